Source: an optimization exercise on an open RTL-to-GDS flow (aim: small area and a short achievable clock period). Production flows keep margins and buffers that such runs may drop. RTL that was checked went through simulation tests only; none was proved equivalent to the original. Runs are listed by start time; runs that overlapped did not see each other's results, and the first one shown may already differ from the original design. Not every run is shown, and edits may drop behaviour that the tests do not exercise. Function not checked in runs 1 to 4: the RTL went through the layout flow alone. No driver is modelled on the clock port, so clocking that relies on it looks cheaper here than on a real chip. Power is estimated from default activity; no workload was simulated.

===== run.sh =====
#!/bin/bash
# synth_recipe.tcl (not shown) runs the flow's synth.tcl, then flattens the netlist and writes it again
# the make line also repeats each setting of config.mk as NAME=value (left out here)
make -C /OpenROAD-flow-scripts/flow DESIGN_CONFIG=/design/flow/config.mk WORK_HOME=/design/flow/orfs CLKGATE_MAP_FILE= SYNTH_SCRIPT=/design/flow/synth_recipe.tcl finish

===== config.mk =====
export PLATFORM = sky130hd
export DESIGN_NAME = CC_top
export DESIGN_NICKNAME = CC_top
export VERILOG_FILES = /design/flow/design.v
export SDC_FILE = /design/flow/constraint.sdc
export NUM_CORES = 4
export LEC_CHECK = 0
export CAP_MARGIN = 20
export CORE_MARGIN = 2
export CORE_UTILIZATION = 40
export SLEW_MARGIN = 20

===== constraint.sdc =====
create_clock -name core_clock -period 18.0 [get_ports {clk}]
set_input_delay 3.6000 -clock core_clock [delete_from_list [all_inputs] [get_ports {clk}]]
set_output_delay 3.6000 -clock core_clock [all_outputs]
set_load 0.01 [all_outputs]

===== design.v =====
module CC_top(
	input  wire              clk,
	input  wire signed [3:0] in_n0,
	input  wire signed [3:0] in_n1,
	input  wire signed [3:0] in_n2,
	input  wire signed [3:0] in_n3,
	input  wire        [2:0] opt,
	output reg  signed [8:0] out_n
);
reg signed [3:0] r_n0, r_n1, r_n2, r_n3;
reg        [2:0] r_opt;
wire signed [8:0] cc_out;
CC cc_0(
	.in_n0(r_n0),
	.in_n1(r_n1),
	.in_n2(r_n2),
	.in_n3(r_n3),
	.opt(r_opt),
	.out_n(cc_out)
);
always @(posedge clk) begin
	r_n0  <= in_n0;
	r_n1  <= in_n1;
	r_n2  <= in_n2;
	r_n3  <= in_n3;
	r_opt <= opt;
	out_n <= cc_out;
end
endmodule

module CC(
	in_n0,
	in_n1, 
	in_n2, 
	in_n3, 
	opt,
	out_n
);
input wire signed [3:0] in_n0, in_n1, in_n2, in_n3;
input wire [2:0] opt;
output reg signed [8:0] out_n;
reg signed [5:0] n0, n1, n2, n3;				 
reg signed [8:0] ar_n0, ar_n1, ar_n2, ar_n3;	 
wire signed [3:0] sort_n0, sort_n1, sort_n2, sort_n3;  
wire signed [5:0] rm_n0, rm_n1, rm_n2, rm_n3;	 
Sort sort_0(
	in_n0, in_n1, in_n2, in_n3, 
	sort_n0, sort_n1, sort_n2,sort_n3	
);
Reduce_mean rm_0(
	n0, n1, n2, n3,
	rm_n0, rm_n1, rm_n2, rm_n3
);
always @(*) begin
	case (opt[0])
		1'b0: begin
			n0 <= in_n0;
			n1 <= in_n1;
			n2 <= in_n2;
			n3 <= in_n3;
		end
		1'b1: begin
			n0 <= sort_n0;
			n1 <= sort_n1;
			n2 <= sort_n2;
			n3 <= sort_n3;			
		end
	endcase
	case (opt[1])
		1'b0: begin
			ar_n0 <= n0;
			ar_n1 <= n1;
			ar_n2 <= n2;
			ar_n3 <= n3;	
		end
		1'b1: begin
			ar_n0 <= rm_n0;
			ar_n1 <= rm_n1;
			ar_n2 <= rm_n2;
			ar_n3 <= rm_n3;				
		end
	endcase	
	case (opt[2])
		1'b0: begin
			out_n <= (ar_n3 + ar_n2) * ar_n1;
		end
		1'b1: begin
			out_n <= (2 * ar_n1 * ar_n0) + ar_n3;
		end
	endcase	
end
endmodule
module Reduce_mean (
	n0, n1, n2, n3,
	rm_n0, rm_n1, rm_n2, rm_n3
);
input wire signed [5:0] n0, n1, n2, n3;	 
output reg signed [5:0] rm_n0, rm_n1, rm_n2, rm_n3;
reg signed [6:0] mean;	 
always @(*) begin
	mean = (n0 + n1 + n2 + n3);
	if (mean >= 0) begin
		mean = mean >>> 2;
	end else begin
		mean = -mean;
		mean = mean >>> 2;
		mean = -mean;
	end
	rm_n0 <= n0 - mean;
	rm_n1 <= n1 - mean;
	rm_n2 <= n2 - mean;
	rm_n3 <= n3 - mean;
end
endmodule
module Sort (
	in_n0, in_n1, in_n2, in_n3, 
	sort_n0, sort_n1, sort_n2, sort_n3	
);
input signed [3:0] in_n0, in_n1, in_n2, in_n3;
output signed [3:0] sort_n0, sort_n1, sort_n2, sort_n3;
wire [1:0] max_idx, min_idx;
wire [3:0] temp_max[0:1], temp_min[0:1], mux_num_out_0[0:2], mux_num_out_1[0:1];
wire [1:0] temp_max_idx[0:1], temp_min_idx[0:1], mux_idx_out_0[0:2], mux_idx_out_1[0:1];
max max_0(in_n0, in_n1, 2'b00, 2'b01, temp_max[0], temp_max_idx[0]);
max max_1(temp_max[0], in_n2, temp_max_idx[0], 2'b10, temp_max[1], temp_max_idx[1]);
max max_2(temp_max[1], in_n3, temp_max_idx[1], 2'b11, sort_n0, max_idx);
min min_0(in_n0, in_n1, 2'b00, 2'b01, temp_min[0], temp_min_idx[0]);
min min_1(temp_min[0], in_n2, temp_min_idx[0], 2'b10, temp_min[1], temp_min_idx[1]);
min min_2(temp_min[1], in_n3, temp_min_idx[1], 2'b11, sort_n3, min_idx);
mux_4_3 mux_4_3_0(
				{in_n0, in_n1, in_n2, in_n3}, 
				{2'b00, 2'b01, 2'b10, 2'b11},
				max_idx, 
				{mux_num_out_0[0], mux_num_out_0[1], mux_num_out_0[2]},
				{mux_idx_out_0[0], mux_idx_out_0[1], mux_idx_out_0[2]}
				); 
mux_3_2 mux_3_2_0(
				{mux_num_out_0[0], mux_num_out_0[1], mux_num_out_0[2]},
				{mux_idx_out_0[0], mux_idx_out_0[1], mux_idx_out_0[2]},
				min_idx, 
				{mux_num_out_1[0], mux_num_out_1[1]},
				{mux_idx_out_1[0], mux_idx_out_1[1]}
				);
compare compare_0(mux_num_out_1[0], mux_num_out_1[1], sort_n1, sort_n2);
endmodule
module mux_4_3 (
		num,
		idx,
		sel_idx,
		num_out,
		idx_out
	);
input wire [15:0] num;
input wire [7:0] idx;
input wire [1:0] sel_idx;
wire [3:0] temp_num [0:3];
wire [1:0] temp_idx [0:3];
output reg [11:0] num_out;  
output reg [5:0] idx_out;  
assign {temp_num[0], temp_num[1], temp_num[2], temp_num[3]} = num;
assign {temp_idx[0], temp_idx[1], temp_idx[2], temp_idx[3]} = idx;
always @(*) begin
	if (sel_idx == temp_idx[0]) begin
		num_out <= {temp_num[1], temp_num[2], temp_num[3]};
		idx_out <= {temp_idx[1], temp_idx[2], temp_idx[3]};
	end else if (sel_idx == temp_idx[1]) begin
		num_out <= {temp_num[0], temp_num[2], temp_num[3]};
		idx_out <= {temp_idx[0], temp_idx[2], temp_idx[3]};
	end else if (sel_idx == temp_idx[2]) begin
		num_out <= {temp_num[0], temp_num[1], temp_num[3]};
		idx_out <= {temp_idx[0], temp_idx[1], temp_idx[3]};
	end else begin
		num_out <= {temp_num[0], temp_num[1], temp_num[2]};
		idx_out <= {temp_idx[0], temp_idx[1], temp_idx[2]};
	end	
end
endmodule
module mux_3_2 (
		num,
		idx,
		sel_idx,
		num_out,
		idx_out
	);
input wire [11:0] num;
input wire [5:0] idx;
input wire [1:0] sel_idx;
wire [3:0] temp_num [0:2];
wire [1:0] temp_idx [0:2];
output reg [7:0] num_out;  
output reg [3:0] idx_out;  
assign {temp_num[0], temp_num[1], temp_num[2]} = num;
assign {temp_idx[0], temp_idx[1], temp_idx[2]} = idx;
always @(*) begin
	if (sel_idx == temp_idx[0]) begin
		num_out <= {temp_num[1], temp_num[2]};
		idx_out <= {temp_idx[1], temp_idx[2]};
	end else if (sel_idx == temp_idx[1]) begin
		num_out <= {temp_num[0], temp_num[2]};
		idx_out <= {temp_idx[0], temp_idx[2]};
	end else begin
		num_out <= {temp_num[0], temp_num[1]};
		idx_out <= {temp_idx[0], temp_idx[1]};
	end	
end
endmodule
module max (
	num_1,
	num_2,
	idx_1,
	idx_2,
	max_num,
	max_idx
	);
input signed [3:0] num_1, num_2;
input wire [1:0] idx_1, idx_2;
output reg signed [3:0] max_num;
output reg [1:0] max_idx;
always @(*) begin
	if (num_1 > num_2) begin
		max_num <= num_1;
		max_idx <= idx_1;
	end else begin
		max_num <= num_2;
		max_idx <= idx_2;	
	end
end
endmodule
module min (
	num_1,
	num_2,
	idx_1,
	idx_2,
	min_num,
	min_idx
	);
input signed [3:0] num_1, num_2;
input wire [1:0] idx_1, idx_2;
output reg signed [3:0] min_num;
output reg [1:0] min_idx;
always @(*) begin
	if (num_1 > num_2) begin
		min_num <= num_2;
		min_idx <= idx_2;
	end else begin
		min_num <= num_1;
		min_idx <= idx_1;	
	end
end
endmodule
module compare (
		num_1,
		num_2,
		max_num,
		min_num
	);
input wire signed [3:0] num_1, num_2;
output reg signed [3:0] max_num, min_num;
always @(*) begin
	if (num_1 > num_2) begin
		max_num <= num_1;
		min_num <= num_2;
	end else begin
		max_num <= num_2;
		min_num <= num_1;
	end
end
endmodule

==> results of run 1 <==
cell usage after synthesis (4+ instances only):
cell	n	area (um^2)
nand2_1	61	229
inv_1	106	398
o211ai_1	8	60.1
o21a_1	7	52.6
nand3_1	19	95.1
mux2i_1	14	140
or3_1	8	50.1
nand2b_1	7	43.8
fa_1	42	841
and3b_1	4	35.0
o211a_1	5	50.1
clkbuf_1	12	45.0
nor3_1	17	85.1
and3_1	4	25.0
a21o_1	13	97.6
o22ai_1	4	25.0
ha_1	100	1250
a21oi_1	42	210
a31oi_1	6	37.5
o21ai_0	30	150
xor2_1	11	96.3
xnor2_1	46	403
nor2b_1	10	62.6
nor2_1	81	304
or2_2	6	37.5
dfxtp_1	28	561
a211oi_1	12	90.1
mux2_2	10	113
o21bai_1	7	52.6
placed cells by master (no fill, tap or decap), types with 4 or more instances in the layout:
cell / count
ha_1: 100
nand2b_1: 7
o21bai_1: 7
a211oi_1: 12
nor3_1: 17
mux2i_1: 14
o211a_1: 5
mux2_2: 10
and3_1: 4
or3_1: 8
a31oi_1: 6
and3b_1: 4
xor2_1: 11
o21ai_0: 30
inv_1: 106
clkdlybuf4s50_1: 28
nand2_1: 61
o21a_1: 7
a21o_1: 13
nor2b_1: 10
fa_1: 42
nand3_1: 19
xnor2_1: 46
buf_4: 6
nor2_1: 80
or2_2: 6
dfxtp_1: 28
a21oi_1: 41
o211ai_1: 8
timing repair:
item | in CTS | in global routing
gates resized for setup | 0 | 6
setup endpoints to repair | 0 | 1
hold buffers | 0 | 0
setup buffers | 0 | 0
hold endpoints to repair | 0 | 0
worst min path at each step:
stage                        start       end  slack [ps]  depth (start not counted)
final                     r_opt[2]  out_n[7]         710                          1
after global routing      r_opt[2]  out_n[2]         760                          1
after CTS                 r_opt[2]  out_n[7]         720                          1
after detailed placement  r_opt[2]  out_n[7]         700                          1
after global placement    r_opt[2]  out_n[7]         690                          1
after floorplan           r_opt[2]  out_n[1]         510                          1
final cells by class:
type,instances,area [um^2],area share [%]
inverters,110,413,5.94
well taps,216,270,3.89
flip-flops and latches,28,561,8.07
multi-input cells,637,5300,76.3
clock buffers,3,75.1,1.08
repair buffers,34,325,4.68
kinds of logic (layout without fill, tap and decap cells):
group,count (synthesis),in the layout
AOI/OAI and AO/OA,176,176
xor gates and xnor gates,62,62
adders and majority gates,143,143
buffers and inverters,130,147
DFF,28,28
muxes,24,24
and+or+nand+nor,232,232
registers in the layout, summed over array words and instances (netlist names):
name and flops:
r_n0 4, out_n 9, r_opt 3, r_n2 4, r_n1 4, r_n3 4
routing by layer:
layer	global-route usage, %	up-vias	wire [um]
li1	-	2780	-
met1	27.9	2515	7790
met2	31.4	130	7050
met3	1.56	31	666
met4	5.69	0	381
met5	0	-	0
per-stage QoR:
stage	util, %	instance area (um^2)	setup WS, ps	instances	hold slack, ps
after detailed placement	43.6	6850	817	1025	695
after global routing	44.2	6950	-16.1	1028	758
after floorplan	-	6340	2600	795	506
final	44.2	6950	1200	1028	712
after global placement	43.6	6850	1000	1025	690
after CTS	44.0	6920	746	1028	722
critical path, delay by kind of cell, from the launching register on:
family / cells / cell delay [ps]
adders and majority gates: 17 / 6160
AOI/OAI and AO/OA: 17 / 4120
and+or+nand+nor: 16 / 3280
xor gates and xnor gates: 6 / 1410
muxes: 3 / 880
DFF: 1 / 400
buffers and inverters: 6 / 390
==> flow_metrics.tcl, run 1 <==
set metrics [dict create \
    cts.reportedPaths.clkPinSlew_ps 70 \
    areaGrowthSynthToFinish_pct 9.55 \
    setup_tns_ps 0 \
    max_cap_violations 0 \
    report.final.slew_viol_count 0 \
    num_antenna_cells 0 \
    synthSimpleGateAreaFrac_pct 17.0 \
    drt-initial-drc-count 416 \
    die_y_um 130 \
    tightestPinTransition_ps 826 \
    clkSinkCount 28 \
    ys_warn_count 9 \
    nets 976 \
    reg2regPathDepth 65 \
    start_util_pct 40.3 \
    die_area_um2 16900 \
    finalHoldViolCount 0 \
    fmax_ghz 0.0595 \
    end_kind "flop" \
    cp_max_fo 11 \
    io_pins 29 \
    drcViolationCount 0 \
    htreeDepth 1 \
    cts_tree "yes" \
    globalRouteTotalUtil_pct 19.5 \
    numCtsBuffers 3 \
    globalplace.congestion 0.958 \
    synth_area_per_cell_um2 7.97 \
    status "timing/DRC/antenna clean" \
    setup_viol 0 \
    slowest_delay_ps 540 \
    crit_arrival_ps 16960 \
    r2r-end "out_n[8]" \
    yosys_most_used_dff "dfxtp_1" \
    synth_xor_xnor_area_share_pct 9.45 \
    critPathCapture "out_n[8]" \
    fillers 1598 \
    die_x_um 130 \
    synth_edf_count 0 \
    cpMostUsedCell "ha_1" \
    clockRootBuffer "clkbuf_16" \
    io_buffers 28 \
    netlist_area_um2 6340 \
    drt.antenna.violating_nets 0 \
    via_count 5456 \
    placementRows 46 \
    grt_antenna_before_repair 0 \
    hpwl_um 13200 \
    detail_route.vias_per_cell 5.31 \
    ys_seq_area_share_pct 8.84 \
    fin_crit_ps 16800 \
    worst_clock_skew_ps 7.68 \
    synth_top_family_by_area "adder cells" \
    yosys-mux-area-fraction_pct 3.99 \
    r2r_start "r_n1[1]" \
    grt_pass1_wl_um 26300 \
    drive_gt1_share_pct 6.03 \
    synth_seq_cells 28 \
    synth-async-reset-ratio_pct 0 \
    grt_max_degree 35 \
    first_global_vias 5288 \
    syn_inst 795 \
    synth_fp_nets 957 \
    slowest_stage "or4_4" \
    startpoint_type "flop" \
    core-area_um2 15700 \
    wl_per_cell_um 15.5 \
    dr.pass1.iters 6 \
    synth_cell_types 78 \
    fin_crit_sh_pct 93.3 \
    startpoint "r_n1[1]" \
    yosys.area_share.adder_pct 33.2 \
    drt_wl_total_um 15900 \
    crit_required_ps 18150 \
    synth_compound_area_share_pct 19.6 \
    hold_class "reg2reg" \
    clk_path_buf_depth 2 \
    clkLatencyLatePin_ps 270 \
    relSlewSlack_pct 45.0 \
    worst-setup-path-type "reg2reg" \
    r2r_setup_slack_ps 1200 \
    grt_overflow 0 \
]
Power of run 1 is not shown: default switching activity piles up to over one toggle a cycle in this logic, so the estimate is an artifact.
==> run 2: changes to the inputs <==
==> design.v (replaced) <==
module CC_top(
	input  wire              clk,
	input  wire signed [3:0] in_n0,
	input  wire signed [3:0] in_n1,
	input  wire signed [3:0] in_n2,
	input  wire signed [3:0] in_n3,
	input  wire        [2:0] opt,
	output reg  signed [8:0] out_n
);
reg signed [3:0] r_n0, r_n1, r_n2, r_n3;
reg        [2:0] r_opt;
wire signed [8:0] cc_out;
CC cc_0(
	.in_n0(r_n0),
	.in_n1(r_n1),
	.in_n2(r_n2),
	.in_n3(r_n3),
	.opt(r_opt),
	.out_n(cc_out)
);
always @(posedge clk) begin
	r_n0  <= in_n0;
	r_n1  <= in_n1;
	r_n2  <= in_n2;
	r_n3  <= in_n3;
	r_opt <= opt;
	out_n <= cc_out;
end
endmodule

module CC(
	in_n0,
	in_n1,
	in_n2,
	in_n3,
	opt,
	out_n
);
input wire signed [3:0] in_n0, in_n1, in_n2, in_n3;
input wire [2:0] opt;
output wire signed [8:0] out_n;
wire signed [5:0] sum = in_n0 + in_n1 + in_n2 + in_n3;
wire signed [5:0] sum_adj = sum + {4'b0, sum[5], sum[5]};
wire signed [3:0] mean = opt[1] ? sum_adj[5:2] : 4'sd0;
wire signed [3:0] hi0 = (in_n0 > in_n1) ? in_n0 : in_n1;
wire signed [3:0] lo0 = (in_n0 > in_n1) ? in_n1 : in_n0;
wire signed [3:0] hi1 = (in_n2 > in_n3) ? in_n2 : in_n3;
wire signed [3:0] lo1 = (in_n2 > in_n3) ? in_n3 : in_n2;
wire signed [3:0] s_max  = (hi0 > hi1) ? hi0 : hi1;
wire signed [3:0] mid_a  = (hi0 > hi1) ? hi1 : hi0;
wire signed [3:0] s_min  = (lo0 > lo1) ? lo1 : lo0;
wire signed [3:0] mid_b  = (lo0 > lo1) ? lo0 : lo1;
wire signed [3:0] s_2nd  = (mid_a > mid_b) ? mid_a : mid_b;
wire signed [3:0] s_3rd  = (mid_a > mid_b) ? mid_b : mid_a;
wire signed [3:0] a = opt[0] ? s_max : in_n0;
wire signed [3:0] b = opt[0] ? s_2nd : in_n1;
wire signed [3:0] c = opt[0] ? s_min : in_n3;
wire signed [4:0] p = opt[0] ? (s_3rd + s_min) : (in_n2 + in_n3);
wire signed [8:0] x = b - mean;
wire signed [8:0] y = opt[2] ? ((a - mean) <<< 1) : (p - (mean <<< 1));
wire signed [8:0] z = opt[2] ? (c - mean) : 9'sd0;
assign out_n = x * y + z;
endmodule
==> run 2 against run 1 <==
Compared with the run above:
- critical path depth down 22
- via count down 44%
- non-clock buffer count down 6
- flip-flop and latch count unchanged
- wire length down 47%
- final cell count down 41%
- die area down 37%
- setup slack better by 5600 ps
- count of clock-buffer cells in the layout unchanged
- clock skew down 4.2 ps
==> flow_metrics.tcl, run 2 <==
set metrics [dict create \
    numCtsBuffers 3 \
    cp_max_fo 12 \
    synth_top_area_cell "ha_1" \
    clk_path_buf_depth 2 \
    tightestPinTransition_ps 916 \
    worst-setup-path-type "reg2reg" \
    synth_top_area_share_pct 19.9 \
    clkLatencyLatePin_ps 280 \
    max_cap_violations 0 \
    grt_pass1_wl_um 14700 \
    hold_class "reg2reg" \
    synth_cell_types 50 \
    detail_route.vias_per_cell 5.05 \
    io_buffers 28 \
    post_cts_resized 0 \
    fin_crit_sh_pct 62.1 \
    globalRouteTotalUtil_pct 17.7 \
    synth-async-reset-ratio_pct 0 \
    die_y_um 103 \
    ys_top_cells_by_area "ha_1 (20%), fa_1 (17%), dfxtp_1 (14%), inv_1 (7.3%), mux2i_1 (4.8%)" \
    synthTopCellsByCount "inv_1 (77), ha_1 (63), nor2_1 (43)" \
    setup_viol 0 \
    io_pins 29 \
    first_global_vias 3150 \
    clkSinkCount 28 \
    end_kind "flop" \
    largest_register_ffs 9 \
    yosysMostFrequentCell "inv_1" \
    drcViolationCount 0 \
    startpoint_type "flop" \
    worst_clock_skew_ps 3.51 \
    cts_setup_buffers 0 \
    drt_wl_total_um 8490 \
    yosys_most_used_dff "dfxtp_1" \
    num_antenna_cells 0 \
    wl_per_cell_um 14.1 \
    synth_seq_cells 28 \
    ys_seq_area_share_pct 14.2 \
    syn_inst 446 \
    drive_gt1_share_pct 5.74 \
    cts_hold_buf 0 \
    crit_arrival_ps 11410 \
    htreeDepth 1 \
    nets 588 \
    cts.reportedPaths.clkPinSlew_ps 100 \
    top_register "out_n" \
    grt_max_degree 23 \
    finalHoldViolCount 0 \
    slowest_stage "a21oi_1" \
    final_common_cell "inv_1" \
    cts_tree "yes" \
    die_area_um2 10700 \
    ys_warn_count 1 \
    areaGrowthSynthToFinish_pct 11.5 \
    grt_antenna_before_repair 0 \
    start_util_pct 40.9 \
    dr.pass1.iters 5 \
    fmax_ghz 0.0894 \
    netlist_area_um2 3960 \
    status "timing/DRC/antenna clean" \
    synth_fp_nets 562 \
    fin_crit_ps 11190 \
    setup_tns_ps 0 \
    crit_required_ps 18220 \
    drt.antenna.violating_nets 0 \
    placementRows 36 \
    relSlewSlack_pct 38.8 \
    report.final.slew_viol_count 0 \
    rsz0062_at_grt "no" \
    final_cell_mix "inv_1 (77), ha_1 (63), nor2_1 (43), fa_1 (33)" \
    via_count 3044 \
    clockRootBuffer "clkbuf_8" \
    grt_overflow 0 \
    globalplace.congestion 0.873 \
    cpMostUsedCell "inv_1" \
    synth_area_per_cell_um2 8.88 \
    synth_edf_count 0 \
    hpwl_um 7400 \
    core-area_um2 9680 \
    die_x_um 103 \
    slowest_delay_ps 700 \
    drt-initial-drc-count 124 \
]
## run 2: cell types whose count changed in the layout (fill, tap and decap cells not counted), moves of 11 or more
cell and delta:
o21ai_0 -23, nor2_1 -37, ha_1 -37, inv_1 -29, nand2_1 -47, a21oi_1 -14
nand3_1 -18, a211oi_1 -11, nor3_1 -16, xnor2_1 -27
## run 2: worst paths after layout
kind                                from       end  slack, ps  depth (start not counted)
worst min register to register  r_opt[2]  out_n[0]        900                          2
worst max register to register   r_n1[3]  out_n[8]       6810                         43
worst min-delay path            r_opt[2]  out_n[0]        900                          2
worst max-delay path             r_n1[3]  out_n[8]       6810                         43
## run 2: cells by family (layout without fill, tap and decap cells)
logic type	count (synthesis)	count (layout)	share of synthesized area, %
AO/OA/AOI/OAI	78	78	12.7
XOR/XNOR	31	31	6.86
adder cells (fa/ha/maj)	97	97	36.9
buffers and inverters	84	108	8.15
flip-flops	28	28	14.2
multiplexers	28	28	8.60
AND/OR/NAND/NOR	100	100	12.6
## run 2: per-layer routing
metal / vias up / share of wire, % / wire length [um] / GRT usage [%]
li1: 1526 / - / - / -
met1: 1417 / 43 / 3680 / 21.7
met4: 0 / 3.2 / 269 / 6.07
met2: 80 / 50 / 4240 / 31.6
met3: 21 / 3.6 / 304 / 2.76
met5: - / 0 / 0 / 0
## run 2: layout make-up
cell class	count	area [um^2]
repair buffers	28	280
flip-flops and latches	28	561
multi-input cells	334	3080
inverters	77	289
fillers	930	5270
clock buffers	3	41.3
well taps	133	166
## run 2: metrics by stage
step / worst slack, ps / instances / utilization, % / instance area [um^2] / hold slack, ps
floorplan: 7790 / 446 / - / 3960 / 832
global placement: 7060 / 600 / 45.1 / 4370 / 891
detailed placement: 6830 / 600 / 45.1 / 4370 / 892
CTS: 6840 / 603 / 45.6 / 4410 / 919
global route: 5930 / 603 / 45.6 / 4410 / 952
finish: 6810 / 603 / 45.6 / 4410 / 904
## run 2: critical path, delay by kind of cell, from the launching register on
family	cells	cell delay [ps]
xor+xnor	4	770
buf+inv	7	650
simple gates	5	940
compound gates	13	2930
mux	2	850
fa+ha+maj	12	4570
flops	1	420
Power of run 2 is left out for the same reason.
==> run 3: changes to the inputs <==
==> design.v (replaced) <==
module CC_top(
	input  wire              clk,
	input  wire signed [3:0] in_n0,
	input  wire signed [3:0] in_n1,
	input  wire signed [3:0] in_n2,
	input  wire signed [3:0] in_n3,
	input  wire        [2:0] opt,
	output reg  signed [8:0] out_n
);
reg signed [3:0] r_n0, r_n1, r_n2, r_n3;
reg        [2:0] r_opt;
wire signed [8:0] cc_out;
CC cc_0(
	.in_n0(r_n0),
	.in_n1(r_n1),
	.in_n2(r_n2),
	.in_n3(r_n3),
	.opt(r_opt),
	.out_n(cc_out)
);
always @(posedge clk) begin
	r_n0  <= in_n0;
	r_n1  <= in_n1;
	r_n2  <= in_n2;
	r_n3  <= in_n3;
	r_opt <= opt;
	out_n <= cc_out;
end
endmodule

module CC(
	in_n0,
	in_n1,
	in_n2,
	in_n3,
	opt,
	out_n
);
input wire signed [3:0] in_n0, in_n1, in_n2, in_n3;
input wire [2:0] opt;
output wire signed [8:0] out_n;
wire t1 = ~opt[0];
wire t2 = ~in_n0[3];
wire t3 = ~in_n1[3];
wire t4 = ~in_n1[0];
wire t5 = in_n0[0] | t4;
wire t6 = (in_n0[1] & ~in_n1[1]) | (~(in_n0[1] ^ in_n1[1]) & t5);
wire t7 = (in_n0[2] & ~in_n1[2]) | (~(in_n0[2] ^ in_n1[2]) & t6);
wire t8 = (t2 & ~t3) | (~(t2 ^ t3) & t7);
wire t9 = t8 | t1;
wire t10 = ~t9;
wire t11 = ~in_n0[3];
wire t12 = ~in_n2[3];
wire t13 = ~in_n2[0];
wire t14 = in_n0[0] | t13;
wire t15 = (in_n0[1] & ~in_n2[1]) | (~(in_n0[1] ^ in_n2[1]) & t14);
wire t16 = (in_n0[2] & ~in_n2[2]) | (~(in_n0[2] ^ in_n2[2]) & t15);
wire t17 = (t11 & ~t12) | (~(t11 ^ t12) & t16);
wire t18 = t17 | t1;
wire t19 = ~t18;
wire t20 = ~in_n0[3];
wire t21 = ~in_n3[3];
wire t22 = ~in_n3[0];
wire t23 = in_n0[0] | t22;
wire t24 = (in_n0[1] & ~in_n3[1]) | (~(in_n0[1] ^ in_n3[1]) & t23);
wire t25 = (in_n0[2] & ~in_n3[2]) | (~(in_n0[2] ^ in_n3[2]) & t24);
wire t26 = (t20 & ~t21) | (~(t20 ^ t21) & t25);
wire t27 = t26 | t1;
wire t28 = ~t27;
wire t29 = ~in_n1[3];
wire t30 = ~in_n2[3];
wire t31 = ~in_n2[0];
wire t32 = in_n1[0] | t31;
wire t33 = (in_n1[1] & ~in_n2[1]) | (~(in_n1[1] ^ in_n2[1]) & t32);
wire t34 = (in_n1[2] & ~in_n2[2]) | (~(in_n1[2] ^ in_n2[2]) & t33);
wire t35 = (t29 & ~t30) | (~(t29 ^ t30) & t34);
wire t36 = t35 | t1;
wire t37 = ~t36;
wire t38 = ~in_n1[3];
wire t39 = ~in_n3[3];
wire t40 = ~in_n3[0];
wire t41 = in_n1[0] | t40;
wire t42 = (in_n1[1] & ~in_n3[1]) | (~(in_n1[1] ^ in_n3[1]) & t41);
wire t43 = (in_n1[2] & ~in_n3[2]) | (~(in_n1[2] ^ in_n3[2]) & t42);
wire t44 = (t38 & ~t39) | (~(t38 ^ t39) & t43);
wire t45 = t44 | t1;
wire t46 = ~t45;
wire t47 = ~in_n2[3];
wire t48 = ~in_n3[3];
wire t49 = ~in_n3[0];
wire t50 = in_n2[0] | t49;
wire t51 = (in_n2[1] & ~in_n3[1]) | (~(in_n2[1] ^ in_n3[1]) & t50);
wire t52 = (in_n2[2] & ~in_n3[2]) | (~(in_n2[2] ^ in_n3[2]) & t51);
wire t53 = (t47 & ~t48) | (~(t47 ^ t48) & t52);
wire t54 = t53 | t1;
wire t55 = ~t54;
wire t56 = ~(t10 | t19 | t28);
wire t57 = t10 & t19 & t28;
wire t58 = (t10 ^ t19 ^ t28) & ~(t10 & t19 & t28);
wire t59 = ((t10 & t19) | (t10 & t28) | (t19 & t28)) & ~(t10 & t19 & t28);
wire t60 = ~(t9 | t37 | t46);
wire t61 = t9 & t37 & t46;
wire t62 = (t9 ^ t37 ^ t46) & ~(t9 & t37 & t46);
wire t63 = ((t9 & t37) | (t9 & t46) | (t37 & t46)) & ~(t9 & t37 & t46);
wire t64 = ~(t18 | t36 | t55);
wire t65 = t18 & t36 & t55;
wire t66 = (t18 ^ t36 ^ t55) & ~(t18 & t36 & t55);
wire t67 = ((t18 & t36) | (t18 & t55) | (t36 & t55)) & ~(t18 & t36 & t55);
wire t68 = ~(t27 | t45 | t54);
wire t69 = t27 & t45 & t54;
wire t70 = (t27 ^ t45 ^ t54) & ~(t27 & t45 & t54);
wire t71 = ((t27 & t45) | (t27 & t54) | (t45 & t54)) & ~(t27 & t45 & t54);
wire t72 = (t56 & in_n0[0]) | (t60 & in_n1[0]) | (t64 & in_n2[0]) | (t68 & in_n3[0]);
wire t73 = (t56 & in_n0[1]) | (t60 & in_n1[1]) | (t64 & in_n2[1]) | (t68 & in_n3[1]);
wire t74 = (t56 & in_n0[2]) | (t60 & in_n1[2]) | (t64 & in_n2[2]) | (t68 & in_n3[2]);
wire t75 = (t56 & in_n0[3]) | (t60 & in_n1[3]) | (t64 & in_n2[3]) | (t68 & in_n3[3]);
wire t76 = (t58 & in_n0[0]) | (t62 & in_n1[0]) | (t66 & in_n2[0]) | (t70 & in_n3[0]);
wire t77 = (t58 & in_n0[1]) | (t62 & in_n1[1]) | (t66 & in_n2[1]) | (t70 & in_n3[1]);
wire t78 = (t58 & in_n0[2]) | (t62 & in_n1[2]) | (t66 & in_n2[2]) | (t70 & in_n3[2]);
wire t79 = (t58 & in_n0[3]) | (t62 & in_n1[3]) | (t66 & in_n2[3]) | (t70 & in_n3[3]);
wire t80 = (t59 & in_n0[0]) | (t63 & in_n1[0]) | (t67 & in_n2[0]) | (t71 & in_n3[0]);
wire t81 = (t59 & in_n0[1]) | (t63 & in_n1[1]) | (t67 & in_n2[1]) | (t71 & in_n3[1]);
wire t82 = (t59 & in_n0[2]) | (t63 & in_n1[2]) | (t67 & in_n2[2]) | (t71 & in_n3[2]);
wire t83 = (t59 & in_n0[3]) | (t63 & in_n1[3]) | (t67 & in_n2[3]) | (t71 & in_n3[3]);
wire t84 = (t57 & in_n0[0]) | (t61 & in_n1[0]) | (t65 & in_n2[0]) | (t69 & in_n3[0]);
wire t85 = (t57 & in_n0[1]) | (t61 & in_n1[1]) | (t65 & in_n2[1]) | (t69 & in_n3[1]);
wire t86 = (t57 & in_n0[2]) | (t61 & in_n1[2]) | (t65 & in_n2[2]) | (t69 & in_n3[2]);
wire t87 = (t57 & in_n0[3]) | (t61 & in_n1[3]) | (t65 & in_n2[3]) | (t69 & in_n3[3]);
wire t88 = ~in_n0[3];
wire t89 = ~in_n1[3];
wire t90 = ~in_n2[3];
wire t91 = ~in_n3[3];
wire t92 = in_n0[0] ^ in_n1[0] ^ in_n2[0];
wire t93 = (in_n0[0] & in_n1[0]) | (in_n0[0] & in_n2[0]) | (in_n1[0] & in_n2[0]);
wire t94 = in_n0[1] ^ in_n1[1] ^ in_n2[1];
wire t95 = (in_n0[1] & in_n1[1]) | (in_n0[1] & in_n2[1]) | (in_n1[1] & in_n2[1]);
wire t96 = in_n0[2] ^ in_n1[2] ^ in_n2[2];
wire t97 = (in_n0[2] & in_n1[2]) | (in_n0[2] & in_n2[2]) | (in_n1[2] & in_n2[2]);
wire t98 = t88 ^ t89 ^ t90;
wire t99 = (t88 & t89) | (t88 & t90) | (t89 & t90);
wire t100 = t93 ^ t94 ^ in_n3[1];
wire t101 = (t93 & t94) | (t93 & in_n3[1]) | (t94 & in_n3[1]);
wire t102 = t95 ^ t96 ^ in_n3[2];
wire t103 = (t95 & t96) | (t95 & in_n3[2]) | (t96 & in_n3[2]);
wire t104 = t97 ^ t98 ^ t91;
wire t105 = (t97 & t98) | (t97 & t91) | (t98 & t91);
wire [5:0] s106 = {1'b1, t105, t103, t101, t100, t92} + {1'b0, t99, t104, t102, 1'b0, in_n3[0]};
wire t107 = s106[1] | s106[0];
wire t108 = s106[5] & t107;
wire [3:0] s109 = {s106[5], s106[4], s106[3], s106[2]} + {1'b0, 1'b0, 1'b0, t108};
wire t110 = opt[1] & s109[0];
wire t111 = opt[1] & s109[1];
wire t112 = opt[1] & s109[2];
wire t113 = opt[1] & s109[3];
wire t114 = ~t110;
wire t115 = ~t111;
wire t116 = ~t112;
wire t117 = ~t113;
wire [4:0] s118 = {t79, t79, t78, t77, t76} + {t117, t117, t116, t115, t114} + 1'b1;
wire t119 = ~opt[2];
wire t120 = t119 & t80;
wire t121 = opt[2] ? t72 : t81;
wire t122 = opt[2] ? t73 : t82;
wire t123 = opt[2] ? t74 : t83;
wire t124 = opt[2] ? t75 : t83;
wire t125 = t119 & t84;
wire t126 = t119 & t85;
wire t127 = t119 & t86;
wire t128 = t119 & t87;
wire t129 = ~t124;
wire t130 = ~t128;
wire t131 = ~t117;
wire t132 = t121 ^ t126 ^ t114;
wire t133 = (t121 & t126) | (t121 & t114) | (t126 & t114);
wire t134 = t122 ^ t127 ^ t115;
wire t135 = (t122 & t127) | (t122 & t115) | (t127 & t115);
wire t136 = t123 ^ t130 ^ t116;
wire t137 = (t123 & t130) | (t123 & t116) | (t130 & t116);
wire t138 = t129 ^ t131;
wire t139 = ~t138;
wire t140 = t129 | t131;
wire t141 = t135 ^ t136;
wire t142 = ~t141;
wire t143 = t135 | t136;
wire t144 = t143 ^ t137 ^ t139;
wire t145 = (t143 & t137) | (t143 & t139) | (t137 & t139);
wire [5:0] s146 = {t145, t144, t142, t133, t132, t120} + {t140, 1'b0, 1'b0, t134, 1'b1, t125};
wire t147 = s118[0] & s146[0];
wire t148 = s118[0] & s146[1];
wire t149 = s118[0] & s146[2];
wire t150 = s118[0] & s146[3];
wire t151 = s118[0] & s146[4];
wire t152 = ~(s118[0] & s146[5]);
wire t153 = s118[1] & s146[0];
wire t154 = s118[1] & s146[1];
wire t155 = s118[1] & s146[2];
wire t156 = s118[1] & s146[3];
wire t157 = s118[1] & s146[4];
wire t158 = ~(s118[1] & s146[5]);
wire t159 = s118[2] & s146[0];
wire t160 = s118[2] & s146[1];
wire t161 = s118[2] & s146[2];
wire t162 = s118[2] & s146[3];
wire t163 = s118[2] & s146[4];
wire t164 = ~(s118[2] & s146[5]);
wire t165 = s118[3] & s146[0];
wire t166 = s118[3] & s146[1];
wire t167 = s118[3] & s146[2];
wire t168 = s118[3] & s146[3];
wire t169 = s118[3] & s146[4];
wire t170 = ~(s118[3] & s146[5]);
wire t171 = ~(s118[4] & s146[0]);
wire t172 = ~(s118[4] & s146[1]);
wire t173 = ~(s118[4] & s146[2]);
wire t174 = ~(s118[4] & s146[3]);
wire t175 = ~(s118[4] & s146[4]);
wire t176 = opt[2] & t84;
wire t177 = opt[2] & t85;
wire t178 = opt[2] & t86;
wire t179 = opt[2] & t87;
wire t180 = ~t179;
wire t181 = opt[2] & t114;
wire t182 = opt[2] & t115;
wire t183 = opt[2] & t116;
wire t184 = opt[2] & t117;
wire t185 = ~t184;
wire t186 = t147 ^ t176 ^ t181;
wire t187 = (t147 & t176) | (t147 & t181) | (t176 & t181);
wire t188 = t148 ^ t153 ^ t177;
wire t189 = (t148 & t153) | (t148 & t177) | (t153 & t177);
wire t190 = t149 ^ t154 ^ t159;
wire t191 = (t149 & t154) | (t149 & t159) | (t154 & t159);
wire t192 = t150 ^ t155 ^ t160;
wire t193 = (t150 & t155) | (t150 & t160) | (t155 & t160);
wire t194 = t165 ^ t180 ^ t185;
wire t195 = (t165 & t180) | (t165 & t185) | (t180 & t185);
wire t196 = t151 ^ t156 ^ t161;
wire t197 = (t151 & t156) | (t151 & t161) | (t156 & t161);
wire t198 = t152 ^ t157 ^ t162;
wire t199 = (t152 & t157) | (t152 & t162) | (t157 & t162);
wire t200 = t167 ^ t172;
wire t201 = ~t200;
wire t202 = t167 | t172;
wire t203 = t158 ^ t163 ^ t168;
wire t204 = (t158 & t163) | (t158 & t168) | (t163 & t168);
wire t205 = t164 ^ t169 ^ t174;
wire t206 = (t164 & t169) | (t164 & t174) | (t169 & t174);
wire t207 = t187 ^ t188 ^ t182;
wire t208 = (t187 & t188) | (t187 & t182) | (t188 & t182);
wire t209 = t189 ^ t190 ^ t178;
wire t210 = (t189 & t190) | (t189 & t178) | (t190 & t178);
wire t211 = t191 ^ t192 ^ t194;
wire t212 = (t191 & t192) | (t191 & t194) | (t192 & t194);
wire t213 = t193 ^ t195 ^ t196;
wire t214 = (t193 & t195) | (t193 & t196) | (t195 & t196);
wire t215 = t197 ^ t198 ^ t201;
wire t216 = (t197 & t198) | (t197 & t201) | (t198 & t201);
wire t217 = t199 ^ t202 ^ t203;
wire t218 = (t199 & t202) | (t199 & t203) | (t202 & t203);
wire t219 = t206 ^ t170 ^ t175;
wire t220 = (t206 & t170) | (t206 & t175) | (t170 & t175);
wire t221 = t208 ^ t209 ^ t183;
wire t222 = (t208 & t209) | (t208 & t183) | (t209 & t183);
wire t223 = t212 ^ t213 ^ t166;
wire t224 = (t212 & t213) | (t212 & t166) | (t213 & t166);
wire t225 = t216 ^ t217 ^ t173;
wire t226 = (t216 & t217) | (t216 & t173) | (t217 & t173);
wire t227 = t218 ^ t204 ^ t205;
wire t228 = (t218 & t204) | (t218 & t205) | (t204 & t205);
wire t229 = t222 ^ t210 ^ t211;
wire t230 = (t222 & t210) | (t222 & t211) | (t210 & t211);
wire t231 = t224 ^ t214 ^ t215;
wire t232 = (t224 & t214) | (t224 & t215) | (t214 & t215);
wire t233 = t230 ^ t223 ^ t171;
wire t234 = (t230 & t223) | (t230 & t171) | (t223 & t171);
wire [8:0] s235 = {t228, t226, t232, t234, t233, t229, t221, t207, t186} + {t219, t227, t225, t231, 1'b0, 1'b0, 1'b0, 1'b0, opt[2]};
assign out_n = {s235[8], s235[7], s235[6], s235[5], s235[4], s235[3], s235[2], s235[1], s235[0]};
endmodule
==> run 3 against run 2 <==
Compared with the run above:
- non-clock buffer count increased by 1
- sequential share of layout area up 1.5 points
- setup slack better by 3000 ps
- die area down 12%
- via count shrank 9.3%
- clock skew is 14 ps higher
- critical path depth down 16
- critical path type unchanged
- largest cell class unchanged
==> flow_metrics.tcl, run 3 <==
set metrics [dict create \
    clk_path_buf_depth 2 \
    fillers 794 \
    drive_gt1_share_pct 4.37 \
    largest_register_ffs 9 \
    final_common_cell "inv_1" \
    die_area_um2 9410 \
    synth-async-reset-ratio_pct 0 \
    cp_max_fo 8 \
    io_pins 29 \
    ys_top_cells_by_area "fa_1 (20%), ha_1 (17%), dfxtp_1 (16%), inv_1 (6.1%), xnor2_1 (4.0%)" \
    crit_required_ps 18190 \
    placementRows 33 \
    status "timing/DRC/antenna clean" \
    fin_crit_ps 8180 \
    startpoint_type "flop" \
    num_antenna_cells 0 \
    worst_clock_skew_ps 17.1 \
    slowest_delay_ps 580 \
    cts.reportedPaths.clkPinSlew_ps 120 \
    top_register "out_n" \
    cts_setup_buffers 0 \
    netlist_area_um2 3460 \
    grt_antenna_before_repair 0 \
    clkSinkCount 28 \
    rsz0062_at_grt "no" \
    drt-initial-drc-count 224 \
    io_buffers 28 \
    synth_cell_types 49 \
    synth_edf_count 0 \
    max_cap_violations 0 \
    fin_crit_sh_pct 45.4 \
    crit_arrival_ps 8370 \
    post_cts_resized 0 \
    cts_hold_buf 0 \
    cpMostUsedCell "fa_1" \
    relSlewSlack_pct 54.1 \
    globalplace.congestion 0.891 \
    clkLatencyLatePin_ps 290 \
    hpwl_um 6590 \
    setup_viol 0 \
    nets 515 \
    yosysMostFrequentCell "inv_1" \
    synth_fp_nets 485 \
    synth_top_area_cell "fa_1" \
    grt_max_degree 22 \
    start_util_pct 41.7 \
    synth_top_area_share_pct 20.2 \
    wl_per_cell_um 15.9 \
    synthTopCellsByCount "inv_1 (56), ha_1 (47), fa_1 (35)" \
    dr.pass1.iters 8 \
    finalHoldViolCount 0 \
    yosys_most_used_dff "dfxtp_1" \
    globalRouteTotalUtil_pct 18.4 \
    hold_class "reg2reg" \
    fmax_ghz 0.122 \
    ys_seq_area_share_pct 16.2 \
    slowest_stage "fa_1" \
    synth_seq_cells 28 \
    clockRootBuffer "clkbuf_8" \
    ys_warn_count 1 \
    core-area_um2 8300 \
    drt.antenna.violating_nets 0 \
    die_y_um 97.0 \
    hold_depth 1 \
    syn_inst 383 \
    synth_area_per_cell_um2 9.04 \
    grt_pass1_wl_um 14100 \
    drcViolationCount 0 \
    report.final.slew_viol_count 0 \
    areaGrowthSynthToFinish_pct 13.7 \
    setup_tns_ps 0 \
    worst-setup-path-type "reg2reg" \
    detail_route.vias_per_cell 5.34 \
    drt_wl_total_um 8230 \
    numCtsBuffers 3 \
    cts_tree "yes" \
    tightestPinTransition_ps 688 \
    htreeDepth 1 \
    end_kind "flop" \
    reg2regPathDepth 27 \
    die_x_um 97.0 \
    first_global_vias 2833 \
    final_cell_mix "inv_1 (56), ha_1 (47), fa_1 (35), nand2_1 (29)" \
    via_count 2761 \
    grt_overflow 0 \
]
run 3: cell count changes in the layout (fill, tap and decap cells not counted), sizes merged, moves of 6 or more:
cell	before	now
nand3	1	17
ha	63	47
a21o	11	3
mux2i	19	4
inv	77	58
a21oi	29	11
nand2b	7	13
nand2	14	29
or2	9	2
nor2	43	21
run 3: per-stage QoR:
step	util (%)	area [um^2]	std cells	setup WS, ps	hold slack [ps]
2_1_floorplan	-	3460	383	10420	461
3_3_place_gp	46.5	3860	513	10000	917
3_5_place_dp	46.5	3860	513	9830	918
4_1_cts	47.4	3930	517	9790	947
5_1_grt	47.4	3930	517	9340	1010
6_report	47.4	3930	517	9820	964
run 3: worst paths after layout:
check                           startpoint        to  slack [ps]
worst max-delay path               r_n1[2]  out_n[8]        9820
worst min register to register    r_opt[2]  out_n[0]         960
worst max register to register     r_n1[2]  out_n[8]        9820
worst min-delay path              r_opt[2]  out_n[0]         960
run 3: per-layer routing:
layer / share of wire, % / wire, um / global-route usage, %
met5: 0 / 0 / 0
met4: 0.92 / 76 / 3.36
met3: 6.7 / 552 / 2.53
met2: 44 / 3640 / 29.3
met1: 48 / 3950 / 26.9
run 3: cells by family after synthesis:
kind of cell	share of synthesized area, %
AND/OR/NAND/NOR	17.7
AO/OA/AOI/OAI	13.8
multiplexers	1.16
flip-flops	16.2
buffers and inverters	6.94
XOR/XNOR	6.98
adder cells (fa/ha/maj)	37.2
run 3: worst max-delay path: cells and delay by family, from the launching register on:
kind	cells	cell delay, ps
AO/OA/AOI/OAI	6	1220
AND/OR/NAND/NOR	2	260
buffers and inverters	3	170
XOR/XNOR	3	820
adder cells (fa/ha/maj)	13	5080
flip-flops	1	540
run 3: cell type report:
cell class	count	area [um^2]	share of cell area, %
inverter	58	223	5.66
clock inverter	1	30.0	0.763
timing repair buffer	29	288	7.32
clock buffer	3	41.3	1.05
sequential	28	561	14.2
multi-input combinational	293	2660	67.6
tap	105	131	3.34
Power of run 3 is left out for the same reason.
==> run 4: changes to the inputs <==
--- a/design.v
+++ b/design.v
@@ -146,133 +146,186 @@
 wire t105 = (t97 & t98) | (t97 & t91) | (t98 & t91);
-wire [5:0] s106 = {1'b1, t105, t103, t101, t100, t92} + {1'b0, t99, t104, t102, 1'b0, in_n3[0]};
-wire t107 = s106[1] | s106[0];
-wire t108 = s106[5] & t107;
-wire [3:0] s109 = {s106[5], s106[4], s106[3], s106[2]} + {1'b0, 1'b0, 1'b0, t108};
-wire t110 = opt[1] & s109[0];
-wire t111 = opt[1] & s109[1];
-wire t112 = opt[1] & s109[2];
-wire t113 = opt[1] & s109[3];
-wire t114 = ~t110;
-wire t115 = ~t111;
-wire t116 = ~t112;
-wire t117 = ~t113;
-wire [4:0] s118 = {t79, t79, t78, t77, t76} + {t117, t117, t116, t115, t114} + 1'b1;
-wire t119 = ~opt[2];
-wire t120 = t119 & t80;
-wire t121 = opt[2] ? t72 : t81;
-wire t122 = opt[2] ? t73 : t82;
-wire t123 = opt[2] ? t74 : t83;
-wire t124 = opt[2] ? t75 : t83;
-wire t125 = t119 & t84;
-wire t126 = t119 & t85;
-wire t127 = t119 & t86;
-wire t128 = t119 & t87;
-wire t129 = ~t124;
-wire t130 = ~t128;
-wire t131 = ~t117;
-wire t132 = t121 ^ t126 ^ t114;
-wire t133 = (t121 & t126) | (t121 & t114) | (t126 & t114);
-wire t134 = t122 ^ t127 ^ t115;
-wire t135 = (t122 & t127) | (t122 & t115) | (t127 & t115);
-wire t136 = t123 ^ t130 ^ t116;
-wire t137 = (t123 & t130) | (t123 & t116) | (t130 & t116);
-wire t138 = t129 ^ t131;
-wire t139 = ~t138;
-wire t140 = t129 | t131;
-wire t141 = t135 ^ t136;
-wire t142 = ~t141;
-wire t143 = t135 | t136;
-wire t144 = t143 ^ t137 ^ t139;
-wire t145 = (t143 & t137) | (t143 & t139) | (t137 & t139);
-wire [5:0] s146 = {t145, t144, t142, t133, t132, t120} + {t140, 1'b0, 1'b0, t134, 1'b1, t125};
-wire t147 = s118[0] & s146[0];
-wire t148 = s118[0] & s146[1];
-wire t149 = s118[0] & s146[2];
-wire t150 = s118[0] & s146[3];
-wire t151 = s118[0] & s146[4];
-wire t152 = ~(s118[0] & s146[5]);
-wire t153 = s118[1] & s146[0];
-wire t154 = s118[1] & s146[1];
-wire t155 = s118[1] & s146[2];
-wire t156 = s118[1] & s146[3];
-wire t157 = s118[1] & s146[4];
-wire t158 = ~(s118[1] & s146[5]);
-wire t159 = s118[2] & s146[0];
-wire t160 = s118[2] & s146[1];
-wire t161 = s118[2] & s146[2];
-wire t162 = s118[2] & s146[3];
-wire t163 = s118[2] & s146[4];
-wire t164 = ~(s118[2] & s146[5]);
-wire t165 = s118[3] & s146[0];
-wire t166 = s118[3] & s146[1];
-wire t167 = s118[3] & s146[2];
-wire t168 = s118[3] & s146[3];
-wire t169 = s118[3] & s146[4];
-wire t170 = ~(s118[3] & s146[5]);
-wire t171 = ~(s118[4] & s146[0]);
-wire t172 = ~(s118[4] & s146[1]);
-wire t173 = ~(s118[4] & s146[2]);
-wire t174 = ~(s118[4] & s146[3]);
-wire t175 = ~(s118[4] & s146[4]);
-wire t176 = opt[2] & t84;
-wire t177 = opt[2] & t85;
-wire t178 = opt[2] & t86;
-wire t179 = opt[2] & t87;
-wire t180 = ~t179;
-wire t181 = opt[2] & t114;
-wire t182 = opt[2] & t115;
-wire t183 = opt[2] & t116;
-wire t184 = opt[2] & t117;
-wire t185 = ~t184;
-wire t186 = t147 ^ t176 ^ t181;
-wire t187 = (t147 & t176) | (t147 & t181) | (t176 & t181);
-wire t188 = t148 ^ t153 ^ t177;
-wire t189 = (t148 & t153) | (t148 & t177) | (t153 & t177);
-wire t190 = t149 ^ t154 ^ t159;
-wire t191 = (t149 & t154) | (t149 & t159) | (t154 & t159);
-wire t192 = t150 ^ t155 ^ t160;
-wire t193 = (t150 & t155) | (t150 & t160) | (t155 & t160);
-wire t194 = t165 ^ t180 ^ t185;
-wire t195 = (t165 & t180) | (t165 & t185) | (t180 & t185);
-wire t196 = t151 ^ t156 ^ t161;
-wire t197 = (t151 & t156) | (t151 & t161) | (t156 & t161);
-wire t198 = t152 ^ t157 ^ t162;
-wire t199 = (t152 & t157) | (t152 & t162) | (t157 & t162);
-wire t200 = t167 ^ t172;
-wire t201 = ~t200;
-wire t202 = t167 | t172;
-wire t203 = t158 ^ t163 ^ t168;
-wire t204 = (t158 & t163) | (t158 & t168) | (t163 & t168);
-wire t205 = t164 ^ t169 ^ t174;
-wire t206 = (t164 & t169) | (t164 & t174) | (t169 & t174);
-wire t207 = t187 ^ t188 ^ t182;
-wire t208 = (t187 & t188) | (t187 & t182) | (t188 & t182);
-wire t209 = t189 ^ t190 ^ t178;
-wire t210 = (t189 & t190) | (t189 & t178) | (t190 & t178);
-wire t211 = t191 ^ t192 ^ t194;
-wire t212 = (t191 & t192) | (t191 & t194) | (t192 & t194);
-wire t213 = t193 ^ t195 ^ t196;
-wire t214 = (t193 & t195) | (t193 & t196) | (t195 & t196);
-wire t215 = t197 ^ t198 ^ t201;
-wire t216 = (t197 & t198) | (t197 & t201) | (t198 & t201);
-wire t217 = t199 ^ t202 ^ t203;
-wire t218 = (t199 & t202) | (t199 & t203) | (t202 & t203);
-wire t219 = t206 ^ t170 ^ t175;
-wire t220 = (t206 & t170) | (t206 & t175) | (t170 & t175);
-wire t221 = t208 ^ t209 ^ t183;
-wire t222 = (t208 & t209) | (t208 & t183) | (t209 & t183);
-wire t223 = t212 ^ t213 ^ t166;
-wire t224 = (t212 & t213) | (t212 & t166) | (t213 & t166);
-wire t225 = t216 ^ t217 ^ t173;
-wire t226 = (t216 & t217) | (t216 & t173) | (t217 & t173);
-wire t227 = t218 ^ t204 ^ t205;
-wire t228 = (t218 & t204) | (t218 & t205) | (t204 & t205);
-wire t229 = t222 ^ t210 ^ t211;
-wire t230 = (t222 & t210) | (t222 & t211) | (t210 & t211);
-wire t231 = t224 ^ t214 ^ t215;
-wire t232 = (t224 & t214) | (t224 & t215) | (t214 & t215);
-wire t233 = t230 ^ t223 ^ t171;
-wire t234 = (t230 & t223) | (t230 & t171) | (t223 & t171);
-wire [8:0] s235 = {t228, t226, t232, t234, t233, t229, t221, t207, t186} + {t219, t227, t225, t231, 1'b0, 1'b0, 1'b0, 1'b0, opt[2]};
-assign out_n = {s235[8], s235[7], s235[6], s235[5], s235[4], s235[3], s235[2], s235[1], s235[0]};
+wire t106 = t92 ^ in_n3[0];
+wire t107 = t92 & in_n3[0];
+wire t108 = t100 ^ t107;
+wire t109 = t100 & t107;
+wire t110 = t101 ^ t102 ^ t109;
+wire t111 = (t101 & t102) | (t101 & t109) | (t102 & t109);
+wire t112 = t103 ^ t104 ^ t111;
+wire t113 = (t103 & t104) | (t103 & t111) | (t104 & t111);
+wire t114 = t105 ^ t99 ^ t113;
+wire t115 = (t105 & t99) | (t105 & t113) | (t99 & t113);
+wire t116 = ~t115;
+wire t117 = t108 | t106;
+wire t118 = t116 & t117;
+wire t119 = t110 ^ t118;
+wire t120 = t110 & t118;
+wire t121 = t112 ^ t120;
+wire t122 = t112 & t120;
+wire t123 = t114 ^ t122;
+wire t124 = t114 & t122;
+wire t125 = t116 ^ t124;
+wire t126 = opt[1] & t119;
+wire t127 = opt[1] & t121;
+wire t128 = opt[1] & t123;
+wire t129 = opt[1] & t125;
+wire t130 = ~t126;
+wire t131 = ~t127;
+wire t132 = ~t128;
+wire t133 = ~t129;
+wire t134 = t76 ^ t130 ^ 1'b1;
+wire t135 = (t76 & t130) | (t76 & 1'b1) | (t130 & 1'b1);
+wire t136 = t77 ^ t131 ^ t135;
+wire t137 = (t77 & t131) | (t77 & t135) | (t131 & t135);
+wire t138 = t78 ^ t132 ^ t137;
+wire t139 = (t78 & t132) | (t78 & t137) | (t132 & t137);
+wire t140 = t79 ^ t133 ^ t139;
+wire t141 = (t79 & t133) | (t79 & t139) | (t133 & t139);
+wire t142 = t79 ^ t133;
+wire t143 = t142 ^ t141;
+wire t144 = ~opt[2];
+wire t145 = t144 & t80;
+wire t146 = opt[2] ? t72 : t81;
+wire t147 = opt[2] ? t73 : t82;
+wire t148 = opt[2] ? t74 : t83;
+wire t149 = opt[2] ? t75 : t83;
+wire t150 = t144 & t84;
+wire t151 = t144 & t85;
+wire t152 = t144 & t86;
+wire t153 = t144 & t87;
+wire t154 = ~t149;
+wire t155 = ~t153;
+wire t156 = ~t133;
+wire t157 = t146 ^ t151 ^ t130;
+wire t158 = (t146 & t151) | (t146 & t130) | (t151 & t130);
+wire t159 = t147 ^ t152 ^ t131;
+wire t160 = (t147 & t152) | (t147 & t131) | (t152 & t131);
+wire t161 = t148 ^ t155 ^ t132;
+wire t162 = (t148 & t155) | (t148 & t132) | (t155 & t132);
+wire t163 = t154 ^ t156;
+wire t164 = ~t163;
+wire t165 = t154 | t156;
+wire t166 = t160 ^ t161;
+wire t167 = ~t166;
+wire t168 = t160 | t161;
+wire t169 = t168 ^ t162 ^ t164;
+wire t170 = (t168 & t162) | (t168 & t164) | (t162 & t164);
+wire t171 = t145 ^ t150;
+wire t172 = t145 & t150;
+wire t173 = t157 ^ 1'b1 ^ t172;
+wire t174 = (t157 & 1'b1) | (t157 & t172) | (1'b1 & t172);
+wire t175 = t158 ^ t159 ^ t174;
+wire t176 = (t158 & t159) | (t158 & t174) | (t159 & t174);
+wire t177 = t167 ^ t176;
+wire t178 = t167 & t176;
+wire t179 = t169 ^ t178;
+wire t180 = t169 & t178;
+wire t181 = t170 ^ t165;
+wire t182 = t181 ^ t180;
+wire t183 = t134 & t171;
+wire t184 = t134 & t173;
+wire t185 = t134 & t175;
+wire t186 = t134 & t177;
+wire t187 = t134 & t179;
+wire t188 = ~(t134 & t182);
+wire t189 = t136 & t171;
+wire t190 = t136 & t173;
+wire t191 = t136 & t175;
+wire t192 = t136 & t177;
+wire t193 = t136 & t179;
+wire t194 = ~(t136 & t182);
+wire t195 = t138 & t171;
+wire t196 = t138 & t173;
+wire t197 = t138 & t175;
+wire t198 = t138 & t177;
+wire t199 = t138 & t179;
+wire t200 = ~(t138 & t182);
+wire t201 = t140 & t171;
+wire t202 = t140 & t173;
+wire t203 = t140 & t175;
+wire t204 = t140 & t177;
+wire t205 = t140 & t179;
+wire t206 = ~(t140 & t182);
+wire t207 = ~(t143 & t171);
+wire t208 = ~(t143 & t173);
+wire t209 = ~(t143 & t175);
+wire t210 = ~(t143 & t177);
+wire t211 = ~(t143 & t179);
+wire t212 = opt[2] & t84;
+wire t213 = opt[2] & t85;
+wire t214 = opt[2] & t86;
+wire t215 = opt[2] & t87;
+wire t216 = ~t215;
+wire t217 = opt[2] & t130;
+wire t218 = opt[2] & t131;
+wire t219 = opt[2] & t132;
+wire t220 = opt[2] & t133;
+wire t221 = ~t220;
+wire t222 = t183 ^ t212 ^ t217;
+wire t223 = (t183 & t212) | (t183 & t217) | (t212 & t217);
+wire t224 = t184 ^ t189 ^ t213;
+wire t225 = (t184 & t189) | (t184 & t213) | (t189 & t213);
+wire t226 = t185 ^ t190 ^ t195;
+wire t227 = (t185 & t190) | (t185 & t195) | (t190 & t195);
+wire t228 = t186 ^ t191 ^ t196;
+wire t229 = (t186 & t191) | (t186 & t196) | (t191 & t196);
+wire t230 = t201 ^ t216 ^ t221;
+wire t231 = (t201 & t216) | (t201 & t221) | (t216 & t221);
+wire t232 = t187 ^ t192 ^ t197;
+wire t233 = (t187 & t192) | (t187 & t197) | (t192 & t197);
+wire t234 = t188 ^ t193 ^ t198;
+wire t235 = (t188 & t193) | (t188 & t198) | (t193 & t198);
+wire t236 = t203 ^ t208;
+wire t237 = ~t236;
+wire t238 = t203 | t208;
+wire t239 = t194 ^ t199 ^ t204;
+wire t240 = (t194 & t199) | (t194 & t204) | (t199 & t204);
+wire t241 = t200 ^ t205 ^ t210;
+wire t242 = (t200 & t205) | (t200 & t210) | (t205 & t210);
+wire t243 = t223 ^ t224 ^ t218;
+wire t244 = (t223 & t224) | (t223 & t218) | (t224 & t218);
+wire t245 = t225 ^ t226 ^ t214;
+wire t246 = (t225 & t226) | (t225 & t214) | (t226 & t214);
+wire t247 = t227 ^ t228 ^ t230;
+wire t248 = (t227 & t228) | (t227 & t230) | (t228 & t230);
+wire t249 = t229 ^ t231 ^ t232;
+wire t250 = (t229 & t231) | (t229 & t232) | (t231 & t232);
+wire t251 = t233 ^ t234 ^ t237;
+wire t252 = (t233 & t234) | (t233 & t237) | (t234 & t237);
+wire t253 = t235 ^ t238 ^ t239;
+wire t254 = (t235 & t238) | (t235 & t239) | (t238 & t239);
+wire t255 = t242 ^ t206 ^ t211;
+wire t256 = (t242 & t206) | (t242 & t211) | (t206 & t211);
+wire t257 = t244 ^ t245 ^ t219;
+wire t258 = (t244 & t245) | (t244 & t219) | (t245 & t219);
+wire t259 = t248 ^ t249 ^ t202;
+wire t260 = (t248 & t249) | (t248 & t202) | (t249 & t202);
+wire t261 = t252 ^ t253 ^ t209;
+wire t262 = (t252 & t253) | (t252 & t209) | (t253 & t209);
+wire t263 = t254 ^ t240 ^ t241;
+wire t264 = (t254 & t240) | (t254 & t241) | (t240 & t241);
+wire t265 = t258 ^ t246 ^ t247;
+wire t266 = (t258 & t246) | (t258 & t247) | (t246 & t247);
+wire t267 = t260 ^ t250 ^ t251;
+wire t268 = (t260 & t250) | (t260 & t251) | (t250 & t251);
+wire t269 = t266 ^ t259 ^ t207;
+wire t270 = (t266 & t259) | (t266 & t207) | (t259 & t207);
+wire t271 = t222 ^ opt[2];
+wire t272 = t222 & opt[2];
+wire t273 = t243 ^ t272;
+wire t274 = t243 & t272;
+wire t275 = t257 ^ t274;
+wire t276 = t257 & t274;
+wire t277 = t265 ^ t276;
+wire t278 = t265 & t276;
+wire t279 = t269 ^ t278;
+wire t280 = t269 & t278;
+wire t281 = t270 ^ t267 ^ t280;
+wire t282 = (t270 & t267) | (t270 & t280) | (t267 & t280);
+wire t283 = t268 ^ t261 ^ t282;
+wire t284 = (t268 & t261) | (t268 & t282) | (t261 & t282);
+wire t285 = t262 ^ t263 ^ t284;
+wire t286 = (t262 & t263) | (t262 & t284) | (t263 & t284);
+wire t287 = t264 ^ t255;
+wire t288 = t287 ^ t286;
+assign out_n = {t288, t285, t283, t281, t279, t277, t275, t273, t271};
 endmodule
==> flow/run.sh (new file) <==
#!/bin/bash
# Own layout flow: the standard flow (standard.sh), with these synthesis changes:
#  - no full/half-adder extraction (ADDER_MAP_FILE empty), so ABC maps all logic;
#  - ABC area script replaced by flow/abc_area.script (delay-targeted mapping).
# Everything else, from floorplan to the final layout, is the standard flow, run
# from an unmodified copy of ORFS's scripts folder.
set -euo pipefail
W=$(pwd)
rm -rf "$W/myscripts"
cp -r "$FLOW_HOME/scripts" "$W/myscripts"
cp "$W/flow/abc_area.script" "$W/myscripts/abc_area.script"
export SCRIPTS_DIR="$W/myscripts"
export ADDER_MAP_FILE=
export ABC_AREA=1
bash "$W/standard.sh" > "$W/standard.log" 2>&1
==> flow/abc_area.script (new file) <==
strash
dch
map -D 4500
topo
stime -c
buffer -c
upsize -c -D 4500
dnsize -c -D 4500
==> standard.sh (new file) <==
#!/bin/bash
# synth_recipe.tcl (not shown) runs the flow's synth.tcl, then flattens the netlist and writes it again
# the make line also repeats each setting of config.mk as NAME=value (left out here)
make -C /OpenROAD-flow-scripts/flow DESIGN_CONFIG=/design/flow/config.mk WORK_HOME=/design/flow/orfs CLKGATE_MAP_FILE= SYNTH_SCRIPT=/design/flow/synth_recipe.tcl "${@:-finish}"
--- a/config.mk
+++ b/config.mk
@@ -7,2 +7,3 @@
 export LEC_CHECK = 0
+export ABC_AREA = 1
 export CAP_MARGIN = 20
removed: run.sh
==> run 4 against run 3 <==
Compared with the run above:
- still clean on timing, DRC and antenna
- synthesized cell count grew 47%
- setup slack gained 2600 ps
- die area grew 0.66%
- wire length grew 11%
- final cell count grew 34%
- via count grew 33%
- sequential share of layout area is essentially flat
- non-clock buffer count shrank 1
- global-route usage grew 1.4 points
- worst hold slack gained 12 ps
- clock skew shrank 9.8 ps
- critical path type unchanged
==> flow_metrics.tcl, run 4 <==
set metrics [dict create \
    status "timing/DRC/antenna clean" \
    final_common_cell "nand2_1" \
    synth_seq_cells 28 \
    rsz0062_at_grt "no" \
    syn_inst 562 \
    nets 607 \
    cpMostUsedCell "nand2_1" \
    grt_pass1_wl_um 15600 \
    synth-async-reset-ratio_pct 0 \
    fillers 890 \
    drive_gt1_share_pct 16.2 \
    globalRouteTotalUtil_pct 19.8 \
    ys_seq_area_share_pct 16.1 \
    drcViolationCount 0 \
    crit_arrival_ps 5820 \
    fmax_ghz 0.178 \
    start_util_pct 40.6 \
    clkSinkCount 28 \
    max_cap_violations 0 \
    areaGrowthSynthToFinish_pct 12.9 \
    setup_viol 0 \
    fin_crit_ps 5610 \
    die_x_um 97.3 \
    worst_clock_skew_ps 7.31 \
    drt_wl_total_um 9130 \
    synth_top_area_cell "dfxtp_1" \
    final_cell_mix "nand2_1 (127), nor2_1 (87), inv_1 (49), clkdlybuf4s50_1 (28), dfxtp_1 (28)" \
    slowest_delay_ps 570 \
    num_antenna_cells 0 \
    synth_fp_nets 582 \
    synth_area_per_cell_um2 6.20 \
    top_layer "met4" \
    hpwl_um 7420 \
    cp_max_fo 9 \
    synth_edf_count 0 \
    grt_overflow 0 \
    pre_cts_ws_ps 12470 \
    yosysMostFrequentCell "nand2_1" \
    drt-initial-drc-count 227 \
    report.final.slew_viol_count 0 \
    synth_top_area_share_pct 16.1 \
    placementRows 34 \
    grt_max_degree 17 \
    relSlewSlack_pct 53.8 \
    finalHoldViolCount 0 \
    fin_util_pct 45.8 \
    htreeDepth 1 \
    io_buffers 28 \
    route.met3.wl_um 533 \
    netlist_area_um2 3480 \
    synthTopCellsByCount "nand2_1 (127), nor2_1 (87), inv_1 (49)" \
    setup_tns_ps 0 \
    cts.reportedPaths.clkPinSlew_ps 120 \
    wl_per_cell_um 13.2 \
    clkLatencyLatePin_ps 300 \
    synth_cell_types 54 \
    dr.pass1.iters 5 \
    cts_tree "yes" \
    tightestPinTransition_ps 688 \
    clk_path_buf_depth 2 \
    cts_setup_buffers 0 \
    hold_class "reg2reg" \
    die_y_um 97.3 \
    numCtsBuffers 3 \
    first_global_vias 3400 \
    globalplace.congestion 0.974 \
    fin_crit_sh_pct 31.2 \
    crit_required_ps 18210 \
    core-area_um2 8590 \
    wl_met1_um 4220 \
    end_kind "flop" \
    io_pins 29 \
    grt_antenna_before_repair 0 \
    met2_length_um 4230 \
    startpoint_type "flop" \
    hold-worst-slack_ps 975 \
    via_count 3676 \
    worst-setup-path-type "reg2reg" \
    die_area_um2 9470 \
    ys_top_cells_by_area "dfxtp_1 (16%), nand2_1 (14%), nor2_1 (9.4%), xor2_1 (6.0%), inv_1 (5.3%)" \
    clockRootBuffer "clkbuf_8" \
    cts_hold_buf 0 \
    drt.antenna.violating_nets 0 \
    largest_register_ffs 9 \
    worst_slack_ps 12390 \
    yosys_most_used_dff "dfxtp_1" \
    post_cts_resized 0 \
    slowest_stage "xnor2_1" \
    top_register "out_n" \
    ys_warn_count 1 \
    detail_route.vias_per_cell 5.30 \
]
==> run 4: cell count changes after synthesis, moves of 9 or more <==
cell | previous run | this run
fa_1 | 35 | 0
xor2_1 | 9 | 24
nand2_1 | 29 | 127
nor2_1 | 21 | 87
nand2_2 | 0 | 14
a21oi_1 | 11 | 20
nand2b_1 | 13 | 0
o22ai_1 | 0 | 21
inv_2 | 0 | 27
nor2_2 | 0 | 11
ha_1 | 47 | 0
or2_1 | 0 | 11
==> run 4: logic make-up after synthesis <==
| group | count (synthesis) | share of synthesized area [%] |
|---|---|---|
| buffers and inverters | 87 | 9.62 |
| DFF | 28 | 16.1 |
| AOI/OAI and AO/OA | 109 | 22.6 |
| and+or+nand+nor | 292 | 38.2 |
| xor gates and xnor gates | 45 | 13.2 |
| adders and majority gates | 1 | 0.287 |
==> run 4: per-stage QoR <==
step / instances / instance area (um^2)
after detailed placement: 690 / 3860
after floorplan: 562 / 3480
final: 694 / 3930
after global routing: 694 / 3930
after CTS: 694 / 3930
after global placement: 690 / 3860
==> run 4: layout make-up <==
type                       count  area [um^2]  area share [%]
clock buffer                   3         41.3            1.05
clock inverter                 1         30.0           0.764
inverter                      79          297            7.54
multi-input combinational    447         2590            65.8
sequential                    28          561            14.3
tap                          108          135            3.44
timing repair buffer          28          280            7.13
==> run 4: path summary, 6_finish.rpt <==
check | startpoint | endpoint | slack, ps | depth (start not counted)
setup reg to reg | r_n1[1] | out_n[8] | 12390 | 33
setup / recovery | r_n1[1] | out_n[8] | 12390 | 33
hold / removal | r_opt[1] | out_n[0] | 980 | 5
hold reg to reg | r_opt[1] | out_n[0] | 980 | 5
==> run 4: metal layers <==
| metal | vias up | GRT usage, % |
|---|---|---|
| met5 | - | 0 |
| met3 | 9 | 2.37 |
| met4 | 0 | 5.34 |
| met2 | 116 | 34.7 |
| met1 | 1673 | 25.8 |
| li1 | 1878 | - |
==> run 4: critical path, delay by kind of cell (launching register included) <==
kind	cells	cell delay, ps
compound gates	14	1990
simple gates	13	1560
buf+inv	4	540
xor+xnor	2	880
flops	1	560
Power of run 4 is not shown: the default activity estimate is doubtful for this run.
==> run 5: changes to the inputs <==
==> design.v (replaced) <==
module CC_top(
	input  wire              clk,
	input  wire signed [3:0] in_n0,
	input  wire signed [3:0] in_n1,
	input  wire signed [3:0] in_n2,
	input  wire signed [3:0] in_n3,
	input  wire        [2:0] opt,
	output reg  signed [8:0] out_n
);
reg signed [3:0] r_n0, r_n1, r_n2, r_n3;
reg        [2:0] r_opt;
wire signed [8:0] cc_out;
CC cc_0(
	.in_n0(r_n0),
	.in_n1(r_n1),
	.in_n2(r_n2),
	.in_n3(r_n3),
	.opt(r_opt),
	.out_n(cc_out)
);
always @(posedge clk) begin
	r_n0  <= in_n0;
	r_n1  <= in_n1;
	r_n2  <= in_n2;
	r_n3  <= in_n3;
	r_opt <= opt;
	out_n <= cc_out;
end
endmodule

module CC(
	in_n0,
	in_n1,
	in_n2,
	in_n3,
	opt,
	out_n
);
input wire signed [3:0] in_n0, in_n1, in_n2, in_n3;
input wire [2:0] opt;
output wire signed [8:0] out_n;
wire t1 = ~opt[0];
wire t2 = ~in_n0[3];
wire t3 = ~in_n1[3];
wire t4 = ~in_n1[0];
wire t5 = in_n0[0] | t4;
wire t6 = (in_n0[1] & ~in_n1[1]) | (~(in_n0[1] ^ in_n1[1]) & t5);
wire t7 = (in_n0[2] & ~in_n1[2]) | (~(in_n0[2] ^ in_n1[2]) & t6);
wire t8 = (t2 & ~t3) | (~(t2 ^ t3) & t7);
wire t9 = t8 | t1;
wire t10 = ~t9;
wire t11 = ~in_n0[3];
wire t12 = ~in_n2[3];
wire t13 = ~in_n2[0];
wire t14 = in_n0[0] | t13;
wire t15 = (in_n0[1] & ~in_n2[1]) | (~(in_n0[1] ^ in_n2[1]) & t14);
wire t16 = (in_n0[2] & ~in_n2[2]) | (~(in_n0[2] ^ in_n2[2]) & t15);
wire t17 = (t11 & ~t12) | (~(t11 ^ t12) & t16);
wire t18 = t17 | t1;
wire t19 = ~t18;
wire t20 = ~in_n0[3];
wire t21 = ~in_n3[3];
wire t22 = ~in_n3[0];
wire t23 = in_n0[0] | t22;
wire t24 = (in_n0[1] & ~in_n3[1]) | (~(in_n0[1] ^ in_n3[1]) & t23);
wire t25 = (in_n0[2] & ~in_n3[2]) | (~(in_n0[2] ^ in_n3[2]) & t24);
wire t26 = (t20 & ~t21) | (~(t20 ^ t21) & t25);
wire t27 = t26 | t1;
wire t28 = ~t27;
wire t29 = ~in_n1[3];
wire t30 = ~in_n2[3];
wire t31 = ~in_n2[0];
wire t32 = in_n1[0] | t31;
wire t33 = (in_n1[1] & ~in_n2[1]) | (~(in_n1[1] ^ in_n2[1]) & t32);
wire t34 = (in_n1[2] & ~in_n2[2]) | (~(in_n1[2] ^ in_n2[2]) & t33);
wire t35 = (t29 & ~t30) | (~(t29 ^ t30) & t34);
wire t36 = t35 | t1;
wire t37 = ~t36;
wire t38 = ~in_n1[3];
wire t39 = ~in_n3[3];
wire t40 = ~in_n3[0];
wire t41 = in_n1[0] | t40;
wire t42 = (in_n1[1] & ~in_n3[1]) | (~(in_n1[1] ^ in_n3[1]) & t41);
wire t43 = (in_n1[2] & ~in_n3[2]) | (~(in_n1[2] ^ in_n3[2]) & t42);
wire t44 = (t38 & ~t39) | (~(t38 ^ t39) & t43);
wire t45 = t44 | t1;
wire t46 = ~t45;
wire t47 = ~in_n2[3];
wire t48 = ~in_n3[3];
wire t49 = ~in_n3[0];
wire t50 = in_n2[0] | t49;
wire t51 = (in_n2[1] & ~in_n3[1]) | (~(in_n2[1] ^ in_n3[1]) & t50);
wire t52 = (in_n2[2] & ~in_n3[2]) | (~(in_n2[2] ^ in_n3[2]) & t51);
wire t53 = (t47 & ~t48) | (~(t47 ^ t48) & t52);
wire t54 = t53 | t1;
wire t55 = ~t54;
wire t56 = ~(t10 | t19 | t28);
wire t57 = t10 & t19 & t28;
wire t58 = (t10 ^ t19 ^ t28) & ~(t10 & t19 & t28);
wire t59 = ((t10 & t19) | (t10 & t28) | (t19 & t28)) & ~(t10 & t19 & t28);
wire t60 = ~(t9 | t37 | t46);
wire t61 = t9 & t37 & t46;
wire t62 = (t9 ^ t37 ^ t46) & ~(t9 & t37 & t46);
wire t63 = ((t9 & t37) | (t9 & t46) | (t37 & t46)) & ~(t9 & t37 & t46);
wire t64 = ~(t18 | t36 | t55);
wire t65 = t18 & t36 & t55;
wire t66 = (t18 ^ t36 ^ t55) & ~(t18 & t36 & t55);
wire t67 = ((t18 & t36) | (t18 & t55) | (t36 & t55)) & ~(t18 & t36 & t55);
wire t68 = ~(t27 | t45 | t54);
wire t69 = t27 & t45 & t54;
wire t70 = (t27 ^ t45 ^ t54) & ~(t27 & t45 & t54);
wire t71 = ((t27 & t45) | (t27 & t54) | (t45 & t54)) & ~(t27 & t45 & t54);
wire t72 = (t56 & in_n0[0]) | (t60 & in_n1[0]) | (t64 & in_n2[0]) | (t68 & in_n3[0]);
wire t73 = (t56 & in_n0[1]) | (t60 & in_n1[1]) | (t64 & in_n2[1]) | (t68 & in_n3[1]);
wire t74 = (t56 & in_n0[2]) | (t60 & in_n1[2]) | (t64 & in_n2[2]) | (t68 & in_n3[2]);
wire t75 = (t56 & in_n0[3]) | (t60 & in_n1[3]) | (t64 & in_n2[3]) | (t68 & in_n3[3]);
wire t76 = (t58 & in_n0[0]) | (t62 & in_n1[0]) | (t66 & in_n2[0]) | (t70 & in_n3[0]);
wire t77 = (t58 & in_n0[1]) | (t62 & in_n1[1]) | (t66 & in_n2[1]) | (t70 & in_n3[1]);
wire t78 = (t58 & in_n0[2]) | (t62 & in_n1[2]) | (t66 & in_n2[2]) | (t70 & in_n3[2]);
wire t79 = (t58 & in_n0[3]) | (t62 & in_n1[3]) | (t66 & in_n2[3]) | (t70 & in_n3[3]);
wire t80 = (t59 & in_n0[0]) | (t63 & in_n1[0]) | (t67 & in_n2[0]) | (t71 & in_n3[0]);
wire t81 = (t59 & in_n0[1]) | (t63 & in_n1[1]) | (t67 & in_n2[1]) | (t71 & in_n3[1]);
wire t82 = (t59 & in_n0[2]) | (t63 & in_n1[2]) | (t67 & in_n2[2]) | (t71 & in_n3[2]);
wire t83 = (t59 & in_n0[3]) | (t63 & in_n1[3]) | (t67 & in_n2[3]) | (t71 & in_n3[3]);
wire t84 = (t57 & in_n0[0]) | (t61 & in_n1[0]) | (t65 & in_n2[0]) | (t69 & in_n3[0]);
wire t85 = (t57 & in_n0[1]) | (t61 & in_n1[1]) | (t65 & in_n2[1]) | (t69 & in_n3[1]);
wire t86 = (t57 & in_n0[2]) | (t61 & in_n1[2]) | (t65 & in_n2[2]) | (t69 & in_n3[2]);
wire t87 = (t57 & in_n0[3]) | (t61 & in_n1[3]) | (t65 & in_n2[3]) | (t69 & in_n3[3]);
wire t88 = ~in_n0[3];
wire t89 = ~in_n1[3];
wire t90 = ~in_n2[3];
wire t91 = ~in_n3[3];
wire t92 = in_n0[0] ^ in_n1[0] ^ in_n2[0];
wire t93 = (in_n0[0] & in_n1[0]) | (in_n0[0] & in_n2[0]) | (in_n1[0] & in_n2[0]);
wire t94 = in_n0[1] ^ in_n1[1] ^ in_n2[1];
wire t95 = (in_n0[1] & in_n1[1]) | (in_n0[1] & in_n2[1]) | (in_n1[1] & in_n2[1]);
wire t96 = in_n0[2] ^ in_n1[2] ^ in_n2[2];
wire t97 = (in_n0[2] & in_n1[2]) | (in_n0[2] & in_n2[2]) | (in_n1[2] & in_n2[2]);
wire t98 = t88 ^ t89 ^ t90;
wire t99 = (t88 & t89) | (t88 & t90) | (t89 & t90);
wire t100 = t93 ^ t94 ^ in_n3[1];
wire t101 = (t93 & t94) | (t93 & in_n3[1]) | (t94 & in_n3[1]);
wire t102 = t95 ^ t96 ^ in_n3[2];
wire t103 = (t95 & t96) | (t95 & in_n3[2]) | (t96 & in_n3[2]);
wire t104 = t97 ^ t98 ^ t91;
wire t105 = (t97 & t98) | (t97 & t91) | (t98 & t91);
wire t106 = t92 ^ in_n3[0];
wire t107 = t92 & in_n3[0];
wire t108 = t100 ^ t107;
wire t109 = t100 & t107;
wire t110 = t101 ^ t102 ^ t109;
wire t111 = (t101 & t102) | (t101 & t109) | (t102 & t109);
wire t112 = t103 ^ t104 ^ t111;
wire t113 = (t103 & t104) | (t103 & t111) | (t104 & t111);
wire t114 = t105 ^ t99 ^ t113;
wire t115 = (t105 & t99) | (t105 & t113) | (t99 & t113);
wire t116 = ~t115;
wire t117 = t108 | t106;
wire t118 = t116 & t117;
wire t119 = opt[1] & t110;
wire t120 = opt[1] & t112;
wire t121 = opt[1] & t114;
wire t122 = opt[1] & t116;
wire t123 = opt[1] & t118;
wire t124 = ~t119;
wire t125 = ~t120;
wire t126 = ~t121;
wire t127 = ~t122;
wire t128 = ~t123;
wire t129 = t76 ^ t124 ^ t128;
wire t130 = (t76 & t124) | (t76 & t128) | (t124 & t128);
wire t131 = t77 ^ t125 ^ t130;
wire t132 = (t77 & t125) | (t77 & t130) | (t125 & t130);
wire t133 = t78 ^ t126 ^ t132;
wire t134 = (t78 & t126) | (t78 & t132) | (t126 & t132);
wire t135 = t79 ^ t127 ^ t134;
wire t136 = (t79 & t127) | (t79 & t134) | (t127 & t134);
wire t137 = t79 ^ t127;
wire t138 = t137 ^ t136;
wire t139 = ~opt[2];
wire t140 = t139 & t80;
wire t141 = opt[2] ? t72 : t81;
wire t142 = opt[2] ? t73 : t82;
wire t143 = opt[2] ? t74 : t83;
wire t144 = opt[2] ? t75 : t83;
wire t145 = t139 & t84;
wire t146 = t139 & t85;
wire t147 = t139 & t86;
wire t148 = t139 & t87;
wire t149 = ~t144;
wire t150 = ~t148;
wire t151 = ~t127;
wire t152 = t141 ^ t146 ^ t124;
wire t153 = (t141 & t146) | (t141 & t124) | (t146 & t124);
wire t154 = t142 ^ t147 ^ t125;
wire t155 = (t142 & t147) | (t142 & t125) | (t147 & t125);
wire t156 = t143 ^ t150 ^ t126;
wire t157 = (t143 & t150) | (t143 & t126) | (t150 & t126);
wire t158 = t149 ^ t151;
wire t159 = ~t158;
wire t160 = t149 | t151;
wire t161 = t155 ^ t156;
wire t162 = ~t161;
wire t163 = t155 | t156;
wire t164 = t163 ^ t157 ^ t159;
wire t165 = (t163 & t157) | (t163 & t159) | (t157 & t159);
wire t166 = t140 ^ t145;
wire t167 = t140 & t145;
wire t168 = t152 ^ t128 ^ t167;
wire t169 = (t152 & t128) | (t152 & t167) | (t128 & t167);
wire t170 = t153 ^ t154 ^ t169;
wire t171 = (t153 & t154) | (t153 & t169) | (t154 & t169);
wire t172 = t162 ^ t171;
wire t173 = t162 & t171;
wire t174 = t164 ^ t173;
wire t175 = t164 & t173;
wire t176 = t165 ^ t160;
wire t177 = t176 ^ t175;
wire t178 = t129 & t166;
wire t179 = t129 & t168;
wire t180 = t129 & t170;
wire t181 = t129 & t172;
wire t182 = t129 & t174;
wire t183 = ~(t129 & t177);
wire t184 = t131 & t166;
wire t185 = t131 & t168;
wire t186 = t131 & t170;
wire t187 = t131 & t172;
wire t188 = t131 & t174;
wire t189 = ~(t131 & t177);
wire t190 = t133 & t166;
wire t191 = t133 & t168;
wire t192 = t133 & t170;
wire t193 = t133 & t172;
wire t194 = t133 & t174;
wire t195 = ~(t133 & t177);
wire t196 = t135 & t166;
wire t197 = t135 & t168;
wire t198 = t135 & t170;
wire t199 = t135 & t172;
wire t200 = t135 & t174;
wire t201 = ~(t135 & t177);
wire t202 = ~(t138 & t166);
wire t203 = ~(t138 & t168);
wire t204 = ~(t138 & t170);
wire t205 = ~(t138 & t172);
wire t206 = ~(t138 & t174);
wire t207 = opt[2] & t84;
wire t208 = opt[2] & t85;
wire t209 = opt[2] & t86;
wire t210 = opt[2] & t87;
wire t211 = ~t210;
wire t212 = opt[2] & t124;
wire t213 = opt[2] & t125;
wire t214 = opt[2] & t126;
wire t215 = opt[2] & t127;
wire t216 = ~t215;
wire t217 = opt[2] & t128;
wire t218 = t178 ^ t207 ^ t212;
wire t219 = (t178 & t207) | (t178 & t212) | (t207 & t212);
wire t220 = t179 ^ t184 ^ t208;
wire t221 = (t179 & t184) | (t179 & t208) | (t184 & t208);
wire t222 = t180 ^ t185 ^ t190;
wire t223 = (t180 & t185) | (t180 & t190) | (t185 & t190);
wire t224 = t181 ^ t186 ^ t191;
wire t225 = (t181 & t186) | (t181 & t191) | (t186 & t191);
wire t226 = t196 ^ t211 ^ t216;
wire t227 = (t196 & t211) | (t196 & t216) | (t211 & t216);
wire t228 = t182 ^ t187 ^ t192;
wire t229 = (t182 & t187) | (t182 & t192) | (t187 & t192);
wire t230 = t183 ^ t188 ^ t193;
wire t231 = (t183 & t188) | (t183 & t193) | (t188 & t193);
wire t232 = t198 ^ t203;
wire t233 = ~t232;
wire t234 = t198 | t203;
wire t235 = t189 ^ t194 ^ t199;
wire t236 = (t189 & t194) | (t189 & t199) | (t194 & t199);
wire t237 = t195 ^ t200 ^ t205;
wire t238 = (t195 & t200) | (t195 & t205) | (t200 & t205);
wire t239 = t219 ^ t220 ^ t213;
wire t240 = (t219 & t220) | (t219 & t213) | (t220 & t213);
wire t241 = t221 ^ t222 ^ t209;
wire t242 = (t221 & t222) | (t221 & t209) | (t222 & t209);
wire t243 = t223 ^ t224 ^ t226;
wire t244 = (t223 & t224) | (t223 & t226) | (t224 & t226);
wire t245 = t225 ^ t227 ^ t228;
wire t246 = (t225 & t227) | (t225 & t228) | (t227 & t228);
wire t247 = t229 ^ t230 ^ t233;
wire t248 = (t229 & t230) | (t229 & t233) | (t230 & t233);
wire t249 = t231 ^ t234 ^ t235;
wire t250 = (t231 & t234) | (t231 & t235) | (t234 & t235);
wire t251 = t238 ^ t201 ^ t206;
wire t252 = (t238 & t201) | (t238 & t206) | (t201 & t206);
wire t253 = t240 ^ t241 ^ t214;
wire t254 = (t240 & t241) | (t240 & t214) | (t241 & t214);
wire t255 = t244 ^ t245 ^ t197;
wire t256 = (t244 & t245) | (t244 & t197) | (t245 & t197);
wire t257 = t248 ^ t249 ^ t204;
wire t258 = (t248 & t249) | (t248 & t204) | (t249 & t204);
wire t259 = t250 ^ t236 ^ t237;
wire t260 = (t250 & t236) | (t250 & t237) | (t236 & t237);
wire t261 = t254 ^ t242 ^ t243;
wire t262 = (t254 & t242) | (t254 & t243) | (t242 & t243);
wire t263 = t256 ^ t246 ^ t247;
wire t264 = (t256 & t246) | (t256 & t247) | (t246 & t247);
wire t265 = t262 ^ t255 ^ t202;
wire t266 = (t262 & t255) | (t262 & t202) | (t255 & t202);
wire t267 = t218 ^ t217;
wire t268 = t218 & t217;
wire t269 = t239 ^ t268;
wire t270 = t239 & t268;
wire t271 = t253 ^ t270;
wire t272 = t253 & t270;
wire t273 = t261 ^ t272;
wire t274 = t261 & t272;
wire t275 = t265 ^ t274;
wire t276 = t265 & t274;
wire t277 = t266 ^ t263 ^ t276;
wire t278 = (t266 & t263) | (t266 & t276) | (t263 & t276);
wire t279 = t264 ^ t257 ^ t278;
wire t280 = (t264 & t257) | (t264 & t278) | (t257 & t278);
wire t281 = t258 ^ t259 ^ t280;
wire t282 = (t258 & t259) | (t258 & t280) | (t259 & t280);
wire t283 = t260 ^ t251;
wire t284 = t283 ^ t282;
assign out_n = {t284, t281, t279, t277, t275, t273, t271, t269, t267};
endmodule
--- a/flow/run.sh
+++ b/flow/run.sh
@@ -4,2 +4,3 @@
 #  - ABC area script replaced by flow/abc_area.script (delay-targeted mapping).
+#  - ports buffered with the smallest buffer, buf_1 (BUFFER_PORTS_ARGS).
 # Everything else, from floorplan to the final layout, is the standard flow, run
@@ -14,2 +15,3 @@
 export ABC_AREA=1
+export BUFFER_PORTS_ARGS="-buffer_cell sky130_fd_sc_hd__buf_1"
 bash "$W/standard.sh" > "$W/standard.log" 2>&1
==> flow/abc_area.script (replaced) <==
strash
dch
map -D 4000
strash
dch
map -D 4000
topo
stime -c
buffer -c
upsize -c -D 4000
dnsize -c -D 4000
==> run 5 against run 4 <==
Compared with the run above:
- flip-flop and latch count unchanged
- highest routed layer unchanged
- wire length up 3.2%
- via count down 0.44%
- worst hold slack worse by 250 ps
- global-route usage up 1.9 points
- die area down 2.6%
- setup slack better by 430 ps
- first-iteration DRC count up 85%
- largest cell class unchanged
- clock skew about the same
- critical endpoint is now out_n[7]
- final cell count up 1.2%
- count of clock-buffer cells in the layout unchanged
- critical path depth up 5
==> flow_metrics.tcl, run 5 <==
set metrics [dict create \
    status "timing/DRC/antenna clean" \
    synth-async-reset-ratio_pct 0 \
    clkSinkCount 28 \
    startpoint_type "flop" \
    ys_top_cells_by_area "nand2_1 (18%), dfxtp_1 (17%), nor2_1 (9.1%), inv_1 (5.9%), xor2_1 (4.9%)" \
    synth_fp_nets 597 \
    globalplace.congestion 0.982 \
    die_x_um 96.1 \
    register_area_um2 561 \
    placementRows 33 \
    drcViolationCount 0 \
    drt-initial-drc-count 421 \
    ys_warn_count 1 \
    slowest_delay_ps 600 \
    clk_path_buf_depth 2 \
    crit_arrival_ps 5360 \
    multi_input_area_um2 2500 \
    first_global_vias 3402 \
    core-area_um2 8220 \
    detail_route.vias_per_cell 5.21 \
    cts.reportedPaths.clkPinSlew_ps 100 \
    yosys_most_used_dff "dfxtp_1" \
    end_kind "flop" \
    synthTopCellsByCount "nand2_1 (167), nor2_1 (82), inv_1 (53)" \
    final_common_cell "nand2_1" \
    cts_hold_buf 0 \
    setup_tns_ps 0 \
    grt_pass1_wl_um 15700 \
    syn_inst 577 \
    netlist_area_um2 3390 \
    post_cts_resized 0 \
    via_count 3660 \
    rsz0062_at_grt "no" \
    synth_seq_cells 28 \
    hold_class "reg2reg" \
    io_pins 29 \
    drt_wl_total_um 9430 \
    crit_buf_inv 6 \
    num_antenna_cells 0 \
    nets 619 \
    globalRouteTotalUtil_pct 21.7 \
    critPathTopFamily "simple AND/OR/NAND/NOR gates" \
    top_register "out_n" \
    slowest_stage "dfxtp_1" \
    cts_setup_buffers 0 \
    final_cell_mix "nand2_1 (167), nor2_1 (82), inv_1 (53), buf_1 (28), dfxtp_1 (28)" \
    yosysMostFrequentCell "nand2_1" \
    hpwl_um 7650 \
    synth_edf_count 0 \
    die_area_um2 9230 \
    fmax_ghz 0.193 \
    synth_cell_types 51 \
    dr.pass1.iters 6 \
    wl_per_cell_um 13.4 \
    io_buffers 28 \
    synth_top_area_share_pct 18.5 \
    largest_register_ffs 9 \
    clkLatencyLatePin_ps 280 \
    ys_seq_area_share_pct 16.5 \
    areaGrowthSynthToFinish_pct 6.49 \
    grt_max_degree 15 \
    relSlewSlack_pct 64.8 \
    setup_viol 0 \
    die_y_um 96.1 \
    fillers 896 \
    cts_tree "yes" \
    max_cap_violations 0 \
    dp_cells 699 \
    cp_max_fo 7 \
    start_util_pct 41.3 \
    fin_crit_ps 5180 \
    crit_required_ps 18180 \
    worst-setup-path-type "reg2reg" \
    synth_top_area_cell "nand2_1" \
    synth_area_per_cell_um2 5.88 \
    cpMostUsedCell "nand2_1" \
    grt_antenna_before_repair 0 \
    worst_clock_skew_ps 6.92 \
    drt.antenna.violating_nets 0 \
    clockRootBuffer "clkbuf_8" \
    grt_overflow 0 \
    numCtsBuffers 3 \
    finalHoldViolCount 0 \
    stdcell_count 702 \
    htreeDepth 1 \
    drive_gt1_share_pct 10.9 \
    report.final.slew_viol_count 0 \
    tightestPinTransition_ps 528 \
    fin_crit_sh_pct 28.8 \
]
==> run 5: cell types whose count changed after synthesis, moves of 6 or more <==
cell / delta
o21ai_0: +7
inv_2: -9
nand2_1: +40
o21ai_1: +6
a311oi_1: -6
nand3_1: +7
==> run 5: cells by family (layout without fill, tap and decap cells) <==
kind of cell / after synthesis / count (layout) / synth area share (%)
AO/OA/AOI/OAI: 106 / 106 / 20.8
AND/OR/NAND/NOR: 324 / 324 / 42.0
XOR/XNOR: 36 / 36 / 11.1
flip-flops: 28 / 28 / 16.5
buffers and inverters: 83 / 103 / 9.67
==> run 5: per-layer routing <==
| layer | part of all wire (%) | up-vias | GRT usage (%) | wire length, um |
|---|---|---|---|---|
| li1 | - | 1923 | - | - |
| met1 | 49 | 1587 | 30.5 | 4610 |
| met2 | 42 | 133 | 33.8 | 3940 |
| met3 | 7.6 | 17 | 4.78 | 720 |
| met4 | 1.6 | 0 | 4.88 | 148 |
| met5 | 0 | - | 0 | 0 |
==> run 5: path summary, 6_finish.rpt <==
path	from	end	slack, ps	cells after the start
setup / recovery	r_n3[1]	out_n[7]	12820	38
hold / removal	r_opt[2]	out_n[0]	720	2
setup reg to reg	r_n3[1]	out_n[7]	12820	38
hold reg to reg	r_opt[2]	out_n[0]	720	2
==> run 5: layout make-up <==
type | instances | share of cell area, %
inverter | 72 | 7.48
timing repair buffer | 28 | 2.91
tap | 105 | 3.64
sequential | 28 | 15.5
clock buffer | 3 | 1.14
multi-input combinational | 466 | 69.3
==> run 5: worst min-delay path, stage by stage, from the launching register on <==
cell and delay [ps]:
dfxtp_1 450, nand2_1 160, xor2_1 70
==> run 5: metrics by stage <==
step           setup slack (ps)  hold slack, ps  utilization [%]  area (um^2)
2_1_floorplan             13750             697                -         3390
3_3_place_gp              12820             705             43.4         3570
3_5_place_dp              12890             704             43.4         3570
4_1_cts                   12870             719             43.9         3610
5_1_grt                   12210             757             43.9         3610
6_report                  12820             723             43.9         3610
Power of run 5 is not shown: the default activity estimate is doubtful for this run.
==> run 6: changes to the inputs <==
--- a/flow/run.sh
+++ b/flow/run.sh
@@ -5,2 +5,6 @@
 #  - ports buffered with the smallest buffer, buf_1 (BUFFER_PORTS_ARGS).
+#  - after clock tree synthesis, flow/post_cts.tcl delays the clock of the output
+#    registers by a short buffer chain (SKEW_CHAIN), trading the large slack of
+#    the register-to-output paths for slack on the paths through CC.
+#  - the same hook can ask the resizer for extra setup slack (REPAIR_SETUP_MARGIN).
 # Everything else, from floorplan to the final layout, is the standard flow, run
@@ -16,2 +20,5 @@
 export BUFFER_PORTS_ARGS="-buffer_cell sky130_fd_sc_hd__buf_1"
+export POST_CTS_TCL="$W/flow/post_cts.tcl"
+export SKEW_CHAIN=""
+export REPAIR_SETUP_MARGIN="13"
 bash "$W/standard.sh" > "$W/standard.log" 2>&1
==> flow/post_cts.tcl (new file) <==
# POST_CTS hook: delay the clock of the output registers (out_n) with a short
# chain of clock buffers. This trades slack on the register-to-output paths
# (which have plenty) for slack on the register-to-register paths through CC.
# Input registers and all IO constraints are untouched.
set chain [expr {[info exists ::env(SKEW_CHAIN)] ? $::env(SKEW_CHAIN) : ""}]
if {$chain ne ""} {
  set chain $::env(SKEW_CHAIN)
  set blk [ord::get_db_block]
  set db [ord::get_db]
  set sinks {}
  foreach inst [$blk getInsts] {
    if {[string match {out_n*} [$inst getName]] && [[$inst getMaster] isSequential]} {
      lappend sinks $inst
    }
  }
  puts "skew: [llength $sinks] output registers, chain $chain"
  set first [lindex $sinks 0]
  set oldnet [[$first findITerm CLK] getNet]
  # centroid of the sinks
  set sx 0; set sy 0
  foreach s $sinks { set loc [$s getLocation]; incr sx [lindex $loc 0]; incr sy [lindex $loc 1] }
  set cx [expr {$sx / [llength $sinks]}]; set cy [expr {$sy / [llength $sinks]}]
  set src $oldnet
  set k 0
  foreach m $chain {
    set master [$db findMaster sky130_fd_sc_hd__$m]
    set b [odb::dbInst_create $blk $master skew_buf_$k]
    $b setLocation $cx $cy
    $b setPlacementStatus PLACED
    set n [odb::dbNet_create $blk skew_clk_$k]
    $n setSigType CLOCK
    [$b findITerm A] connect $src
    [$b findITerm X] connect $n
    set src $n
    incr k
  }
  foreach s $sinks {
    set it [$s findITerm CLK]
    $it disconnect
    $it connect $src
  }
  # power pins of the new cells, by the design's stored global connections
  global_connect

  detailed_placement
}
estimate_parasitics -placement
# Optional: ask the resizer for more setup slack than the clock needs, so it
# speeds up the paths through CC (the clock and constraints stay as they are).
if {[info exists ::env(REPAIR_SETUP_MARGIN)] && $::env(REPAIR_SETUP_MARGIN) ne ""} {
  repair_timing -setup -setup_margin $::env(REPAIR_SETUP_MARGIN) -verbose
  detailed_placement
  estimate_parasitics -placement
}
report_clock_skew
repair_timing_helper -hold
detailed_placement
check_placement -verbose
==> run 6 against run 5 <==
Compared with the run above:
- still clean on timing, DRC and antenna
- final area rose by 1.1%
- first-iteration DRC count rose by 7.6%
- global-route usage barely moved
- via count rose by 0.33%
- final cell count rose by 0.14%
- area after synthesis did not move
- register-to-register slack improved by 30 ps
- die area did not move
- utilization rose by 0.47 points
- maximum frequency rose by 0.61%
- worst hold slack improved by 1.8 ps
- wire length rose by 1.3%
- critical path type unchanged
==> flow_metrics.tcl, run 6 <==
set metrics [dict create \
    status "timing/DRC/antenna clean" \
    synth_fp_nets 597 \
    end_kind "flop" \
    finalHoldViolCount 0 \
    start_util_pct 41.3 \
    yosysMostFrequentCell "nand2_1" \
    synthTopCellsByCount "nand2_1 (167), nor2_1 (82), inv_1 (53)" \
    cts.reportedPaths.clkPinSlew_ps 100 \
    slowest_delay_ps 480 \
    hold_depth 2 \
    worst-setup-path-type "reg2reg" \
    netlist_area_um2 3390 \
    io_pins 29 \
    core-area_um2 8220 \
    final_common_cell "nand2_1" \
    cpMostUsedCell "nand2_1" \
    cts_tree "yes" \
    num_antenna_cells 0 \
    crit_arrival_ps 5340 \
    drt_wl_total_um 9550 \
    grt_overflow 0 \
    hpwl_um 7650 \
    die_area_um2 9230 \
    dr.pass1.iters 5 \
    synth_cell_types 51 \
    stdcell_count 703 \
    clkSinkCount 28 \
    io_buffers 28 \
    synth_area_per_cell_um2 5.88 \
    relSlewSlack_pct 66.7 \
    clkLatencyLatePin_ps 280 \
    ys_warn_count 1 \
    hold_class "reg2reg" \
    die_y_um 96.1 \
    grt_max_degree 15 \
    fin_crit_ps 5150 \
    nets 620 \
    drcViolationCount 0 \
    globalplace.congestion 0.982 \
    synth_top_area_share_pct 18.5 \
    cp_max_fo 7 \
    reg2regPathDepth 35 \
    worst_clock_skew_ps 7.35 \
    wl_per_cell_um 13.6 \
    drive_gt1_share_pct 12.4 \
    fmax_ghz 0.194 \
    worst_slack_ps 12850 \
    ys_seq_area_share_pct 16.5 \
    placementRows 33 \
    setup_viol 0 \
    fin_crit_sh_pct 28.6 \
    rsz0062_at_grt "no" \
    final_cell_mix "nand2_1 (167), nor2_1 (82), inv_1 (53), buf_1 (28), nand3_1 (24)" \
    synth_edf_count 0 \
    ys_top_cells_by_area "nand2_1 (18%), dfxtp_1 (17%), nor2_1 (9.1%), inv_1 (5.9%), xor2_1 (4.9%)" \
    detail_route.vias_per_cell 5.22 \
    via_count 3672 \
    dp_cells 699 \
    register_area_um2 567 \
    drt-initial-drc-count 453 \
    pre_cts_ws_ps 12890 \
    yosys_most_used_dff "dfxtp_1" \
    grt_antenna_before_repair 0 \
    largest_register_ffs 9 \
    slowest_stage "dfxtp_1" \
    tightestPinTransition_ps 497 \
    multi_input_area_um2 2530 \
    top_register "out_n" \
    drt.antenna.violating_nets 0 \
    crit_required_ps 18190 \
    report.final.slew_viol_count 0 \
    first_global_vias 3421 \
    fillers 889 \
    syn_inst 577 \
    startpoint_type "flop" \
    fin_util_pct 44.4 \
    areaGrowthSynthToFinish_pct 7.64 \
    synth-async-reset-ratio_pct 0 \
    synth_top_area_cell "nand2_1" \
    die_x_um 96.1 \
    globalRouteTotalUtil_pct 21.7 \
    setup_tns_ps 0 \
    synth_seq_cells 28 \
    max_cap_violations 0 \
    grt_pass1_wl_um 15700 \
]
-- run 6: cell types whose count changed in the layout (fill, tap and decap cells not counted), moves of 2 or more --
cell / before / now
dfxtp_1: 28 / 23
a221oi_2: 1 / 3
dfxtp_2: 0 / 5
a221oi_1: 5 / 3
-- run 6: area by class of cell, without the clock buffers --
class | count | share of cell area, %
Sequential cell | 28 | 15.5
Inverter | 72 | 7.40
Multi-Input combinational cell | 466 | 69.2
Tap cell | 105 | 3.60
Timing Repair Buffer | 29 | 3.09
-- run 6: kinds of logic (layout without fill, tap and decap cells) --
family                    count (synthesis)  count (layout)  share of synthesized area (%)
DFF                                      28              28                           16.5
AOI/OAI and AO/OA                       106             106                           20.8
buffers and inverters                    83             104                           9.67
and+or+nand+nor                         324             324                           42.0
xor gates and xnor gates                 36              36                           11.1
-- run 6: per-layer routing --
metal | track usage, % | routed length, um | vias up
li1 | - | - | 1925
met1 | 30.4 | 4700 | 1577
met2 | 34.1 | 3940 | 144
met3 | 4.70 | 729 | 26
met4 | 5.00 | 179 | 0
met5 | 0 | 0 | -
-- run 6: worst paths after layout --
path	start	end	slack [ps]
setup / recovery	r_n3[0]	out_n[7]	12850
hold / removal	r_opt[2]	out_n[0]	730
setup reg to reg	r_n3[0]	out_n[7]	12850
hold reg to reg	r_opt[2]	out_n[0]	730
-- run 6: worst max-delay path: cells and delay by family (launching register included) --
kind                      cells  cell delay, ps
DFF                           1             480
AOI/OAI and AO/OA             7            1390
xor gates and xnor gates      2             270
buffers and inverters         4             450
and+or+nand+nor              22            2480
-- run 6: through the flow --
stage	hold WS, ps	area (um^2)
finish	725	3650
global route	757	3650
detailed placement	704	3570
global placement	705	3570
floorplan	697	3390
Power of run 6 is not shown: the default activity estimate is doubtful for this run.
==> run 7: changes to the inputs <==
--- a/flow/run.sh
+++ b/flow/run.sh
@@ -21,4 +21,4 @@
 export POST_CTS_TCL="$W/flow/post_cts.tcl"
-export SKEW_CHAIN=""
-export REPAIR_SETUP_MARGIN="13"
+export SKEW_CHAIN="clkbuf_1 clkbuf_1 clkbuf_4"
+export REPAIR_SETUP_MARGIN=""
 bash "$W/standard.sh" > "$W/standard.log" 2>&1
==> run 7 against run 6 <==
Compared with the run above:
- worst hold slack lost 370 ps
- clock skew is 330 ps higher
- critical endpoint unchanged
- largest cell class unchanged
- area after synthesis did not move
- synthesized cell count unchanged
- critical path type unchanged
- via count rose by 0.65%
==> flow_metrics.tcl, run 7 <==
set metrics [dict create \
    synth_top_area_share_pct 18.5 \
    placed_area_um2 3570 \
    netlist_area_um2 3390 \
    synth_cell_types 51 \
    final_common_cell "nand2_1" \
    wl_met1_um 4610 \
    die_y_um 96.1 \
    slowest_delay_ps 600 \
    core-area_um2 8220 \
    setup_tns_ps 0 \
    clkSinkCount 28 \
    ys_seq_area_share_pct 16.5 \
    die_area_um2 9230 \
    design_area_um2 3630 \
    tightestPinTransition_ps 549 \
    fillers 895 \
    globalplace.congestion 0.982 \
    yosys_most_used_dff "dfxtp_1" \
    grt_max_degree 15 \
    detail_route.vias_per_cell 5.24 \
    synth_edf_count 0 \
    drt_wl_total_um 9520 \
    hp-start "r_opt[2]" \
    drive_gt1_share_pct 11.0 \
    cpMostUsedCell "nand2_1" \
    clkLatencyLatePin_ps 580 \
    route.met3.wl_um 741 \
    synth_seq_cells 28 \
    ys_top_cells_by_area "nand2_1 (18%), dfxtp_1 (17%), nor2_1 (9.1%), inv_1 (5.9%), xor2_1 (4.9%)" \
    drt-initial-drc-count 418 \
    fin_crit_ps 4890 \
    drt.antenna.violating_nets 0 \
    end_kind "flop" \
    synth_area_per_cell_um2 5.88 \
    die_x_um 96.1 \
    worst_clock_skew_ps 336 \
    grt_pass1_wl_um 15700 \
    fmax_ghz 0.204 \
    grt_overflow 0 \
    reg2regPathDepth 38 \
    cp_max_fo 7 \
    hold_end "out_n[0]" \
    placementRows 33 \
    worst-setup-path-type "reg2reg" \
    globalRouteTotalUtil_pct 21.8 \
    drcViolationCount 0 \
    pre_cts_ws_ps 12890 \
    status "timing/DRC/antenna clean" \
    stdcell_count 705 \
    crit_arrival_ps 5390 \
    max_cap_violations 0 \
    r2r-end "out_n[7]" \
    top_register "out_n" \
    startpoint_type "flop" \
    dp_cells 699 \
    hpwl_um 7650 \
    worst_slack_ps 13110 \
    areaGrowthSynthToFinish_pct 6.94 \
    top_layer "met4" \
    synth_fp_nets 597 \
    yosysMostFrequentCell "nand2_1" \
    start_util_pct 41.3 \
    first_global_vias 3426 \
    slowest_stage "dfxtp_1" \
    io_pins 29 \
    grt_antenna_before_repair 0 \
    final_cell_mix "nand2_1 (167), nor2_1 (82), inv_1 (53), buf_1 (28), dfxtp_1 (28)" \
    fin_crit_sh_pct 27.2 \
    crit_required_ps 18490 \
    setup_viol 0 \
    relSlewSlack_pct 63.4 \
    hold_class "reg2reg" \
    wl_per_cell_um 13.5 \
    synthTopCellsByCount "nand2_1 (167), nor2_1 (82), inv_1 (53)" \
    largest_register_ffs 9 \
    r2r_start "r_n3[1]" \
    syn_inst 577 \
    met2_length_um 4020 \
    synth_top_area_cell "nand2_1" \
    synth-async-reset-ratio_pct 0 \
    finalHoldViolCount 0 \
    cts_tree "yes" \
    ys_warn_count 1 \
    rsz0062_at_grt "no" \
    report.final.slew_viol_count 0 \
    num_antenna_cells 0 \
    nets 622 \
    cts.reportedPaths.clkPinSlew_ps 100 \
    via_count 3696 \
    r2r_setup_slack_ps 13110 \
    hold_depth 2 \
    dr.pass1.iters 8 \
    io_buffers 28 \
]
==> run 7: cell types whose count changed in the layout (fill, tap and decap cells not counted), sizes merged <==
cell / before / now
clkbuf: 3 / 6
buf: 29 / 28
==> run 7: kinds of logic (layout without fill, tap and decap cells) <==
group | after synthesis | after routing | synth area share [%]
AO/OA/AOI/OAI | 106 | 106 | 20.8
XOR/XNOR | 36 | 36 | 11.1
buffers and inverters | 83 | 106 | 9.67
flip-flops | 28 | 28 | 16.5
AND/OR/NAND/NOR | 324 | 324 | 42.0
==> run 7: area by class of cell, without the clock buffers <==
class	instances	area [um^2]	area share, %
Buffer	3	15.0	0.414
Inverter	72	270	7.45
Tap cell	105	131	3.62
Timing Repair Buffer	28	105	2.90
Multi-Input combinational cell	466	2500	69.0
Sequential cell	28	561	15.5
==> run 7: worst max-delay path: cells and delay by family, from the launching register on <==
kind	cells	cell delay [ps]
xor+xnor	3	430
flops	1	600
buf+inv	4	400
simple gates	25	2470
compound gates	6	1200
==> run 7: worst max path at each step <==
stage	from	endpoint
finish	r_n3[1]	out_n[7]
global route	r_n3[1]	out_n[7]
detailed placement	r_n3[1]	out_n[7]
global placement	r_n3[1]	out_n[7]
floorplan	r_n3[1]	out_n[6]
==> run 7: stage by stage <==
step	hold slack, ps	util, %
after floorplan	697	-
after global placement	705	43.4
after detailed placement	704	43.4
after global routing	358	44.1
final	360	44.1
==> run 7: per-layer routing <==
layer	track usage (%)	vias up
met5	0	-
met4	5.12	0
met3	4.78	20
met2	34.0	147
met1	30.4	1601
li1	-	1928
Power of run 7 is not shown: the default activity estimate is doubtful for this run.
==> run 8: changes to the inputs <==
==> flow/run.sh (replaced) <==
#!/bin/bash
# Own layout flow: the standard flow (standard.sh), with these changes:
#  - synthesis: no full/half-adder extraction (ADDER_MAP_FILE empty), so ABC
#    maps all the logic, with flow/abc_area.script as its script;
#  - ports buffered with the smallest buffer, buf_1 (BUFFER_PORTS_ARGS);
#  - the resizer's timing repairs aim for SETUP_SLACK_MARGIN ns of setup slack,
#    more than the clock needs, to speed up the paths through CC (the clock and
#    the constraints stay as they are);
#  - after clock tree synthesis, flow/post_cts.tcl can delay the clock of the
#    output registers by a short buffer chain (SKEW_CHAIN), trading slack of the
#    register-to-output paths for slack on the paths through CC.
# Everything else is the standard flow, run from an unmodified copy of ORFS's
# scripts folder (only abc_area.script replaced). Tool logs: orfs/logs/.
set -euo pipefail
W=$(pwd)
rm -rf "$W/myscripts"
cp -r "$FLOW_HOME/scripts" "$W/myscripts"
cp "$W/flow/abc_area.script" "$W/myscripts/abc_area.script"
export SCRIPTS_DIR="$W/myscripts"
export ADDER_MAP_FILE=
export ABC_AREA=1
export BUFFER_PORTS_ARGS="-buffer_cell sky130_fd_sc_hd__buf_1"
export POST_CTS_TCL="$W/flow/post_cts.tcl"
export SKEW_CHAIN=""
export REPAIR_SETUP_MARGIN=""
export SETUP_SLACK_MARGIN="13.5"
bash "$W/standard.sh" > "$W/standard.log" 2>&1
==> flow/abc_area.script (replaced) <==
strash
balance; rewrite; refactor; balance; rewrite; rewrite -z; balance; refactor -z; rewrite -z; balance
dch -f
amap
topo
stime -c
==> run 8 against run 7 <==
Compared with the run above:
- worst hold slack better by 380 ps
- critical path depth increased by 7
- synthesized cell count is 15% lower
- die area decreased by 16%
==> flow_metrics.tcl, run 8 <==
set metrics [dict create \
    die_area_um2 7780 \
    startpoint_type "flop" \
    slowest_delay_ps 440 \
    power_frac_comb_pct 83.2 \
    drcViolationCount 0 \
    synth_area_per_cell_um2 5.75 \
    yosysMostFrequentCell "nor2_1" \
    grt_overflow 0 \
    cts_tree "yes" \
    nets 642 \
    p_leak_uw 0.00188 \
    drt.antenna.violating_nets 0 \
    wl_per_cell_um 16.4 \
    grt_pass1_wl_um 17600 \
    worst-setup-path-type "reg2reg" \
    hold_class "reg2reg" \
    end_kind "flop" \
    report.final.slew_viol_count 0 \
    finalHoldViolCount 0 \
    globalRouteTotalUtil_pct 28.5 \
    drt-initial-drc-count 429 \
    grt_antenna_before_repair 0 \
    hold_depth 2 \
    ys_warn_count 1 \
    synth_seq_cells 28 \
    worst_slack_ps 11670 \
    core-area_um2 6830 \
    p_switching_uw 419 \
    first_global_vias 3710 \
    io_buffers 28 \
    fin_crit_ps 6330 \
    relSlewSlack_pct 46.6 \
    hpwl_um 7290 \
    synth_cell_types 29 \
    ys_seq_area_share_pct 19.8 \
    p_int_uw 415 \
    synth_edf_count 0 \
    setup_viol 0 \
    detail_route.vias_per_cell 5.88 \
    slowest_stage "nor4_4" \
    pre_cts_ws_ps 11120 \
    clkSinkCount 28 \
    largest_register_ffs 9 \
    r2r_start "r_n0[2]" \
    hold_end "out_n[0]" \
    grt_max_degree 17 \
    status "timing/DRC/antenna clean" \
    synth-async-reset-ratio_pct 0 \
    via_count 4214 \
    clkPwrFrac_pct 6.7 \
    p_sw_share_pct 50.2 \
    num_antenna_cells 0 \
    p_total_uw 834 \
    dr.pass1.iters 7 \
    final_cell_mix "nor2_1 (105), buf_4 (90), a21oi_1 (29), nor2_2 (28), buf_1 (28)" \
    start_util_pct 41.5 \
    yosys_most_used_dff "dfxtp_1" \
    io_pins 29 \
    fin_crit_sh_pct 35.2 \
    die_y_um 88.2 \
    netlist_area_um2 2840 \
    synth_top_area_share_pct 19.9 \
    rsz0062_at_grt "yes" \
    startpoint "r_n0[2]" \
    die_x_um 88.2 \
    powerDensity_nw_per_um2 170 \
    placementRows 30 \
    tightestPinTransition_ps 792 \
    clkLatencyLatePin_ps 290 \
    reg2regPathDepth 45 \
    peakVddDrop_mv 0.132 \
    r2r_setup_slack_ps 11670 \
    synth_top_area_cell "nor2_1" \
    cts.reportedPaths.clkPinSlew_ps 130 \
    top_register "out_n" \
    seqPwrFrac_pct 10.1 \
    ys_top_cells_by_area "nor2_1 (20%), dfxtp_1 (20%), a21oi_1 (11%), o21ai_0 (7.8%), o22ai_1 (6.8%)" \
    drive_gt1_share_pct 50.2 \
    max_cap_violations 0 \
    worst_clock_skew_ps 5.49 \
    r2r-end "out_n[7]" \
    synthTopCellsByCount "nor2_1 (150), a21oi_1 (63), o21ai_0 (44)" \
    fmax_ghz 0.158 \
    crit_required_ps 18240 \
    setup_tns_ps 0 \
    globalplace.congestion 0.996 \
    crit_arrival_ps 6580 \
    syn_inst 493 \
    cpMostUsedCell "nor2_1" \
    synth_fp_nets 513 \
    areaGrowthSynthToFinish_pct 73.1 \
    drt_wl_total_um 11800 \
    cp_max_fo 7 \
    final_common_cell "nor2_1" \
    hp-start "r_opt[2]" \
]
run 8: changes by cell type in the layout (fill, tap and decap cells not counted), sizes merged, moves of 22 or more:
cell | before | now
nand3 | 25 | 3
a21oi | 15 | 63
clkinv | 1 | 29
inv | 71 | 5
nor2 | 95 | 150
xor2 | 23 | 0
nand2 | 178 | 37
buf | 28 | 124
run 8: power groups by stage:
stage                     Clock [uW]  Sequential (uW)  Combinational [uW]
after detailed placement           0             86.2                 395
final                           55.9             84.4                 693
after global routing            58.1             85.8                 745
after global placement             0             86.1                 389
after floorplan                    0             90.5                 322
run 8: worst max-delay path by stage:
| stage | to | slack (ps) | cells past startpoint |
|---|---|---|---|
| 6_report | out_n[7] | 11670 | 45 |
| 5_1_grt | out_n[7] | 11380 | 44 |
| 3_5_place_dp | out_n[7] | 11120 | 43 |
| 3_3_place_gp | out_n[7] | 11160 | 43 |
| 2_1_floorplan | out_n[7] | 12330 | 47 |
run 8: layout make-up, without the clock buffers:
class | count | area [um^2]
multi-input cells | 431 | 3070
inverters | 34 | 183
clock inverters | 1 | 30.0
fillers | 553 | 1920
flip-flops and latches | 28 | 608
repair buffers | 124 | 857
well taps | 96 | 120
run 8: logic make-up (layout without fill, tap and decap cells):
| group | Yosys count | after routing | synth area share, % |
|---|---|---|---|
| AOI/OAI and AO/OA | 183 | 183 | 38.5 |
| buffers and inverters | 34 | 162 | 4.50 |
| DFF | 28 | 28 | 19.8 |
| and+or+nand+nor | 248 | 248 | 37.3 |
run 8: per-layer routing:
layer / vias up / wire (um) / track usage, %
li1: 2040 / - / -
met1: 1960 / 5160 / 39.6
met2: 183 / 5410 / 45.2
met3: 31 / 948 / 6.06
met4: 0 / 248 / 7.30
met5: - / 0 / 0
run 8: per-stage QoR:
step | hold slack [ps] | util (%) | instance area (um^2) | std cells
3_5_place_dp | 672 | 48.3 | 3300 | 617
5_1_grt | 793 | 71.9 | 4910 | 717
6_report | 741 | 71.9 | 4910 | 717
3_3_place_gp | 660 | 48.3 | 3300 | 617
2_1_floorplan | 586 | - | 3070 | 493
run 8: worst max-delay path, delay by kind of cell (launching register included):
kind / cells / cell delay (ps)
buffers and inverters: 7 / 860
AO/OA/AOI/OAI: 17 / 2540
flip-flops: 1 / 400
AND/OR/NAND/NOR: 21 / 2490

-- what the ideal ports hide --
Ports are ideal in the flow. The routed layouts listed here were re-timed in OpenROAD.
Step 1 (the two cells are an assumption about what drives the block):
set clk [get_ports {clk}]
set_driving_cell -lib_cell sky130_fd_sc_hd__clkbuf_16 $clk
set_driving_cell -lib_cell sky130_fd_sc_hd__buf_2 [delete_from_list [all_inputs] $clk]
Step 2, shift: input delay + t, output delay - t, t = (earliest + latest rising clock arrival at the registers) / 2. This alone moves slack from input paths to output paths.
Slacks: ideal / step 1 / step 2; pairs: ideal / step 1.
run | t (ns) | slack for setup (ns) | latest minus earliest clock arrival (ns) | worst data-port slew with drivers (ns)
run 1 | 0.302 | 1.199 / 1.199 / 1.199 | 0.007 / 0.008 | 0.04
run 2 | 0.309 | 6.814 / 6.814 / 6.814 | 0.004 / 0.003 | 0.03
run 3 | 0.317 | 9.821 / 9.821 / 9.821 | 0.017 / 0.017 | 0.03
run 4 | 0.332 | 12.387 / 12.387 / 12.387 | 0.008 / 0.007 | 0.03
run 5 | 0.308 | 12.819 / 12.819 / 12.819 | 0.008 / 0.009 | 0.03
run 6 | 0.310 | 12.850 / 12.850 / 12.850 | 0.008 / 0.009 | 0.03
run 7 | 0.449 | 13.105 / 13.105 / 13.105 | 0.336 / 0.336 | 0.03
run 8 | 0.324 | 11.667 / 11.667 / 11.667 | 0.005 / 0.005 | 0.04
Clock arrivals are far apart in run 7, so t is only a midpoint there and step 2 fits no single register.
